Source: an optimization exercise on an open RTL-to-GDS flow (aim: a short achievable clock period and few clock cycles). Production flows keep margins and buffers that such runs may drop.
RTL that was checked went through simulation tests only; none was proved equivalent to the original.
Runs are listed by start time; runs that overlapped did not see each other's results, and the first one shown may already differ from the original design.
Some runs may be left out. An edit can pass the tests and still lose a function that they never use.
For run 1, only the layout was checked, not whether the RTL still works.
Power and IR drop assume default switching activity.

==> flow/design.v <==
`timescale 1ns/1ps
module riscv #(
  parameter RESET_PC     = 32'h0000_0000,
  parameter CPU_AWIDTH   = 6
) (
  input  clk,
  input  rst,
  input [31:0]  imem_addr1,
  input [31:0]  imem_din1,
  output [31:0] imem_dout1,
  input         imem_we1,
  input mmio_stall,
  output [31:0] mmio_addr,
  output [31:0] mmio_din,
  input  [31:0] mmio_dout,
  output        mmio_wen,
  output        mmio_ren
);
  reg [31:0] imem [0:63];
  reg [31:0] imem_dout1_r;
  always @(posedge clk) begin
    if (imem_we1) imem[imem_addr1[5:0]] <= imem_din1;
    imem_dout1_r <= imem[imem_addr1[5:0]];
  end
  assign imem_dout1 = imem_dout1_r;
  reg  [5:0]  fidx;         
  reg  [31:0] seq_pc;       
  reg         d_valid;
  reg  [31:0] d_inst;
  reg  [31:0] d_pc;
  reg         d_pred;
  reg         e_valid;
  reg         e_we;
  reg  [4:0]  e_rd;
  reg  [31:0] e_a, e_b, e_s;
  reg         e_bypa, e_bypb, e_byps;
  reg         e_sub;
  reg  [7:0]  e_sel;        
  reg         e_sra;
  reg         e_link;       
  reg  [31:0] e_lnk;        
  reg  [31:0] e_alt;        
  reg         e_br, e_jalr, e_ld, e_st, e_pred;
  reg  [2:0]  e_f3;
  reg  [5:0]  e_idx;
  reg         m_we;
  reg  [4:0]  m_rd;
  reg  [31:0] m_res;
  reg  [31:0] m_maddr;
  reg  [31:0] m_sdata;
  reg  [31:0] m_mdin;
  reg  [3:0]  m_dwe;
  reg         m_dld;
  reg         m_wen, m_ren;
  reg  [2:0]  m_f3;
  reg         w_we;
  reg  [4:0]  w_rd;
  reg  [31:0] w_res;
  reg         w_mld;
  reg  [2:0]  w_f3;
  reg  [1:0]  w_ab;
  reg  [31:0] rf   [1:31];
  reg  [31:0] dmem [0:31];
  reg  [1:0]  bht  [0:63];   
  wire gstall = mmio_stall & (m_wen | m_ren);
  wire [31:0] finst = imem[fidx];
  wire [1:0]  fbht  = bht[fidx];
  wire f_jal = finst[6] & finst[3];
  wire f_br  = finst[6] & ~finst[2];
  wire f_pred = f_jal | (f_br & (fbht[1] ? fbht[0] : finst[31]));
  wire [5:0] f_off  = f_jal ? finst[27:22] : {finst[27:25], finst[11:9]};
  wire [5:0] f_nidx = f_pred ? (fidx + f_off) : (fidx + 6'd1);
  wire [4:0] d_op  = d_inst[6:2];
  wire [2:0] d_f3  = d_inst[14:12];
  wire [4:0] d_rd  = d_inst[11:7];
  wire [4:0] d_rs1 = d_inst[19:15];
  wire [4:0] d_rs2 = d_inst[24:20];
  wire d_lui   = (d_op == 5'b01101);
  wire d_auipc = (d_op == 5'b00101);
  wire d_jal   = (d_op == 5'b11011);
  wire d_jalr  = (d_op == 5'b11001);
  wire d_br    = (d_op == 5'b11000);
  wire d_ld    = (d_op == 5'b00000);
  wire d_st    = (d_op == 5'b01000);
  wire d_opi   = (d_op == 5'b00100);
  wire d_opr   = (d_op == 5'b01100);
  wire d_use1 = d_jalr | d_br | d_ld | d_st | d_opi | d_opr;
  wire d_use2 = d_br | d_st | d_opr;
  wire d_wr   = (d_lui | d_auipc | d_jal | d_jalr | d_ld | d_opi | d_opr) & (d_rd != 5'd0);
  wire [31:0] imm_i = {{21{d_inst[31]}}, d_inst[30:20]};
  wire [31:0] imm_s = {{21{d_inst[31]}}, d_inst[30:25], d_inst[11:7]};
  wire [31:0] imm_b = {{20{d_inst[31]}}, d_inst[7], d_inst[30:25], d_inst[11:8], 1'b0};
  wire [31:0] imm_u = {d_inst[31:12], 12'b0};
  wire [31:0] imm_j = {{12{d_inst[31]}}, d_inst[19:12], d_inst[20], d_inst[30:21], 1'b0};
  wire [31:0] d_imm = d_st ? imm_s : (d_lui | d_auipc) ? imm_u : imm_i;
  wire [31:0] d_lnk  = d_pc + 32'd4;
  wire [31:0] d_tgt  = d_pc + (d_jal ? imm_j : imm_b);
  wire [31:0] d_next = d_pred ? d_tgt : d_lnk;
  wire [31:0] dm_word = dmem[m_res[6:2]];
  reg  [31:0] m_ldv;
  always @(*) begin
    case (m_f3[1:0])
      2'b00: begin
        case (m_res[1:0])
          2'd0: m_ldv = {{24{~m_f3[2] & dm_word[7]}},  dm_word[7:0]};
          2'd1: m_ldv = {{24{~m_f3[2] & dm_word[15]}}, dm_word[15:8]};
          2'd2: m_ldv = {{24{~m_f3[2] & dm_word[23]}}, dm_word[23:16]};
          default: m_ldv = {{24{~m_f3[2] & dm_word[31]}}, dm_word[31:24]};
        endcase
      end
      2'b01: m_ldv = m_res[1] ? {{16{~m_f3[2] & dm_word[31]}}, dm_word[31:16]}
                              : {{16{~m_f3[2] & dm_word[15]}}, dm_word[15:0]};
      default: m_ldv = dm_word;
    endcase
  end
  wire [31:0] m_val = m_dld ? m_ldv : m_res;
  reg [31:0] w_mv;
  always @(*) begin
    case (w_f3[1:0])
      2'b00: begin
        case (w_ab)
          2'd0: w_mv = {{24{~w_f3[2] & mmio_dout[7]}},  mmio_dout[7:0]};
          2'd1: w_mv = {{24{~w_f3[2] & mmio_dout[15]}}, mmio_dout[15:8]};
          2'd2: w_mv = {{24{~w_f3[2] & mmio_dout[23]}}, mmio_dout[23:16]};
          default: w_mv = {{24{~w_f3[2] & mmio_dout[31]}}, mmio_dout[31:24]};
        endcase
      end
      2'b01: w_mv = w_ab[1] ? {{16{~w_f3[2] & mmio_dout[31]}}, mmio_dout[31:16]}
                            : {{16{~w_f3[2] & mmio_dout[15]}}, mmio_dout[15:0]};
      default: w_mv = mmio_dout;
    endcase
  end
  wire [31:0] w_data = w_mld ? w_mv : w_res;
  wire [31:0] rf1 = (d_rs1 == 5'd0) ? 32'd0 : rf[d_rs1];
  wire [31:0] rf2 = (d_rs2 == 5'd0) ? 32'd0 : rf[d_rs2];
  wire hitE1 = e_valid & e_we & (e_rd == d_rs1);
  wire hitE2 = e_valid & e_we & (e_rd == d_rs2);
  wire hitM1 = m_we & (m_rd == d_rs1);
  wire hitM2 = m_we & (m_rd == d_rs2);
  wire hitW1 = w_we & (w_rd == d_rs1);
  wire hitW2 = w_we & (w_rd == d_rs2);
  wire [31:0] v1 = hitM1 ? m_val : hitW1 ? w_data : rf1;
  wire [31:0] v2 = hitM2 ? m_val : hitW2 ? w_data : rf2;
  wire st1 = d_use1 & (hitE1 ? e_ld : (hitM1 & m_ren));
  wire st2 = d_use2 & (hitE2 ? e_ld : (hitM2 & m_ren));
  wire dstall = d_valid & (st1 | st2);
  wire [31:0] ea = e_bypa ? m_res : e_a;
  wire [31:0] eb = e_bypb ? m_res : e_b;
  wire [31:0] es = e_byps ? m_res : e_s;
  wire [31:0] ebx  = eb ^ {32{e_sub}};
  wire [32:0] esum = {1'b0, ea} + {1'b0, ebx} + {32'd0, e_sub};
  wire e_eq  = (ea == eb);
  wire e_ltu = ~esum[32];
  wire e_lt  = (ea[31] ^ eb[31]) ? ea[31] : esum[31];
  wire [31:0] e_sll = ea << eb[4:0];
  wire [31:0] e_srl = $signed({e_sra & ea[31], ea}) >>> eb[4:0];
  wire [31:0] e_alu = ({32{e_sel[0]}} & esum[31:0]) |
                      ({32{e_sel[1]}} & e_sll) |
                      ({32{e_sel[2]}} & {31'd0, e_lt}) |
                      ({32{e_sel[3]}} & {31'd0, e_ltu}) |
                      ({32{e_sel[4]}} & (ea ^ eb)) |
                      ({32{e_sel[5]}} & e_srl) |
                      ({32{e_sel[6]}} & (ea | eb)) |
                      ({32{e_sel[7]}} & (ea & eb));
  wire [31:0] e_res = e_link ? e_lnk : e_alu;
  wire e_taken = e_f3[2] ? ((e_f3[1] ? e_ltu : e_lt) ^ e_f3[0]) : (e_eq ^ e_f3[0]);
  wire e_mis = e_valid & ((e_br & (e_taken ^ e_pred)) | e_jalr);
  wire [31:0] e_tgt = e_jalr ? {esum[31:1], 1'b0} : e_alt;
  wire e_mmio = (esum[31:28] == 4'h8);
  wire [1:0] e_ab = esum[1:0];
  reg [31:0] e_sd;
  reg [3:0]  e_be;
  always @(*) begin
    case (e_f3[1:0])
      2'b00: begin
        e_sd = {24'd0, es[7:0]} << {e_ab, 3'b000};
        e_be = 4'b0001 << e_ab;
      end
      2'b01: begin
        e_sd = e_ab[1] ? {es[15:0], 16'd0} : {16'd0, es[15:0]};
        e_be = e_ab[1] ? 4'b1100 : 4'b0011;
      end
      default: begin
        e_sd = es;
        e_be = 4'b1111;
      end
    endcase
  end
  always @(posedge clk) begin
    if (rst) begin
      fidx    <= 6'd0;
      seq_pc  <= RESET_PC;
      d_valid <= 1'b0;
      e_valid <= 1'b0;
      m_we    <= 1'b0;
      m_dwe   <= 4'd0;
      m_dld   <= 1'b0;
      m_wen   <= 1'b0;
      m_ren   <= 1'b0;
      w_we    <= 1'b0;
      w_mld   <= 1'b0;
    end else begin
      if (!gstall) begin
        fidx <= e_mis ? e_tgt[7:2] : dstall ? fidx : f_nidx;
        if (e_mis) seq_pc <= e_tgt;
        if (e_mis) d_valid <= 1'b0;
        else if (!dstall) begin
          d_valid <= 1'b1;
          d_inst  <= finst;
          d_pc    <= d_valid ? d_next : seq_pc;
          d_pred  <= f_pred;
        end
        e_valid <= d_valid & ~dstall & ~e_mis;
        e_we    <= d_wr;
        e_rd    <= d_rd;
        e_a     <= d_lui ? 32'd0 : d_auipc ? d_pc : v1;
        e_b     <= (d_opr | d_br) ? v2 : d_imm;
        e_s     <= v2;
        e_bypa  <= hitE1 & d_use1;
        e_bypb  <= hitE2 & (d_opr | d_br);
        e_byps  <= hitE2 & d_st;
        e_sub   <= d_br | (d_opr & d_f3 == 3'b000 & d_inst[30]) |
                   ((d_opr | d_opi) & (d_f3 == 3'b010 | d_f3 == 3'b011));
        e_sel   <= (d_opr | d_opi) ? (8'd1 << d_f3) : 8'd1;
        e_sra   <= d_inst[30];
        e_link  <= d_jal | d_jalr;
        e_lnk   <= d_lnk;
        e_alt   <= d_pred ? d_lnk : d_tgt;
        e_br    <= d_br;
        e_jalr  <= d_jalr;
        e_ld    <= d_ld;
        e_st    <= d_st;
        e_pred  <= d_pred;
        e_f3    <= d_f3;
        e_idx   <= d_pc[7:2];
        m_we    <= e_valid & e_we;
        m_rd    <= e_rd;
        m_res   <= e_res;
        if (e_ld | e_st) m_maddr <= esum[31:0];
        if (e_st) m_sdata <= e_sd;
        if (e_st & e_mmio) m_mdin <= e_sd;
        m_dwe   <= {4{e_valid & e_st & ~e_mmio}} & e_be;
        m_dld   <= e_valid & e_ld & ~e_mmio;
        m_wen   <= e_valid & e_st & e_mmio;
        m_ren   <= e_valid & e_ld & e_mmio;
        m_f3    <= e_f3;
      end
      w_we  <= m_we & ~gstall;
      w_rd  <= m_rd;
      w_res <= m_val;
      w_mld <= m_ren;
      w_f3  <= m_f3;
      w_ab  <= m_res[1:0];
    end
  end
  integer i;
  always @(posedge clk) begin
    if (rst) begin
      for (i = 0; i < 64; i = i + 1) bht[i] <= 2'b00;
    end else if (e_valid & e_br) begin
      bht[e_idx] <= {1'b1, e_taken};
    end
  end
  always @(posedge clk) begin
    if (w_we) rf[w_rd] <= w_data;
  end
  always @(posedge clk) begin
    if (m_dwe[0]) dmem[m_res[6:2]][7:0]   <= m_sdata[7:0];
    if (m_dwe[1]) dmem[m_res[6:2]][15:8]  <= m_sdata[15:8];
    if (m_dwe[2]) dmem[m_res[6:2]][23:16] <= m_sdata[23:16];
    if (m_dwe[3]) dmem[m_res[6:2]][31:24] <= m_sdata[31:24];
  end
  assign mmio_addr = m_maddr;
  assign mmio_din  = m_mdin;
  assign mmio_wen  = m_wen;
  assign mmio_ren  = m_ren;
endmodule
==> flow/run.sh <==
#!/bin/bash
# synth_recipe.tcl (not shown) runs the flow's synth.tcl, then flattens the netlist and writes it again
# the make line also repeats each setting of config.mk as NAME=value (left out here)
make -C /OpenROAD-flow-scripts/flow DESIGN_CONFIG=/design/flow/config.mk WORK_HOME=/design/flow/orfs CLKGATE_MAP_FILE= SYNTH_SCRIPT=/design/flow/synth_recipe.tcl finish
==> flow/config.mk <==
export PLATFORM = sky130hd
export DESIGN_NAME = riscv
export DESIGN_NICKNAME = riscv
export VERILOG_FILES = /design/flow/design.v
export SDC_FILE = /design/flow/constraint.sdc
export NUM_CORES = 4
export LEC_CHECK = 0
export ABC_CLOCK_PERIOD_IN_PS = 3000
export CAP_MARGIN = 20
export CORE_MARGIN = 2
export CORE_UTILIZATION = 35
export PLACE_DENSITY = 0.42
export SETUP_SLACK_MARGIN = 5
export SLEW_MARGIN = 20
==> flow/constraint.sdc <==
create_clock -name core_clock -period 9.0 [get_ports {clk}]
set_input_delay 1.8000 -clock core_clock [delete_from_list [all_inputs] [get_ports {clk}]]
set_output_delay 1.8000 -clock core_clock [all_outputs]
set_load 0.01 [all_outputs]
==> results of run 1 <==
==> through the flow <==
step	hold WS [ps]	instances	utilization (%)	power, mW	cell area (µm²)
2_1_floorplan	424	12300	-	45.5	213000
3_3_place_gp	436	20000	37.2	58.6	226000
3_5_place_dp	443	20000	37.3	58.7	226000
4_1_cts	457	21400	41.8	87.4	253000
5_1_grt	468	21700	42.4	92.4	257000
6_report	457	21700	42.4	89.8	257000
==> cell usage in the layout, fill, tap and decap left out, types with 136 or more instances in the layout <==
master     instances
edfxtp_1        4562
mux4_2          1533
buf_4            664
a22oi_1          650
clkbuf_16        584
nand2_1          393
nor2_1           364
a21oi_1          339
mux2i_1          225
a221oi_1         204
a22o_1           198
a31oi_1          195
o21ai_0          194
and2_1           153
buf_6            149
dfxtp_1          140
inv_1            136
==> critical path: stages (launching register included) <==
cell and delay [ps]:
edfxtp_1 380, buf_6 150, buf_8 160, buf_12 160
mux2i_4 190, buf_4 190, ha_1 340, nor4_1 620
nand2_1 210, nor4_1 340, nand2_2 230, o211a_1 220
a2111oi_4 340, buf_6 200, a21o_4 150, nand4b_4 180
clkinvlp_4 180, buf_12 160, buf_6 110, buf_12 110
==> path summary, 6_finish.rpt <==
path	from	end	slack, ps	depth (start not counted)
min	bht[18][1]	bht[18][1]	460	1
min reg2reg	bht[18][1]	bht[18][1]	460	1
max reg2reg	e_bypa	d_pc[31]	4020	19
max	e_bypa	d_pc[31]	4020	19
==> per-layer routing <==
layer  GRT usage [%]  wire (µm)  vias up
li1                -          -    53600
met1            36.6     347000    72300
met2            44.1     409000     7260
met3            5.22      71000     1460
met4            10.8      40000       14
met5               0         79        -
==> cell type report <==
cell class | count | area [µm²]
antenna | 58 | 145
timing repair buffer | 1227 | 13800
multi-input combinational | 6455 | 74300
sequential | 4729 | 140000
fill | 53500 | 349000
timing repair inverter | 3 | 17.5
inverter | 160 | 632
clock inverter | 283 | 2670
clock buffer | 711 | 15000
tap | 8064 | 10100
==> flip-flops by register name, indices dropped and copies added (netlist names), 32 cells and up, named ones only <==
register / count
m_sdata: 32
rf: 992
m_res: 32
bht: 128
e_s: 32
imem_dout1_r: 32
imem: 2048
m_mdin: 32
e_lnk: 32
dmem: 1024
w_res: 32
m_maddr: 32
e_a: 32
e_b: 32
seq_pc: 32
d_pc: 32
==> report_power, final <==
part / switching (mW) / internal (mW)
registers: 1.78 / 26.3
logic: 22.6 / 16.8
clock network: 9.36 / 12.9
total: 33.7 / 56.0
==> logic make-up (layout without fill, tap and decap cells) <==
group	count (synthesis)	in the layout	synth area share, %
buf+inv	1147	2384	2.15
other cells	0	58	0
flops	4729	4729	65.9
compound gates	2643	2645	8.82
xor+xnor	148	148	0.609
simple gates	1604	1606	3.62
mux	1919	1921	18.1
fa+ha+maj	135	135	0.804
==> repair_timing <==
item / CTS / global route
pin swaps: 239 / 206
gates resized for setup: 998 / 393
cloned: 58 / 11
buffers inserted: 361 / 172
endpoints found under the setup margin: 1772 / 526
hold buffers: 0 / 0
==> results.tsv, run 1 <==
metric	value	unit
die width	784	µm
die extent in y	784	µm
register area share after synthesis	65.9	%
Synth area leaders	edfxtp_1 (64%), mux4_2 (16%), a22oi_1 (2.3%)	
Final WS setup	4020	ps
largest net degree at the start of global routing	134	
area delta synth->final	20.7	%
Peak Freq	0.201	GHz
top_reg_cell synth	edfxtp_1	
Cell Pwr Density	349	nW/µm²
Ports	198	
Post-DP HPWL	508	mm
leakage	81.7	nW
Mapped Nets	12600	
Tmin final	4980	ps
antenna-violating nets left	0	
post-synth top area share	64.3	%
Max Clock Skew	53.1	ps
clock root buffer master	clkbuf_16	
clock slew at reported path FFs	60	ps
total iterations of the first detailed-routing run	6	
maximum vdd drop	334	µV
Die Area	615000	µm²
row count	286	
Worst EP arrival	5760	ps
Fin. Hold Viols	0	
synthesized instance count	12300	
hold crit path type	reg2reg	
number of DRC markers in iteration 0	16500	
outcome	timing/DRC/antenna clean	
vias in the first global route	135000	
pin slew with the least headroom to its limit	1290	ps
Final Cycle Share	55.3	%
setup_tns	0	ps
Slew HR	14.0	%
Clock Path Buffers	4	
unrepaired setup endpoints after global routing	true	
share of cells above drive strength 1	31.8	%
TritonCTS Buffers	559	
port bufs	171	
max-cap viol count	0	
Vias/cell	6.21	
core area	606000	µm²
clk sink count	4729	
CTS tree	built	
leading area contributor after synthesis	edfxtp_1	
Setup CP Type	reg2reg	
#FFs+latches synth	4729	
CP endpoint kind	register	
first-pass GRT wire length	1160	mm
# setup viols final	0	
fin nets	13400	
WP data required	9780	ps
starting density of the core	35.1	%
Synth Cell Area	213000	µm²
Routed WL per cell	39.9	µm
DRC errors left	0	
Max Fanout on Critical Path	6	
number of synthesized flops with an enable pin	4562	
Max Slew Vio Count	0	
Synth warnings	1	
initial antenna violation count	57	
GR Overflow Total	0	
Netlist cell types	99	
CTS H-Tree Depth	6	
crit start category	register	
clk latency of the worst-skew pair	1100	ps
final WL	866	mm
count leader, synth	edfxtp_1	
GRT Total Usage	27.3	%
Setup Slack @ Placement	1610	ps
Post-Syn Area per Cell	17.3	µm²
Synth top cells by count	edfxtp_1 (4562), mux4_2 (1533), clkbuf_1 (696)	
Vias	135000	
Synth async-reset ratio	0	%
routability cong.	0.925	
==> inputs of run 2 (changes only) <==
--- a/flow/design.v
+++ b/flow/design.v
@@ -18,10 +18,4 @@
 );
-  reg [31:0] imem [0:63];
-  reg [31:0] imem_dout1_r;
-  always @(posedge clk) begin
-    if (imem_we1) imem[imem_addr1[5:0]] <= imem_din1;
-    imem_dout1_r <= imem[imem_addr1[5:0]];
-  end
-  assign imem_dout1 = imem_dout1_r;
-  reg  [5:0]  fidx;         
+  integer i;
+  reg  [63:0] fptr;         
   reg  [31:0] seq_pc;       
@@ -31,2 +25,3 @@
   reg         d_pred;
+  reg  [5:0]  d_nidx;       
   reg         e_valid;
@@ -42,5 +37,10 @@
   reg  [31:0] e_alt;        
-  reg         e_br, e_jalr, e_ld, e_st, e_pred;
+  reg         e_br, e_jal, e_jalr, e_ld, e_st, e_pred;
+  reg         e_eld;        
+  reg  [31:0] e_eoh;        
+  reg  [31:0] e_q;          
   reg  [2:0]  e_f3;
-  reg  [5:0]  e_idx;
+  reg  [5:0]  e_idx;        
+  reg  [5:0]  e_tidx;       
+  reg  [5:0]  e_sidx;       
   reg         m_we;
@@ -48,2 +48,3 @@
   reg  [31:0] m_res;
+  reg  [31:0] m_aoh;        
   reg  [31:0] m_maddr;
@@ -61,13 +62,35 @@
   reg  [1:0]  w_ab;
+  reg  [31:0] imem [0:63];
+  reg  [6:0]  ni   [0:63];   
+  reg         u_we;           
+  reg  [5:0]  u_idx;
+  reg  [6:0]  u_ni;
   reg  [31:0] rf   [1:31];
   reg  [31:0] dmem [0:31];
-  reg  [1:0]  bht  [0:63];   
   wire gstall = mmio_stall & (m_wen | m_ren);
-  wire [31:0] finst = imem[fidx];
-  wire [1:0]  fbht  = bht[fidx];
-  wire f_jal = finst[6] & finst[3];
-  wire f_br  = finst[6] & ~finst[2];
-  wire f_pred = f_jal | (f_br & (fbht[1] ? fbht[0] : finst[31]));
-  wire [5:0] f_off  = f_jal ? finst[27:22] : {finst[27:25], finst[11:9]};
-  wire [5:0] f_nidx = f_pred ? (fidx + f_off) : (fidx + 6'd1);
+  reg [31:0] imem_dout1_r;
+  wire [5:0] ha = imem_addr1[5:0];
+  always @(posedge clk) begin
+    if (imem_we1) imem[ha] <= imem_din1;
+    imem_dout1_r <= imem[ha];
+  end
+  assign imem_dout1 = imem_dout1_r;
+  wire h_jal = imem_din1[6] & imem_din1[3];
+  wire h_br  = imem_din1[6] & ~imem_din1[2];
+  wire h_tk  = h_jal | (h_br & imem_din1[31]);
+  wire [5:0] h_off = h_jal ? imem_din1[27:22] : {imem_din1[27:25], imem_din1[11:9]};
+  wire [6:0] h_ni  = h_tk ? {1'b1, ha + h_off} : {1'b0, ha + 6'd1};
+  reg [31:0] finst;
+  reg [6:0]  fni;
+  always @(*) begin
+    finst = 32'd0;
+    fni   = 7'd0;
+    for (i = 0; i < 64; i = i + 1) begin
+      finst = finst | ({32{fptr[i]}} & imem[i]);
+      fni   = fni   | ({7{fptr[i]}} & ni[i]);
+    end
+  end
+  function [63:0] onehot6(input [5:0] x);
+    onehot6 = 64'd1 << x;
+  endfunction
   wire [4:0] d_op  = d_inst[6:2];
@@ -97,4 +120,11 @@
   wire [31:0] d_tgt  = d_pc + (d_jal ? imm_j : imm_b);
-  wire [31:0] d_next = d_pred ? d_tgt : d_lnk;
-  wire [31:0] dm_word = dmem[m_res[6:2]];
+  wire [31:0] d_jp   = {d_pc[31:8], d_nidx, 2'b00};
+  wire [31:0] d_next = ~d_pred ? d_lnk : d_jalr ? d_jp : d_tgt;
+  wire        d_eld  = d_ld & (d_rs1 == 5'd0);
+  reg  [31:0] dm_word;
+  always @(*) begin
+    dm_word = 32'd0;
+    for (i = 0; i < 32; i = i + 1)
+      dm_word = dm_word | ({32{m_aoh[i]}} & dmem[i]);
+  end
   reg  [31:0] m_ldv;
@@ -143,4 +173,4 @@
   wire [31:0] v2 = hitM2 ? m_val : hitW2 ? w_data : rf2;
-  wire st1 = d_use1 & (hitE1 ? e_ld : (hitM1 & m_ren));
-  wire st2 = d_use2 & (hitE2 ? e_ld : (hitM2 & m_ren));
+  wire st1 = d_use1 & (hitE1 ? (e_ld & ~e_eld) : (hitM1 & m_ren));
+  wire st2 = d_use2 & (hitE2 ? (e_ld & ~e_eld) : (hitM2 & m_ren));
   wire dstall = d_valid & (st1 | st2);
@@ -164,7 +194,43 @@
                       ({32{e_sel[7]}} & (ea & eb));
-  wire [31:0] e_res = e_link ? e_lnk : e_alu;
+  reg  [31:0] e_dw0;
+  always @(*) begin
+    e_dw0 = 32'd0;
+    for (i = 0; i < 32; i = i + 1)
+      e_dw0 = e_dw0 | ({32{e_eoh[i]}} & dmem[i]);
+  end
+  wire        e_shit = |(m_aoh & e_eoh);
+  wire [31:0] e_dw = {(e_shit & m_dwe[3]) ? m_sdata[31:24] : e_dw0[31:24],
+                      (e_shit & m_dwe[2]) ? m_sdata[23:16] : e_dw0[23:16],
+                      (e_shit & m_dwe[1]) ? m_sdata[15:8]  : e_dw0[15:8],
+                      (e_shit & m_dwe[0]) ? m_sdata[7:0]   : e_dw0[7:0]};
+  reg  [31:0] e_ldv;
+  always @(*) begin
+    case (e_f3[1:0])
+      2'b00: begin
+        case (e_b[1:0])
+          2'd0: e_ldv = {{24{~e_f3[2] & e_dw[7]}},  e_dw[7:0]};
+          2'd1: e_ldv = {{24{~e_f3[2] & e_dw[15]}}, e_dw[15:8]};
+          2'd2: e_ldv = {{24{~e_f3[2] & e_dw[23]}}, e_dw[23:16]};
+          default: e_ldv = {{24{~e_f3[2] & e_dw[31]}}, e_dw[31:24]};
+        endcase
+      end
+      2'b01: e_ldv = e_b[1] ? {{16{~e_f3[2] & e_dw[31]}}, e_dw[31:16]}
+                            : {{16{~e_f3[2] & e_dw[15]}}, e_dw[15:0]};
+      default: e_ldv = e_dw;
+    endcase
+  end
+  wire [31:0] e_res = e_eld ? e_ldv : e_link ? e_lnk : e_alu;
   wire e_taken = e_f3[2] ? ((e_f3[1] ? e_ltu : e_lt) ^ e_f3[0]) : (e_eq ^ e_f3[0]);
-  wire e_mis = e_valid & ((e_br & (e_taken ^ e_pred)) | e_jalr);
+  wire e_jok = e_pred & (ea == e_q);
+  wire e_mis = e_valid & ((e_br & (e_taken ^ e_pred)) | (e_jal & ~e_pred) | (e_jalr & ~e_jok));
   wire [31:0] e_tgt = e_jalr ? {esum[31:1], 1'b0} : e_alt;
-  wire e_mmio = (esum[31:28] == 4'h8);
+  wire [12:0] e_lo  = {1'b0, ea[11:0]} + {1'b0, eb[11:0]};
+  wire e_c12  = e_lo[12];
+  wire e_ineg = eb[31];
+  wire e_h1   = &ea[27:12];
+  wire e_h0   = ~(|ea[27:12]);
+  wire e_h8   = (ea[31:28] == 4'h8);
+  wire e_mmio = (e_c12 == e_ineg) ? e_h8 :
+                e_c12 ? (((ea[31:28] == 4'h7) & e_h1) | (e_h8 & ~e_h1)) :
+                        (((ea[31:28] == 4'h9) & e_h0) | (e_h8 & ~e_h0));
   wire [1:0] e_ab = esum[1:0];
@@ -190,3 +256,3 @@
     if (rst) begin
-      fidx    <= 6'd0;
+      fptr    <= 64'd1;
       seq_pc  <= RESET_PC;
@@ -203,10 +269,12 @@
       if (!gstall) begin
-        fidx <= e_mis ? e_tgt[7:2] : dstall ? fidx : f_nidx;
-        if (e_mis) seq_pc <= e_tgt;
+        if (e_mis) fptr <= onehot6(e_tgt[7:2]);
+        else if (!dstall) fptr <= onehot6(fni[5:0]);
+        seq_pc <= e_tgt;
         if (e_mis) d_valid <= 1'b0;
-        else if (!dstall) begin
-          d_valid <= 1'b1;
+        else if (!dstall) d_valid <= 1'b1;
+        if (!dstall) begin
           d_inst  <= finst;
           d_pc    <= d_valid ? d_next : seq_pc;
-          d_pred  <= f_pred;
+          d_pred  <= fni[6];
+          d_nidx  <= fni[5:0];
         end
@@ -229,8 +297,14 @@
         e_br    <= d_br;
+        e_jal   <= d_jal;
         e_jalr  <= d_jalr;
         e_ld    <= d_ld;
+        e_eld   <= d_eld;
+        e_eoh   <= 32'd1 << imm_i[6:2];
         e_st    <= d_st;
         e_pred  <= d_pred;
+        e_q     <= d_jp - imm_i;
         e_f3    <= d_f3;
         e_idx   <= d_pc[7:2];
+        e_tidx  <= d_tgt[7:2];
+        e_sidx  <= d_lnk[7:2];
         m_we    <= e_valid & e_we;
@@ -238,7 +312,8 @@
         m_res   <= e_res;
+        m_aoh   <= 32'd1 << esum[6:2];
         if (e_ld | e_st) m_maddr <= esum[31:0];
         if (e_st) m_sdata <= e_sd;
-        if (e_st & e_mmio) m_mdin <= e_sd;
+        if (e_valid & e_st) m_mdin <= e_sd;
         m_dwe   <= {4{e_valid & e_st & ~e_mmio}} & e_be;
-        m_dld   <= e_valid & e_ld & ~e_mmio;
+        m_dld   <= e_valid & e_ld & ~e_eld & ~e_mmio;
         m_wen   <= e_valid & e_st & e_mmio;
@@ -255,9 +330,10 @@
   end
-  integer i;
   always @(posedge clk) begin
-    if (rst) begin
-      for (i = 0; i < 64; i = i + 1) bht[i] <= 2'b00;
-    end else if (e_valid & e_br) begin
-      bht[e_idx] <= {1'b1, e_taken};
-    end
+    u_we  <= ~rst & e_valid & (e_br | e_jalr);
+    u_idx <= e_idx;
+    u_ni  <= e_jalr ? {1'b1, esum[7:2]} : e_taken ? {1'b1, e_tidx} : {1'b0, e_sidx};
+    if (imem_we1)
+      ni[ha] <= h_ni;
+    else if (u_we)
+      ni[u_idx] <= u_ni;
   end
@@ -267,6 +343,8 @@
   always @(posedge clk) begin
-    if (m_dwe[0]) dmem[m_res[6:2]][7:0]   <= m_sdata[7:0];
-    if (m_dwe[1]) dmem[m_res[6:2]][15:8]  <= m_sdata[15:8];
-    if (m_dwe[2]) dmem[m_res[6:2]][23:16] <= m_sdata[23:16];
-    if (m_dwe[3]) dmem[m_res[6:2]][31:24] <= m_sdata[31:24];
+    for (i = 0; i < 32; i = i + 1) begin
+      if (m_aoh[i] & m_dwe[0]) dmem[i][7:0]   <= m_sdata[7:0];
+      if (m_aoh[i] & m_dwe[1]) dmem[i][15:8]  <= m_sdata[15:8];
+      if (m_aoh[i] & m_dwe[2]) dmem[i][23:16] <= m_sdata[23:16];
+      if (m_aoh[i] & m_dwe[3]) dmem[i][31:24] <= m_sdata[31:24];
+    end
   end
--- a/flow/config.mk
+++ b/flow/config.mk
@@ -10,4 +10,4 @@
 export CORE_MARGIN = 2
-export CORE_UTILIZATION = 35
-export PLACE_DENSITY = 0.42
+export CORE_UTILIZATION = 50
+export PLACE_DENSITY = 0.6
 export SETUP_SLACK_MARGIN = 5
==> results.tsv, run 2 <==
metric	value	unit
Worst EP arrival	6150	ps
Max Clock Skew	97.4	ps
Post-DP HPWL	658	mm
hold_sp	e_idx[1]	
max reg flops	2048	
Slew HR	7.70	%
crit start category	register	
area delta synth->final	17.0	%
Fin. Hold Viols	0	
pin slew with the least headroom to its limit	1380	ps
# setup viols final	0	
Slowest Stage Delay on Critical Path	450	ps
setup_tns	0	ps
Post-Syn Area per Cell	15.1	µm²
CP startpoint	e_bypb	
leakage	86.2	nW
Die Area	466000	µm²
crit path cell chain	buf_8 -> buf_16 -> mux2i_4 -> xnor2_2 -> ha_1 -> buf_4 -> o21a_1 -> a2111oi_4 -> nand2_1 -> buf_6 -> a31oi_4 -> o311ai_2 -> a211o_4 -> a211o_4 -> a31oi_4 -> buf_6 -> a211oi_4 -> buf_6 -> clkbuf_16 -> a22o_1	
routability cong.	1.04	
Inst Count DP	20900	
CP endpoint kind	register	
Clock Path Buffers	4	
row count	249	
WP data required	10050	ps
Synth top cells by count	edfxtp_1 (5056), a22oi_1 (1652), clkbuf_1 (938)	
Synth warnings	2	
#FFs+latches synth	5220	
register area share after synthesis	67.4	%
Final Cycle Share	56.6	%
Tot Pwr	94.2	mW
clock root buffer master	clkbuf_16	
Synth area leaders	edfxtp_1 (66%), a22oi_1 (5.4%), mux4_2 (5.3%)	
core area	459000	µm²
CTS tree	built	
CTS H-Tree Depth	6	
Mapped Nets	15500	
hold_buf cts	0	
Non-Filler Instances	22500	
most frequent cells in the layout	edfxtp_1 (5056), a22oi_1 (1648), a22o_1 (887), a221oi_1 (827), buf_4 (704)	
TritonCTS Buffers	563	
Top cell by count, worst path	buf_6	
synthesized instance count	15200	
Synth async-reset ratio	0	%
buffers plus inverters on the worst setup path	7	
Final Util	58.7	%
outcome	timing/DRC/antenna clean	
starting density of the core	50.1	%
die extent in y	683	µm
first-pass GRT wire length	1490	mm
share of cells above drive strength 1	20.3	%
number of synthesized flops with an enable pin	5056	
Vias	185000	
clock slew at reported path FFs	60	ps
die width	683	µm
maximum vdd drop	726	µV
Synth Cell Area	230000	µm²
initial antenna violation count	116	
fin nets	16000	
GRT Total Usage	47.2	%
number of DRC markers in iteration 0	41100	
Cell Pwr Density	349	nW/µm²
post-synth top area share	65.9	%
count leader, synth	edfxtp_1	
unrepaired setup endpoints after global routing	true	
CP max-delay cell	a211o_4	
largest net degree at the start of global routing	138	
max-cap viol count	0	
Netlist cell types	85	
CP top delay family	compound AO/OA/AOI/OAI gates	
hold crit path type	reg2reg	
antenna-violating nets left	0	
DRC errors left	0	
Routed WL per cell	50.5	µm
Worst R2R Start	e_bypb	
leading area contributor after synthesis	edfxtp_1	
GR Overflow Total	0	
Setup CP Type	reg2reg	
top_reg_cell synth	edfxtp_1	
commonest non-fill, non-tap cell in the layout	edfxtp_1	
Ports	198	
clk latency of the worst-skew pair	1200	ps
Tmin final	5100	ps
Vias/cell	8.21	
Peak Freq	0.196	GHz
vias in the first global route	169000	
port bufs	171	
clk sink count	5220	
Max Fanout on Critical Path	8	
Max Slew Vio Count	0	
final WL	1140	mm
total iterations of the first detailed-routing run	16	
==> run 2: cell count changes after synthesis, sizes merged, moves of 242 or more <==
| cell | before | now |
|---|---|---|
| edfxtp | 4562 | 5056 |
| clkbuf | 696 | 938 |
| nand4 | 89 | 386 |
| a221oi | 223 | 847 |
| a22o | 198 | 887 |
| mux4 | 1533 | 546 |
| a22oi | 659 | 1652 |
==> run 2: cell families after synthesis <==
kind of cell,synth area share [%]
DFF,67.4
and+or+nand+nor,4.91
xor gates and xnor gates,0.799
adders and majority gates,0.906
muxes,7.08
buffers and inverters,2.34
AOI/OAI and AO/OA,16.6
==> run 2: where the power goes <==
group / internal, mW / leakage, nW / switching (mW)
sequential: 29.3 / 47.3 / 2.47
combinational: 13.4 / 30.1 / 25.6
clock: 13.2 / 8.86 / 10.2
==> run 2: final timing paths <==
check | endpoint | slack (ps) | depth (start not counted)
min reg2reg | u_idx[1] | 350 | 0
max | fptr[6] | 3900 | 20
min | u_idx[1] | 350 | 0
max reg2reg | fptr[6] | 3900 | 20
==> run 2: what timing repair did <==
action,in CTS,in global routing
gates resized for setup,713,395
gates cloned,22,23
setup endpoints to repair,3201,950
pin swaps,151,127
buffers inserted,244,133
==> run 2: layer usage <==
| layer | global-route usage, % | part of all wire, % | vias up |
|---|---|---|---|
| li1 | - | - | 65400 |
| met1 | 58.2 | 32 | 91200 |
| met2 | 63.9 | 40 | 21900 |
| met3 | 22.2 | 18 | 6362 |
| met4 | 35.9 | 10 | 73 |
| met5 | 0.649 | 0.080 | - |
==> run 2: final cells by class <==
cell class | count | area, µm²
Fill cell | 35100 | 190000
Sequential cell | 5220 | 155000
Multi-Input combinational cell | 8592 | 74800
Clock buffer | 712 | 15200
Timing Repair Buffer | 1186 | 12200
Tap cell | 6149 | 7690
Clock inverter | 309 | 2980
Inverter | 200 | 783
Antenna cell | 151 | 378
Timing Repair inverter | 1 | 5.00
==> run 2: per-stage QoR <==
stage / instance area (µm²) / hold slack, ps / setup slack, ps
finish: 269000 / 352 / 3900
global route: 269000 / 361 / 3820
CTS: 266000 / 349 / 4070
detailed placement: 242000 / 331 / 2080
global placement: 241000 / 336 / 2130
floorplan: 231000 / 323 / 379
Testbench counts for the RTL of run 2, summed over its fixed seeds: cycles 32,511.
==> inputs of run 3 (changes only) <==
--- a/flow/design.v
+++ b/flow/design.v
@@ -1 +1,55 @@
+module ks_add32 (
+  input  [31:0] a,
+  input  [31:0] b,
+  input         ci,
+  output [31:0] s,
+  output        co
+);
+  wire [31:0] p0 = a ^ b;
+  wire [31:0] g0 = a & b;
+  wire [31:0] g1, p1, g2, p2, g3, p3, g4, p4, g5, p5;
+  wire        gi0 = g0[0] | (p0[0] & ci);
+  genvar i;
+  generate
+    for (i = 0; i < 32; i = i + 1) begin : l1
+      if (i == 0) begin
+        assign g1[i] = gi0;          assign p1[i] = 1'b0;
+      end else if (i == 1) begin
+        assign g1[i] = g0[i] | (p0[i] & gi0); assign p1[i] = 1'b0;
+      end else begin
+        assign g1[i] = g0[i] | (p0[i] & g0[i-1]); assign p1[i] = p0[i] & p0[i-1];
+      end
+    end
+    for (i = 0; i < 32; i = i + 1) begin : l2
+      if (i < 2) begin
+        assign g2[i] = g1[i]; assign p2[i] = p1[i];
+      end else begin
+        assign g2[i] = g1[i] | (p1[i] & g1[i-2]); assign p2[i] = p1[i] & p1[i-2];
+      end
+    end
+    for (i = 0; i < 32; i = i + 1) begin : l3
+      if (i < 4) begin
+        assign g3[i] = g2[i]; assign p3[i] = p2[i];
+      end else begin
+        assign g3[i] = g2[i] | (p2[i] & g2[i-4]); assign p3[i] = p2[i] & p2[i-4];
+      end
+    end
+    for (i = 0; i < 32; i = i + 1) begin : l4
+      if (i < 8) begin
+        assign g4[i] = g3[i]; assign p4[i] = p3[i];
+      end else begin
+        assign g4[i] = g3[i] | (p3[i] & g3[i-8]); assign p4[i] = p3[i] & p3[i-8];
+      end
+    end
+    for (i = 0; i < 32; i = i + 1) begin : l5
+      if (i < 16) begin
+        assign g5[i] = g4[i]; assign p5[i] = p4[i];
+      end else begin
+        assign g5[i] = g4[i] | (p4[i] & g4[i-16]); assign p5[i] = p4[i] & p4[i-16];
+      end
+    end
+  endgenerate
+  assign s  = p0 ^ {g5[30:0], ci};
+  assign co = g5[31];
+endmodule
 `timescale 1ns/1ps
@@ -19,3 +73,5 @@
   integer i;
-  reg  [63:0] fptr;         
+  reg  [63:0] fp_s, fp_r;
+  reg         fsel;
+  wire [63:0] fptr = fsel ? fp_r : fp_s;
   reg  [31:0] seq_pc;       
@@ -26,2 +82,3 @@
   reg  [5:0]  d_nidx;       
+  reg  [31:0] d_ibj;        
   reg         e_valid;
@@ -30,3 +87,2 @@
   reg  [31:0] e_a, e_b, e_s;
-  reg         e_bypa, e_bypb, e_byps;
   reg         e_sub;
@@ -34,3 +90,5 @@
   reg         e_sra;
-  reg         e_link;       
+  reg  [31:0] e_jimm;       
+  reg         e_eld;        
+  reg  [31:0] e_eoh;        
   reg  [31:0] e_lnk;        
@@ -38,6 +96,7 @@
   reg         e_br, e_jal, e_jalr, e_ld, e_st, e_pred;
-  reg         e_eld;        
-  reg  [31:0] e_eoh;        
   reg  [31:0] e_q;          
   reg  [2:0]  e_f3;
+  reg         e_ceq, e_clt, e_cltu;   
+  reg         e_inv;        
+  reg         e_jmis;       
   reg  [5:0]  e_idx;        
@@ -48,10 +107,9 @@
   reg  [31:0] m_res;
-  reg  [31:0] m_aoh;        
   reg  [31:0] m_maddr;
-  reg  [31:0] m_sdata;
+  reg  [31:0] m_lnk;        
   reg  [31:0] m_mdin;
-  reg  [3:0]  m_dwe;
-  reg         m_dld;
   reg         m_wen, m_ren;
   reg  [2:0]  m_f3;
+  reg  [31:0] m_aoh;        
+  reg         m_dld;        
   reg         w_we;
@@ -92,2 +150,5 @@
   end
+  wire f_jal = finst[3];
+  wire [31:0] f_ibj = f_jal ? {{12{finst[31]}}, finst[19:12], finst[20], finst[30:21], 1'b0}
+                            : {{20{finst[31]}}, finst[7], finst[30:25], finst[11:8], 1'b0};
   function [63:0] onehot6(input [5:0] x);
@@ -118,12 +179,14 @@
   wire [31:0] d_imm = d_st ? imm_s : (d_lui | d_auipc) ? imm_u : imm_i;
-  wire [31:0] d_lnk  = d_pc + 32'd4;
-  wire [31:0] d_tgt  = d_pc + (d_jal ? imm_j : imm_b);
+  wire [31:0] d_lnk;
+  wire [31:0] d_tgt;
+  wire        d_co0, d_co1;
+  ks_add32 d_add0 (.a(d_pc), .b(32'd4), .ci(1'b0), .s(d_lnk), .co(d_co0));
+  ks_add32 d_add1 (.a(d_pc), .b(d_ibj), .ci(1'b0), .s(d_tgt), .co(d_co1));
   wire [31:0] d_jp   = {d_pc[31:8], d_nidx, 2'b00};
   wire [31:0] d_next = ~d_pred ? d_lnk : d_jalr ? d_jp : d_tgt;
-  wire        d_eld  = d_ld & (d_rs1 == 5'd0);
-  reg  [31:0] dm_word;
+  reg  [31:0] m_dw;
   always @(*) begin
-    dm_word = 32'd0;
+    m_dw = 32'd0;
     for (i = 0; i < 32; i = i + 1)
-      dm_word = dm_word | ({32{m_aoh[i]}} & dmem[i]);
+      m_dw = m_dw | ({32{m_aoh[i]}} & dmem[i]);
   end
@@ -133,12 +196,12 @@
       2'b00: begin
-        case (m_res[1:0])
-          2'd0: m_ldv = {{24{~m_f3[2] & dm_word[7]}},  dm_word[7:0]};
-          2'd1: m_ldv = {{24{~m_f3[2] & dm_word[15]}}, dm_word[15:8]};
-          2'd2: m_ldv = {{24{~m_f3[2] & dm_word[23]}}, dm_word[23:16]};
-          default: m_ldv = {{24{~m_f3[2] & dm_word[31]}}, dm_word[31:24]};
+        case (m_maddr[1:0])
+          2'd0: m_ldv = {{24{~m_f3[2] & m_dw[7]}},  m_dw[7:0]};
+          2'd1: m_ldv = {{24{~m_f3[2] & m_dw[15]}}, m_dw[15:8]};
+          2'd2: m_ldv = {{24{~m_f3[2] & m_dw[23]}}, m_dw[23:16]};
+          default: m_ldv = {{24{~m_f3[2] & m_dw[31]}}, m_dw[31:24]};
         endcase
       end
-      2'b01: m_ldv = m_res[1] ? {{16{~m_f3[2] & dm_word[31]}}, dm_word[31:16]}
-                              : {{16{~m_f3[2] & dm_word[15]}}, dm_word[15:0]};
-      default: m_ldv = dm_word;
+      2'b01: m_ldv = m_maddr[1] ? {{16{~m_f3[2] & m_dw[31]}}, m_dw[31:16]}
+                          : {{16{~m_f3[2] & m_dw[15]}}, m_dw[15:0]};
+      default: m_ldv = m_dw;
     endcase
@@ -171,4 +234,6 @@
   wire hitW2 = w_we & (w_rd == d_rs2);
-  wire [31:0] v1 = hitM1 ? m_val : hitW1 ? w_data : rf1;
-  wire [31:0] v2 = hitM2 ? m_val : hitW2 ? w_data : rf2;
+  wire [31:0] v1 = hitM1 ? m_val : hitW1 ? w_res : rf1;
+  wire [31:0] v2 = hitM2 ? m_val : hitW2 ? w_res : rf2;
+  wire wm1 = ~hitM1 & hitW1 & w_mld;
+  wire wm2 = ~hitM2 & hitW2 & w_mld;
   wire st1 = d_use1 & (hitE1 ? (e_ld & ~e_eld) : (hitM1 & m_ren));
@@ -176,8 +241,9 @@
   wire dstall = d_valid & (st1 | st2);
-  wire [31:0] ea = e_bypa ? m_res : e_a;
-  wire [31:0] eb = e_bypb ? m_res : e_b;
-  wire [31:0] es = e_byps ? m_res : e_s;
+  wire [31:0] ea = e_a;
+  wire [31:0] eb = e_b;
+  wire [31:0] es = e_s;
   wire [31:0] ebx  = eb ^ {32{e_sub}};
-  wire [32:0] esum = {1'b0, ea} + {1'b0, ebx} + {32'd0, e_sub};
-  wire e_eq  = (ea == eb);
+  wire [32:0] esum;
+  ks_add32 e_add (.a(ea), .b(ebx), .ci(e_sub), .s(esum[31:0]), .co(esum[32]));
+  wire e_eq  = ~|(ea ^ eb);
   wire e_ltu = ~esum[32];
@@ -194,13 +260,11 @@
                       ({32{e_sel[7]}} & (ea & eb));
-  reg  [31:0] e_dw0;
+  wire [6:0]  e_lo7 = ea[6:0] + eb[6:0];
+  wire [4:0]  e_ai  = e_lo7[6:2];
+  wire [1:0]  e_ab  = e_lo7[1:0];
+  reg  [31:0] e_dw;
   always @(*) begin
-    e_dw0 = 32'd0;
+    e_dw = 32'd0;
     for (i = 0; i < 32; i = i + 1)
-      e_dw0 = e_dw0 | ({32{e_eoh[i]}} & dmem[i]);
+      e_dw = e_dw | ({32{e_eoh[i]}} & dmem[i]);
   end
-  wire        e_shit = |(m_aoh & e_eoh);
-  wire [31:0] e_dw = {(e_shit & m_dwe[3]) ? m_sdata[31:24] : e_dw0[31:24],
-                      (e_shit & m_dwe[2]) ? m_sdata[23:16] : e_dw0[23:16],
-                      (e_shit & m_dwe[1]) ? m_sdata[15:8]  : e_dw0[15:8],
-                      (e_shit & m_dwe[0]) ? m_sdata[7:0]   : e_dw0[7:0]};
   reg  [31:0] e_ldv;
@@ -217,3 +281,3 @@
       2'b01: e_ldv = e_b[1] ? {{16{~e_f3[2] & e_dw[31]}}, e_dw[31:16]}
-                            : {{16{~e_f3[2] & e_dw[15]}}, e_dw[15:0]};
+                          : {{16{~e_f3[2] & e_dw[15]}}, e_dw[15:0]};
       default: e_ldv = e_dw;
@@ -221,7 +285,11 @@
   end
-  wire [31:0] e_res = e_eld ? e_ldv : e_link ? e_lnk : e_alu;
-  wire e_taken = e_f3[2] ? ((e_f3[1] ? e_ltu : e_lt) ^ e_f3[0]) : (e_eq ^ e_f3[0]);
-  wire e_jok = e_pred & (ea == e_q);
-  wire e_mis = e_valid & ((e_br & (e_taken ^ e_pred)) | (e_jal & ~e_pred) | (e_jalr & ~e_jok));
-  wire [31:0] e_tgt = e_jalr ? {esum[31:1], 1'b0} : e_alt;
+  wire [31:0] e_res = e_eld ? e_ldv : e_alu;
+  wire e_cond  = (e_ceq & e_eq) | (e_clt & e_lt) | (e_cltu & e_ltu);
+  wire e_taken = e_cond ^ e_f3[0];
+  wire [31:0] e_jt;
+  wire        e_jco;
+  ks_add32 e_jadd (.a(es), .b(e_jimm), .ci(1'b0), .s(e_jt), .co(e_jco));
+  wire e_jok = e_pred & (es == e_q);
+  wire e_mis = e_valid & ((e_br & (e_cond ^ e_inv)) | e_jmis | (e_jalr & ~e_jok));
+  wire [31:0] e_tgt = e_jalr ? {e_jt[31:1], 1'b0} : e_alt;
   wire [12:0] e_lo  = {1'b0, ea[11:0]} + {1'b0, eb[11:0]};
@@ -235,3 +303,2 @@
                         (((ea[31:28] == 4'h9) & e_h0) | (e_h8 & ~e_h0));
-  wire [1:0] e_ab = esum[1:0];
   reg [31:0] e_sd;
@@ -255,4 +322,44 @@
   always @(posedge clk) begin
+    e_we    <= d_wr;
+    e_rd    <= d_rd;
+    e_a     <= (hitE1 & d_use1 & ~d_jalr) ? e_res :
+               (~hitE1 & wm1 & d_use1 & ~d_jalr) ? w_mv :
+               (d_lui ? 32'd0 : d_auipc ? d_pc : (d_jal | d_jalr) ? d_lnk : v1);
+    e_b     <= (hitE2 & (d_opr | d_br)) ? e_res :
+               (~hitE2 & wm2 & (d_opr | d_br)) ? w_mv :
+               ((d_opr | d_br) ? v2 : (d_jal | d_jalr) ? 32'd0 : d_imm);
+    e_s     <= (d_jalr ? hitE1 : hitE2) ? e_res :
+               (d_jalr ? (~hitE1 & wm1) : (~hitE2 & wm2)) ? w_mv :
+               (d_jalr ? v1 : v2);
+    e_sub   <= d_br | (d_opr & d_f3 == 3'b000 & d_inst[30]) |
+               ((d_opr | d_opi) & (d_f3 == 3'b010 | d_f3 == 3'b011));
+    e_sel   <= (d_opr | d_opi) ? (8'd1 << d_f3) : 8'd1;
+    e_sra   <= d_inst[30];
+    e_jimm  <= imm_i;
+    e_eld   <= d_ld & (d_rs1 == 5'd0);
+    e_eoh   <= 32'd1 << imm_i[6:2];
+    e_lnk   <= d_lnk;
+    e_alt   <= d_pred ? d_lnk : d_tgt;
+    e_br    <= d_br;
+    e_jal   <= d_jal;
+    e_jalr  <= d_jalr;
+    e_ld    <= d_ld;
+    e_st    <= d_st;
+    e_pred  <= d_pred;
+    e_q     <= d_jp - imm_i;
+    e_f3    <= d_f3;
+    e_ceq   <= ~d_f3[2];
+    e_clt   <= d_f3[2] & ~d_f3[1];
+    e_cltu  <= d_f3[2] & d_f3[1];
+    e_inv   <= d_f3[0] ^ d_pred;
+    e_jmis  <= d_jal & ~d_pred;
+    e_idx   <= d_pc[7:2];
+    e_tidx  <= d_tgt[7:2];
+    e_sidx  <= d_lnk[7:2];
+    m_res   <= e_res;
+  end
+  always @(posedge clk) begin
     if (rst) begin
-      fptr    <= 64'd1;
+      fp_s    <= 64'd1;
+      fsel    <= 1'b0;
       seq_pc  <= RESET_PC;
@@ -261,6 +368,5 @@
       m_we    <= 1'b0;
-      m_dwe   <= 4'd0;
-      m_dld   <= 1'b0;
       m_wen   <= 1'b0;
       m_ren   <= 1'b0;
+      m_dld   <= 1'b0;
       w_we    <= 1'b0;
@@ -268,52 +374,22 @@
     end else begin
+      fsel   <= gstall | e_mis;
+      fp_r   <= onehot6(gstall ? m_lnk[7:2] : e_tgt[7:2]);
+      fp_s   <= dstall ? fptr : onehot6(fni[5:0]);
+      seq_pc <= gstall ? m_lnk : e_tgt;
+      if (gstall | e_mis) d_valid <= 1'b0;
+      else if (!dstall) d_valid <= 1'b1;
+      if (!dstall) begin
+        d_inst  <= finst;
+        d_pc    <= d_valid ? d_next : seq_pc;
+        d_pred  <= fni[6];
+        d_nidx  <= fni[5:0];
+        d_ibj   <= f_ibj;
+      end
+      e_valid <= d_valid & ~dstall & ~e_mis & ~gstall;
       if (!gstall) begin
-        if (e_mis) fptr <= onehot6(e_tgt[7:2]);
-        else if (!dstall) fptr <= onehot6(fni[5:0]);
-        seq_pc <= e_tgt;
-        if (e_mis) d_valid <= 1'b0;
-        else if (!dstall) d_valid <= 1'b1;
-        if (!dstall) begin
-          d_inst  <= finst;
-          d_pc    <= d_valid ? d_next : seq_pc;
-          d_pred  <= fni[6];
-          d_nidx  <= fni[5:0];
-        end
-        e_valid <= d_valid & ~dstall & ~e_mis;
-        e_we    <= d_wr;
-        e_rd    <= d_rd;
-        e_a     <= d_lui ? 32'd0 : d_auipc ? d_pc : v1;
-        e_b     <= (d_opr | d_br) ? v2 : d_imm;
-        e_s     <= v2;
-        e_bypa  <= hitE1 & d_use1;
-        e_bypb  <= hitE2 & (d_opr | d_br);
-        e_byps  <= hitE2 & d_st;
-        e_sub   <= d_br | (d_opr & d_f3 == 3'b000 & d_inst[30]) |
-                   ((d_opr | d_opi) & (d_f3 == 3'b010 | d_f3 == 3'b011));
-        e_sel   <= (d_opr | d_opi) ? (8'd1 << d_f3) : 8'd1;
-        e_sra   <= d_inst[30];
-        e_link  <= d_jal | d_jalr;
-        e_lnk   <= d_lnk;
-        e_alt   <= d_pred ? d_lnk : d_tgt;
-        e_br    <= d_br;
-        e_jal   <= d_jal;
-        e_jalr  <= d_jalr;
-        e_ld    <= d_ld;
-        e_eld   <= d_eld;
-        e_eoh   <= 32'd1 << imm_i[6:2];
-        e_st    <= d_st;
-        e_pred  <= d_pred;
-        e_q     <= d_jp - imm_i;
-        e_f3    <= d_f3;
-        e_idx   <= d_pc[7:2];
-        e_tidx  <= d_tgt[7:2];
-        e_sidx  <= d_lnk[7:2];
         m_we    <= e_valid & e_we;
         m_rd    <= e_rd;
-        m_res   <= e_res;
-        m_aoh   <= 32'd1 << esum[6:2];
+        m_lnk   <= e_lnk;
         if (e_ld | e_st) m_maddr <= esum[31:0];
-        if (e_st) m_sdata <= e_sd;
         if (e_valid & e_st) m_mdin <= e_sd;
-        m_dwe   <= {4{e_valid & e_st & ~e_mmio}} & e_be;
-        m_dld   <= e_valid & e_ld & ~e_eld & ~e_mmio;
         m_wen   <= e_valid & e_st & e_mmio;
@@ -321,2 +397,4 @@
         m_f3    <= e_f3;
+        m_aoh   <= 32'd1 << e_ai;
+        m_dld   <= e_valid & e_ld & ~e_eld & ~e_mmio;
       end
@@ -327,3 +405,3 @@
       w_f3  <= m_f3;
-      w_ab  <= m_res[1:0];
+      w_ab  <= m_maddr[1:0];
     end
@@ -333,3 +411,3 @@
     u_idx <= e_idx;
-    u_ni  <= e_jalr ? {1'b1, esum[7:2]} : e_taken ? {1'b1, e_tidx} : {1'b0, e_sidx};
+    u_ni  <= e_jalr ? {1'b1, e_jt[7:2]} : e_taken ? {1'b1, e_tidx} : {1'b0, e_sidx};
     if (imem_we1)
@@ -343,7 +421,7 @@
   always @(posedge clk) begin
-    for (i = 0; i < 32; i = i + 1) begin
-      if (m_aoh[i] & m_dwe[0]) dmem[i][7:0]   <= m_sdata[7:0];
-      if (m_aoh[i] & m_dwe[1]) dmem[i][15:8]  <= m_sdata[15:8];
-      if (m_aoh[i] & m_dwe[2]) dmem[i][23:16] <= m_sdata[23:16];
-      if (m_aoh[i] & m_dwe[3]) dmem[i][31:24] <= m_sdata[31:24];
+    if (e_valid & e_st & ~e_mmio) begin
+      if (e_be[0]) dmem[e_ai][7:0]   <= e_sd[7:0];
+      if (e_be[1]) dmem[e_ai][15:8]  <= e_sd[15:8];
+      if (e_be[2]) dmem[e_ai][23:16] <= e_sd[23:16];
+      if (e_be[3]) dmem[e_ai][31:24] <= e_sd[31:24];
     end
--- a/flow/config.mk
+++ b/flow/config.mk
@@ -7,7 +7,6 @@
 export LEC_CHECK = 0
-export ABC_CLOCK_PERIOD_IN_PS = 3000
 export CAP_MARGIN = 20
 export CORE_MARGIN = 2
-export CORE_UTILIZATION = 50
-export PLACE_DENSITY = 0.6
+export CORE_UTILIZATION = 35
+export PLACE_DENSITY = 0.42
 export SETUP_SLACK_MARGIN = 5
==> results.tsv, run 3 <==
metric	value	unit
count leader, synth	edfxtp_1	
worst hold slack	325	ps
footprint of the multi-input gates	78000	µm²
DRC errors left	0	
Vias/cell	6.99	
max reg flops	2048	
leakage	90.8	nW
largest family of logic cells by synthesized area	compound AO/OA/AOI/OAI gates	
commonest non-fill, non-tap cell in the layout	edfxtp_1	
Synth top cells by count	edfxtp_1 (4836), a22oi_1 (1594), a221oi_1 (911)	
final WL	1300	mm
switch share	43.0	%
Clock Path Buffers	4	
Pint	59.9	mW
Cell Pwr Density	374	nW/µm²
Setup Slack @ Placement	2640	ps
hold crit path type	reg2reg	
Layout fillers	60000	
die extent in y	819	µm
CP max-delay cell	clkdlybuf4s50_1	
register share of total power	31.0	%
Post-Syn Area per Cell	14.7	µm²
GRT Total Usage	36.9	%
CP top delay family	buffers and inverters	
leading area contributor after synthesis	edfxtp_1	
register area share after synthesis	66.4	%
Max Clock Skew	99.4	ps
Vias	183000	
buffers plus inverters on the worst setup path	2	
Routed WL per cell	49.5	µm
Final Util	42.4	%
# setup viols final	0	
Clock power frac	23.7	%
crit path cell chain	clkdlybuf4s50_1 -> or3_4 -> buf_4 -> a31oi_1 -> nor4_1 -> nand3_2	
setup_tns	0	ps
top_reg_cell synth	edfxtp_1	
crit start category	input port	
post-synthesis compound-gate area fraction	16.7	%
Synth warnings	1	
GR Overflow Total	0	
core area	663000	µm²
routability cong.	0.956	
Slew HR	12.4	%
first-pass GRT wire length	1660	mm
clk latency of the worst-skew pair	1180	ps
initial antenna violation count	152	
Setup CP Type	in2reg	
Mapped Nets	16100	
CTS H-Tree Depth	6	
Worst EP arrival	5200	ps
synthesized instance count	15800	
Gate power share	45.4	%
Final WS setup	4770	ps
Fin. Hold Viols	0	
total iterations of the first detailed-routing run	9	
largest net degree at the start of global routing	109	
Synth Cell Area	233000	µm²
TritonCTS Buffers	618	
port bufs	171	
Non-Filler Instances	26200	
clk sink count	5304	
clock root buffer master	clkbuf_16	
post-synth top area share	62.4	%
number of DRC markers in iteration 0	34700	
CP endpoint kind	register	
Die Area	671000	µm²
Netlist cell types	97	
share of cells above drive strength 1	21.8	%
clock slew at reported path FFs	60	ps
#FFs+latches synth	5304	
max-cap viol count	0	
Max Slew Vio Count	0	
vias in the first global route	170000	
WP data required	9980	ps
hold_buf cts	0	
Simple-Gate Fraction of Synth Area	5.26	%
CTS tree	built	
most frequent cells in the layout	edfxtp_1 (4836), a22oi_1 (1590), a22o_1 (898), a221oi_1 (861), buf_4 (812)	
unrepaired setup endpoints after global routing	true	
Slowest Stage Delay on Critical Path	990	ps
Post-DP HPWL	773	mm
Seq. cell area	155000	µm²
area delta synth->final	20.6	%
number of synthesized flops with an enable pin	4836	
mux contribution to synthesized area	7.14	%
Synth area leaders	edfxtp_1 (62%), mux4_2 (5.7%), a22oi_1 (5.1%)	
Post-Synth Adder-Cell Area	1.08	%
starting density of the core	35.1	%
Post-Synth XOR/XNOR Area	0.930	%
die width	819	µm
Tmin final	4230	ps
Final Cycle Share	47.0	%
Peak Freq	0.236	GHz
Synth async-reset ratio	0	%
Inst Count DP	24400	
outcome	timing/DRC/antenna clean	
pin slew with the least headroom to its limit	1310	ps
fin nets	17000	
Ports	198	
Max Fanout on Critical Path	21	
row count	299	
Switch Pwr	45.2	mW
antenna-violating nets left	0	
maximum vdd drop	359	µV
## run 3: cell types whose count changed in the layout (fill, tap and decap cells not counted), sizes merged, moves of 102 or more
cell	change
buf	+291
clkbuf	+102
nor2	+187
mux2i	-113
edfxtp	-220
dfxtp	+304
a21oi	+105
nand2	+124
## run 3: worst reg2reg max path: cells and delay by family, from the launching register on
kind / cells / cell delay [ps]
buffers and inverters: 5 / 1200
multiplexers: 1 / 180
AND/OR/NAND/NOR: 2 / 200
flip-flops: 1 / 350
AO/OA/AOI/OAI: 7 / 2120
## run 3: metrics by stage
| step | area, µm² | power [mW] |
|---|---|---|
| floorplan | 234000 | 53.3 |
| finish | 281000 | 105 |
| global route | 280000 | 107 |
| CTS | 278000 | 102 |
| global placement | 249000 | 74.4 |
| detailed placement | 250000 | 74.3 |
## run 3: area by class of cell
type	instances	area share, %
inverter	265	0.365
sequential	5304	55.1
timing repair inverter	3	0.00535
clock buffer	825	6.03
timing repair buffer	1464	5.75
tap	8879	3.96
antenna	103	0.0918
multi-input combinational	9051	27.8
clock inverter	292	0.870
## run 3: worst paths after layout
check,start,endpoint,slack (ps),cells after the start
max,imem_addr1[5],imem_dout1_r[19],4770,6
min,e_idx[3],u_idx[3],320,0
max reg2reg,m_aoh[11],e_s[10],4770,15
min reg2reg,e_idx[3],u_idx[3],320,0
## run 3: cells by family (layout without fill, tap and decap cells)
group,Yosys count,count (layout)
flip-flops,5304,5304
AO/OA/AOI/OAI,5150,5154
AND/OR/NAND/NOR,2536,2539
buffers and inverters,1481,2849
multiplexers,910,913
XOR/XNOR,247,247
adder cells (fa/ha/maj),198,198
other,0,103
## run 3: routing by layer
layer / track usage (%) / up-vias / wire [µm] / part of all wire [%]
met3: 11.2 / 4077 / 166000 / 13
met4: 20.7 / 112 / 93600 / 7.2
met1: 49.1 / 95100 / 492000 / 38
li1: - / 67900 / - / -
met2: 53.6 / 15800 / 543000 / 42
met5: 0 / - / 1120 / 0.086
## run 3: power groups by stage
| stage | Combinational [mW] | Clock (mW) | Sequential [mW] |
|---|---|---|---|
| 3_5_place_dp | 40.9 | 0 | 33.3 |
| 4_1_cts | 44.6 | 25.0 | 32.5 |
| 2_1_floorplan | 21.5 | 0 | 31.8 |
| 3_3_place_gp | 41.1 | 0 | 33.3 |
| 6_report | 47.7 | 24.9 | 32.5 |
| 5_1_grt | 48.4 | 25.9 | 32.6 |
## run 3: repair_timing
item	CTS	global route
pin swaps	240	115
setup buffers	420	111
resized for setup	680	294
gates cloned	27	14
endpoints found under the setup margin	3588	1885
Testbench counts for the RTL of run 3, summed over its fixed seeds: cycles 32,511.
==> inputs of run 4 (changes only) <==
--- a/flow/design.v
+++ b/flow/design.v
@@ -91,4 +91,2 @@
   reg  [31:0] e_jimm;       
-  reg         e_eld;        
-  reg  [31:0] e_eoh;        
   reg  [31:0] e_lnk;        
@@ -112,4 +110,2 @@
   reg  [2:0]  m_f3;
-  reg  [31:0] m_aoh;        
-  reg         m_dld;        
   reg         w_we;
@@ -186,25 +182,3 @@
   wire [31:0] d_next = ~d_pred ? d_lnk : d_jalr ? d_jp : d_tgt;
-  reg  [31:0] m_dw;
-  always @(*) begin
-    m_dw = 32'd0;
-    for (i = 0; i < 32; i = i + 1)
-      m_dw = m_dw | ({32{m_aoh[i]}} & dmem[i]);
-  end
-  reg  [31:0] m_ldv;
-  always @(*) begin
-    case (m_f3[1:0])
-      2'b00: begin
-        case (m_maddr[1:0])
-          2'd0: m_ldv = {{24{~m_f3[2] & m_dw[7]}},  m_dw[7:0]};
-          2'd1: m_ldv = {{24{~m_f3[2] & m_dw[15]}}, m_dw[15:8]};
-          2'd2: m_ldv = {{24{~m_f3[2] & m_dw[23]}}, m_dw[23:16]};
-          default: m_ldv = {{24{~m_f3[2] & m_dw[31]}}, m_dw[31:24]};
-        endcase
-      end
-      2'b01: m_ldv = m_maddr[1] ? {{16{~m_f3[2] & m_dw[31]}}, m_dw[31:16]}
-                          : {{16{~m_f3[2] & m_dw[15]}}, m_dw[15:0]};
-      default: m_ldv = m_dw;
-    endcase
-  end
-  wire [31:0] m_val = m_dld ? m_ldv : m_res;
+  wire [31:0] m_val = m_res;
   reg [31:0] w_mv;
@@ -238,4 +212,4 @@
   wire wm2 = ~hitM2 & hitW2 & w_mld;
-  wire st1 = d_use1 & (hitE1 ? (e_ld & ~e_eld) : (hitM1 & m_ren));
-  wire st2 = d_use2 & (hitE2 ? (e_ld & ~e_eld) : (hitM2 & m_ren));
+  wire st1 = d_use1 & (hitE1 ? (e_ld & e_mmio) : (hitM1 & m_ren));
+  wire st2 = d_use2 & (hitE2 ? (e_ld & e_mmio) : (hitM2 & m_ren));
   wire dstall = d_valid & (st1 | st2);
@@ -263,8 +237,3 @@
   wire [1:0]  e_ab  = e_lo7[1:0];
-  reg  [31:0] e_dw;
-  always @(*) begin
-    e_dw = 32'd0;
-    for (i = 0; i < 32; i = i + 1)
-      e_dw = e_dw | ({32{e_eoh[i]}} & dmem[i]);
-  end
+  wire [31:0] e_dw  = dmem[e_ai];
   reg  [31:0] e_ldv;
@@ -273,3 +242,3 @@
       2'b00: begin
-        case (e_b[1:0])
+        case (e_ab)
           2'd0: e_ldv = {{24{~e_f3[2] & e_dw[7]}},  e_dw[7:0]};
@@ -280,4 +249,4 @@
       end
-      2'b01: e_ldv = e_b[1] ? {{16{~e_f3[2] & e_dw[31]}}, e_dw[31:16]}
-                          : {{16{~e_f3[2] & e_dw[15]}}, e_dw[15:0]};
+      2'b01: e_ldv = e_ab[1] ? {{16{~e_f3[2] & e_dw[31]}}, e_dw[31:16]}
+                             : {{16{~e_f3[2] & e_dw[15]}}, e_dw[15:0]};
       default: e_ldv = e_dw;
@@ -285,3 +254,3 @@
   end
-  wire [31:0] e_res = e_eld ? e_ldv : e_alu;
+  wire [31:0] e_res = e_ld ? e_ldv : e_alu;
   wire e_cond  = (e_ceq & e_eq) | (e_clt & e_lt) | (e_cltu & e_ltu);
@@ -338,4 +307,2 @@
     e_jimm  <= imm_i;
-    e_eld   <= d_ld & (d_rs1 == 5'd0);
-    e_eoh   <= 32'd1 << imm_i[6:2];
     e_lnk   <= d_lnk;
@@ -370,3 +337,2 @@
       m_ren   <= 1'b0;
-      m_dld   <= 1'b0;
       w_we    <= 1'b0;
@@ -397,4 +363,2 @@
         m_f3    <= e_f3;
-        m_aoh   <= 32'd1 << e_ai;
-        m_dld   <= e_valid & e_ld & ~e_eld & ~e_mmio;
       end
==> results.tsv, run 4 <==
metric	value	unit
count leader, synth	edfxtp_1	
leading area contributor after synthesis	edfxtp_1	
leakage	89.3	nW
row count	297	
Max Slew Vio Count	0	
clock root buffer master	clkbuf_16	
setup_tns	0	ps
Post-Synth Adder-Cell Area	1.10	%
max reg flops	2048	
antenna-violating nets left	0	
post-synthesis compound-gate area fraction	14.0	%
Max Clock Skew	90.4	ps
Register-to-Register Path Depth	21	
Seq. cell area	153000	µm²
hold crit path type	reg2reg	
number of synthesized flops with an enable pin	4804	
footprint of the multi-input gates	76800	µm²
Worst R2R Start	e_b[1]	
top_reg_cell synth	edfxtp_1	
vias in the first global route	161000	
Max Fanout on Critical Path	6	
total iterations of the first detailed-routing run	9	
outcome	timing/DRC/antenna clean	
Synth top cells by count	edfxtp_1 (4804), nor2_1 (904), a221oi_1 (848)	
Gate power share	57.4	%
hold_sp	e_idx[5]	
routability cong.	0.941	
CP startpoint	e_b[1]	
Setup Slack @ Placement	2370	ps
Worst R2R End	e_s[19]	
starting density of the core	35.1	%
hold depth	0	
CTS tree	built	
Mapped Nets	15400	
Synth warnings	1	
first-pass GRT wire length	1510	mm
Post-Syn Area per Cell	15.2	µm²
Worst EP arrival	5410	ps
# setup viols final	0	
most frequent cells in the layout	edfxtp_1 (4804), a221oi_1 (815), a22o_1 (803), mux4_2 (781), nand2_1 (721)	
Final WS setup	4540	ps
initial antenna violation count	145	
Tot Pwr	134	mW
Layout fillers	58300	
clk latency of the worst-skew pair	1200	ps
core area	654000	µm²
TritonCTS Buffers	595	
Die Area	662000	µm²
maximum vdd drop	563	µV
Slowest Stage Delay on Critical Path	450	ps
Netlist cell types	121	
Pint	71.7	mW
r2r setup slk	4540	ps
CTS H-Tree Depth	6	
largest net degree at the start of global routing	113	
Vias/cell	6.76	
Clock power frac	18.3	%
area delta synth->final	20.1	%
share of cells above drive strength 1	23.5	%
Non-Filler Instances	25100	
Vias	170000	
GR Overflow Total	0	
DRC errors left	0	
Slew HR	18.3	%
CP top delay family	compound AO/OA/AOI/OAI gates	
synthesized instance count	15100	
hold path endpoint	u_idx[5]	
Final Util	42.2	%
CP endpoint kind	register	
Clock Path Buffers	4	
Top cell by count, worst path	buf_6	
commonest non-fill, non-tap cell in the layout	edfxtp_1	
switch share	46.4	%
Switch Pwr	62.1	mW
Simple-Gate Fraction of Synth Area	5.31	%
Peak Freq	0.224	GHz
die extent in y	814	µm
max-cap viol count	0	
Inst Count DP	23400	
GRT Total Usage	33.8	%
Ports	198	
WP data required	9950	ps
crit path cell chain	buf_6 -> clkinvlp_4 -> ha_4 -> a211oi_4 -> buf_6 -> buf_6 -> nor2_4 -> nor2_4 -> buf_12 -> buf_12 -> buf_12 -> buf_6 -> mux4_2 -> a22o_4 -> o41ai_4 -> o221ai_4 -> buf_6 -> a211o_4 -> buf_6 -> a21oi_4 -> o22ai_2	
pin slew with the least headroom to its limit	1220	ps
final WL	1160	mm
post-synth top area share	62.9	%
Routed WL per cell	46.3	µm
number of DRC markers in iteration 0	30200	
Final Cycle Share	49.6	%
port bufs	171	
crit start category	register	
register share of total power	24.3	%
Tmin final	4460	ps
fin nets	16100	
Synth async-reset ratio	0	%
buffers plus inverters on the worst setup path	10	
clock slew at reported path FFs	60	ps
CP max-delay cell	o41ai_4	
Synth area leaders	edfxtp_1 (63%), mux4_2 (7.7%), dfxtp_1 (3.8%)	
Post-Synth XOR/XNOR Area	0.926	%
#FFs+latches synth	5238	
Fin. Hold Viols	0	
unrepaired setup endpoints after global routing	true	
Post-DP HPWL	674	mm
mux contribution to synthesized area	9.42	%
Setup CP Type	reg2reg	
largest family of logic cells by synthesized area	compound AO/OA/AOI/OAI gates	
Synth Cell Area	229000	µm²
register area share after synthesis	66.7	%
clk sink count	5238	
die width	814	µm
Cell Pwr Density	485	nW/µm²
## run 4: worst max-delay path by stage
| stage | cells past startpoint | to |
|---|---|---|
| floorplan | 5 | ni[0][6] |
| global placement | 7 | imem[25][15] |
| detailed placement | 7 | imem[25][30] |
| CTS | 18 | e_s[30] |
| global route | 21 | e_s[19] |
| finish | 21 | e_s[19] |
## run 4: metal layers
metal	global-route usage, %	wire, µm	part of all wire [%]
met5	0.159	683	0.059
met4	18.3	76800	6.6
met3	11.2	145000	12
met2	49.4	496000	43
met1	44.3	444000	38
## run 4: per-stage QoR
stage / instance area, µm² / hold WS, ps
2_1_floorplan: 230000 / 310
3_3_place_gp: 243000 / 319
3_5_place_dp: 244000 / 318
4_1_cts: 272000 / 331
5_1_grt: 275000 / 342
6_report: 276000 / 324
## run 4: cell type report
class                   instances  share of cell area [%]
inverters                     248                   0.362
flip-flops and latches       5238                    55.5
well taps                    8671                    3.94
clock buffers                 767                    5.91
clock inverters               323                    1.09
diodes                        124                   0.113
multi-input cells            8492                    27.9
repair buffers               1268                    5.19
repair inverters                3                 0.00681
## run 4: power groups by stage
stage | logic (mW) | clock network [mW] | registers (mW)
2_1_floorplan | 31.9 | 0 | 31.6
3_3_place_gp | 58.2 | 0 | 33.1
3_5_place_dp | 58.4 | 0 | 33.1
4_1_cts | 71.7 | 24.7 | 32.5
5_1_grt | 78.0 | 25.5 | 32.6
6_report | 76.8 | 24.5 | 32.5
## run 4: cell families (layout without fill, tap and decap cells)
family	Yosys count	after routing
fa+ha+maj	198	198
flops	5238	5238
simple gates	2612	2618
xor+xnor	241	241
buf+inv	1406	2609
other cells	0	124
mux	1167	1170
compound gates	4263	4265
## run 4: what timing repair did
item	CTS	global route
endpoints found under the setup margin	3163	1777
pin swaps	211	130
hold buffers	0	0
buffers inserted	335	130
resized for setup	1089	320
cloned	50	17
Testbench counts for the RTL of run 4, summed over its fixed seeds: cycles 32,416.

static timing again, ports no longer ideal:
Ports are ideal in the flow. The routed layouts listed here were re-timed in OpenROAD. Step 1 (the two cells are an assumption about what drives the block):
set clk [get_ports {clk}]
set_driving_cell -lib_cell sky130_fd_sc_hd__clkbuf_16 $clk
set_driving_cell -lib_cell sky130_fd_sc_hd__buf_2 [delete_from_list [all_inputs] $clk]
Step 2 times the ports against the registers' clock, not the clock port: input delays grow and output delays shrink by t, the midpoint of the rising clock arrivals with the driver on. Slacks: ideal / step 1 / step 2; pairs: ideal / step 1.
| run | t (ns) | setup WS [ns] | slew at the worst register clock pin (ns) | worst data-port slew with drivers (ns) | pins driven straight from the clock port |
|---|---|---|---|---|---|
| run 1 | 1.211 | 4.024 / 4.024 / 3.708 | 0.07 / 0.07 | 0.24 | 1 |
| run 2 | 1.284 | 3.903 / 3.903 / 3.493 | 0.07 / 0.07 | 0.31 | 1 |
| run 3 | 1.270 | 4.771 / 4.772 / 3.611 | 0.07 / 0.07 | 0.37 | 1 |
| run 4 | 1.298 | 4.540 / 4.540 / 3.606 | 0.07 / 0.07 | 0.43 | 1 |
After both steps every run listed still meets setup and hold. The setup slack of run 3, which loses most, moves by +0.001 ns with the drivers and by -1.160 ns with both steps.
